This is an optimization exercise on Yosys and OpenROAD, whose aim is small area, not a production implementation.
At most, simulation tests tie the RTL to the original design; equivalence was not proved.
Order is by start time. A run may have started before the one above it ended, and the first run may already hold edits.
The series may have gaps, and a smaller design here may also do less where the tests do not look.
Function not checked in run 2: the RTL went through the layout flow alone.
Power and IR drop assume default switching activity.

[design/flow/run.sh]
#!/bin/bash
# synth_recipe.tcl (not shown) runs the flow's synth.tcl, then flattens the netlist and writes it again
# the make line also repeats each setting of config.mk as NAME=value (left out here)
make -C /OpenROAD-flow-scripts/flow DESIGN_CONFIG=/design/flow/config.mk WORK_HOME=/design/flow/orfs CLKGATE_MAP_FILE= SYNTH_SCRIPT=/design/flow/synth_recipe.tcl finish
[design/flow/config.mk]
export PLATFORM = sky130hd
export DESIGN_NAME = control
export DESIGN_NICKNAME = control
export VERILOG_FILES = /design/flow/design.v
export SDC_FILE = /design/flow/constraint.sdc
export NUM_CORES = 4
export LEC_CHECK = 0
export CAP_MARGIN = 20
export CORE_MARGIN = 2
export CORE_UTILIZATION = 40
export SLEW_MARGIN = 20
[design/flow/constraint.sdc]
create_clock -name core_clock -period 16.0 [get_ports {clk}]
set_input_delay 3.2000 -clock core_clock [delete_from_list [all_inputs] [get_ports {clk}]]
set_output_delay 3.2000 -clock core_clock [all_outputs]
set_load 0.01 [all_outputs]
[design/flow/design.v]
`timescale 1ns / 1ps
module control (clk,sys_rst,rst_button,game_mode1_button,game_mode2_button,led,buttons,an,seg);
input clk, sys_rst, rst_button;
input [15:0] buttons;
input game_mode1_button,game_mode2_button;
output wire [6:0] seg;
output wire [ 3:0] an;
output wire [15:0] led; 
wire [6:0] score ;
wire [6:0] max_score;
wire [3:0] state;
wire [1:0] action_type;
wire [15:0] press;
wire rst;
wire game_mode1;
wire game_mode2;
  reset dut0(rst_button,rst, clk, sys_rst);   
game_mode dut2( game_mode1_button,game_mode2_button,game_mode1,game_mode2,clk,sys_rst );
spaceship_LED_state dut3( game_mode1,game_mode2,state, clk, rst, led, sys_rst);
check dut4( state, action_type, clk, buttons,press, sys_rst);
score_module dut5(action_type, score, max_score, clk, rst, sys_rst);
display dut6( score,max_score,seg,an,clk, sys_rst);
endmodule
module reset (button_rst_local,rst,clk,sys_rst);
      input button_rst_local,clk,sys_rst;
      output reg rst;
      always @( posedge clk) begin
      if( sys_rst==1'b1)
            rst<=1'b0;
      else if( button_rst_local==1'b1)
            rst<=1'b1;
      else
            rst<=1'b0;
      end
endmodule
`timescale 1ns / 1ps
module game_mode( game_mode1_button_local , game_mode2_button_local ,game_mode1,game_mode2,clk,sys_rst);
    output reg game_mode1;
    output reg game_mode2;
    input game_mode1_button_local , game_mode2_button_local , clk, sys_rst;
    always@ ( posedge clk) begin
        if( sys_rst==1)
            game_mode1<=0;
        else if( game_mode1_button_local==1)
            game_mode1<=1;
        else
            game_mode1<=0;
        if( sys_rst==1)
            game_mode2<=0;
        else if( game_mode2_button_local==1)
            game_mode2<=1;
        else
            game_mode2<=0;
    end
endmodule
module spaceship_LED_state(mode1, mode2, out_state, clk, rst,led_local, sys_rst);
      input clk, rst, mode1, mode2, sys_rst;
      output [3:0] out_state;
      output reg[ 15:0] led_local;
      reg [ 3:0 ] reg_state;     
      localparam [31:0] STEP = 32'd50;
      reg [31:0] counter;
      integer i;
      integer stay1,stay2;
      reg [31:0] ran;
      integer select;
      reg [3:0] n_state;
      reg [31:0] n_counter, n_ran;
      integer n_stay1, n_stay2, n_select;
      reg [15:0] n_led;
      always @ (posedge clk ) begin
            n_state = reg_state;
            n_counter = counter;
            n_ran = ran;
            n_stay1 = stay1;
            n_stay2 = stay2;
            n_select = select;
            if( mode1==1'b1) begin
                n_stay1=1;
                n_stay2=0;
            end
            if( mode2==1'b1) begin
                n_stay1=0;
                n_stay2=1;
            end
            if(n_stay1==1'b1)begin
                  n_stay1=1;
                  n_stay2=0;
                  if(rst==1'b1) begin
                      n_state=4'b0010;
                      n_counter=0;
                  end  
                   else if( n_counter==STEP ) begin
                        if( out_state==4'b1110)
                            n_state=4'b0010;
                        else
                            n_state=n_state+2;
                        n_counter=0;
                   end  
                   else
                        n_counter=n_counter+1; 
            end
            else begin
                  n_stay2=1;
                  n_stay1=0;
                  if( n_counter==STEP ) begin 
                        if( n_select==0) begin 
                              n_ran=n_ran+23;
                              n_select=1;
                        end
                        else if( n_select==1) begin
                              n_ran=n_ran+11;
                              n_select=2;
                        end
                        else if( n_select==2) begin
                              n_ran=n_ran+17;
                              n_select=3;
                        end
                        else begin
                              n_ran=n_ran+41;
                              n_select=0;
                        end
                        n_state= n_ran%14 +2;  
                        n_counter=0;
                  end
                  else
                        n_counter=n_counter+1;
            end
            if( sys_rst==1'b1) begin
                  n_state=4'b0010;
                  n_counter=0;
                  n_ran=0;
                  n_stay1=1;
                  n_stay2=0;
                  n_select=0;
            end
            for( i=0;i<16;i=i+1) begin
                  if( i==n_state-2 || i==n_state-1 || i==n_state) 
                        n_led[i]=1;
                  else
                        n_led[i]=0;
            end
            reg_state <= n_state;
            counter <= n_counter;
            ran <= n_ran;
            stay1 <= n_stay1;
            stay2 <= n_stay2;
            select <= n_select;
            led_local <= n_led;
      end      
      assign out_state=reg_state;
endmodule
module check(state, action_type, clk, buttons_local, press, sys_rst);
    input clk; 
    input sys_rst; 
    input [3:0] state; 
    input [15:0] buttons_local; 
    output reg [1:0] action_type; 
    output reg [15:0] press; 
integer i; 
integer flag; 
reg [1:0] n_action; 
reg [15:0] n_press; 
    always @(posedge clk) begin  
    n_press=press;
    flag=0; 
    n_action=2'b10; 
    for(i=0;i<16;i=i+1)begin
        if(flag!=0)i=i; 
        else if(i==state || i==state-1 || i==state-2)i=i; 
        else if(buttons_local[i]==1 && n_press[i]==0)begin     
            flag=1; 
            n_press[i]=1; 
            n_action=2'b00; 
        end
    end
    if(flag==0)begin     
        for(i=0;i<16;i=i+1)begin
            if((i==state || i==state-1 || i==state-2) && buttons_local[i]==1 && n_press[i]==0)begin  
                n_press[i]=1; 
                n_action=2'b01; 
            end
        end
     end
    for(i=0;i<16;i=i+1) begin
        if(buttons_local[i]==0 && n_press[i]==1) 
            n_press[i]=0;
    end
    if(sys_rst==1)begin
        n_press=16'b0000000000000000;
        n_action=2'b10;
    end
    press<=n_press;
    action_type<=n_action;
end
endmodule
module score_module (action_type,score_local,max_score_local,clk,rst,sys_rst);
      input [1:0] action_type;
      input clk,rst,sys_rst;
      output reg [6:0] max_score_local;
      output reg [6:0] score_local;
      always @(posedge clk) begin
            if( sys_rst==1'b1) begin
                  score_local<=7'b0000000;
                  max_score_local<=7'b0000000;
            end
            else if( rst==1'b1)  begin
                  score_local<=7'b0000000;
            end
            else if( action_type ==2'b01) begin
                  if(score_local==max_score_local)
                      max_score_local<=max_score_local+1;
                  score_local<=score_local+1;
            end
            else if( action_type==2'b00) begin
                if( score_local>0)
                    score_local<=score_local-1;
            end
            else begin
                  max_score_local<=max_score_local;
                  score_local<=score_local;
            end
      end
endmodule
module display( score, max_score, seg, an, clk, sys_rst);
      input clk; 
      input sys_rst; 
      input [6:0] score, max_score; 
      output reg [3:0] an; 
      output reg [6:0] seg; 
      reg [3:0]  score_digit_o, score_digit_t, max_score_digit_o, max_score_digit_t; 
      always @(score or max_score)begin  
            score_digit_o=score%10;
            score_digit_t=score/10;
            max_score_digit_o=max_score%10;
            max_score_digit_t=max_score/10; 
      end
      wire [6:0] s1, s2, s3, s4; 
      reg [1:0] state_dummy;  
      reg [3:0] seg_clk; 
      reg [1:0] state_local; 
      wire newclk; 
      decoder d1( score_digit_o,s1);
      decoder d2( score_digit_t,s2);
      decoder d3( max_score_digit_o,s3);
      decoder d4( max_score_digit_t,s4);
      assign newclk = (seg_clk == 4'b0111); 
      always@(posedge clk)  
          if(sys_rst)
              seg_clk<=0;
          else
              seg_clk<=seg_clk+1;  
      always@( posedge clk )begin 
          if(sys_rst)begin
          seg<=7'b1111111; 
          an<=4'b1111; 
          state_local<=2'b00;
          end
          else if(newclk)begin
          case(state_local) 
          2'b00: begin
          seg<=s1; 
          an<=4'b1011; 
          state_dummy=2'b01; 
          end
          2'b01: begin
          seg<=s2; 
          an<=4'b0111; 
          state_dummy=2'b10; 
          end
          2'b10: begin
          seg<=s3; 
          an<=4'b1110; 
          state_dummy=2'b11; 
          end
          2'b11: begin
          seg<=s4; 
          an<=4'b1101; 
          state_dummy=2'b00; 
          end
          default: begin 
          seg<=s1;
          an<=4'b1011; 
          state_dummy=2'b01;
          end
          endcase
          state_local <= state_dummy; 
          end
      end
endmodule
module decoder(digit_bcd, seg_l);
    input [3:0] digit_bcd;
    output reg [6:0] seg_l;
    always@( digit_bcd) begin
        case(digit_bcd)
            4'b0000: seg_l = 7'b1000000;   
            4'b0001: seg_l = 7'b1111001;   
            4'b0010: seg_l = 7'b0100100;   
            4'b0011: seg_l = 7'b0110000;   
            4'b0100: seg_l = 7'b0011001;   
            4'b0101: seg_l = 7'b0010010;   
            4'b0110: seg_l = 7'b0000010;   
            4'b0111: seg_l = 7'b1111000;   
            4'b1000: seg_l = 7'b0000000;   
            4'b1001: seg_l = 7'b0010000;   
            default: seg_l = 7'b1000000;   
        endcase 
 end
endmodule
==> flow_summary.json, run 1 <==
{
  "final.setup_skew_ns": 0.0117,
  "maximum_number_of_pins_on_one_net_before_global_route_repair": 85,
  "wirelength_mm": 32.5,
  "post-route-min-period_ns": 14.77,
  "detailed_place_hpwl_mm": 23.3,
  "run_status": "finished clean",
  "number_of_enable_flip_flop_cells_after_synthesis": 0,
  "max_freq_ghz": 0.0677,
  "hold_path_end": "dut6.seg_clk[0]",
  "design.die.area_sq_um": 34000,
  "postSynth.topFlopCell": "sky130_fd_sc_hd__dfxtp_1",
  "yosys_register_bits": 139,
  "post-place-ws_ns": 0.167,
  "final_cells": 2172,
  "hp-start": "dut6.seg_clk[0]",
  "placed_cells_incl_taps": 2139,
  "cp_common_cell": "sky130_fd_sc_hd__a21oi_1",
  "critPathKind": "reg2reg",
  "area_growth_pct": 11.5,
  "drtAntennaViolNets": 0,
  "routed_via_density": 5.77,
  "path_buf_inv": 2,
  "r2r-end": "dut3.led_local[2]",
  "mappedNetlistArea_sq_um": 13000,
  "proportion_of_layout_cells_with_a_drive_suffix_above_1_pct": 8.96,
  "wire_per_inst_microns": 14.9,
  "clock_tree.htree_level_count": 4,
  "max_slew_margin_pct": 31.5,
  "fraction_of_the_yosys_area_taken_by_sequential_cells_pct": 21.3,
  "final_weighted_congestion_in_routability_driven_placement": 0.864,
  "finalHoldViolCount": 0,
  "totalNegativeSetupSlack_ns": 0,
  "commonest_non_fill_non_tap_cell_in_the_layout": "sky130_fd_sc_hd__nor2_1",
  "die-height_microns": 185,
  "initial_core_util_pct": 40.4,
  "path_delay_family": "compound AO/OA/AOI/OAI gates",
  "total_global_route_track_usage_pct": 18.9,
  "coreArea_sq_um": 32300,
  "yosys_cell_types": 119,
  "ir_drop_v": 0.000113,
  "clk_pin_slew_ns": 0.06,
  "worst_r2r_startpoint": "dut3.select[0]",
  "drt_first_pass_iters": 5,
  "wire_length_of_the_first_global_routing_pass_mm": 55.2,
  "syn-mean-instance-area_sq_um": 7.53,
  "synth_cells": 1732,
  "holdPathStages": 1,
  "die_x_microns": 185,
  "synth-warning-count": 7,
  "max-cap-violations": 0,
  "postSynth.asyncResetShare_pct": 0,
  "drc_errors": 0,
  "min_period_over_period_pct": 92.3,
  "rows": 66,
  "clockRootBuffer": "sky130_fd_sc_hd__clkbuf_16",
  "critical_path_arrival_ns": 15.07,
  "timing.critical_path.from_type": "flop",
  "placement.io_buffers": 47,
  "clock-sinks": 139,
  "diodes": 0,
  "mappedNetlistNets": 1816,
  "total_clock_buffers_created_by_cts": 17,
  "dr_total_vias": 12500,
  "hold_slack_ns": 0.453,
  "crit_required_ns": 16.30,
  "power_leakage_nw": 5.21,
  "worstSetupEndpointType": "flop",
  "longest_clk_path_bufs": 2,
  "power-per-cell-area_nw_per_um2": 91.6,
  "global_route.overflow_total": 0,
  "rsz_0062_raised_after_global_routing": "no",
  "reg2reg_setup_slack_ns": 1.23,
  "least_setup_slack_across_all_paths_after_layout_ns": 1.23,
  "timing.final.max_slew_violations": 0,
  "final_net_count": 1801,
  "worst-path-max-fanout": 13,
  "tritoncts": "done",
  "cts_hold_buffers": 0,
  "timing.critical_path.slowest_cell_delay_ns": 0.57,
  "holdCritPathClass": "reg2reg",
  "grt_pass1_vias": 11600,
  "detailedRoute.firstIterationViolations": 962,
  "setup_violations": 0,
  "num_io_pins": 48,
  "tightestPinTransition_ns": 1.02,
  "crit_path_top_delay_cell": "sky130_fd_sc_hd__a2111o_1",
  "antenna_found_initial": 0,
  "timing.reg2reg.worst_path_depth": 56,
  "commonest_non_fill_non_tap_cells_in_the_layout": "sky130_fd_sc_hd__nor2_1 (206), sky130_fd_sc_hd__nand2_1 (159), sky130_fd_sc_hd__dfxtp_1 (139)",
  "clkLatencyLatePin_ns": 0.42
}
-- cells in the mapped netlist, types with 12 or more instances --
cell type / number / share of area [%]
sky130_fd_sc_hd__o21ai_0: 71 / 2.7
sky130_fd_sc_hd__a31oi_1: 27 / 1.3
sky130_fd_sc_hd__o21ai_1: 12 / 0.46
sky130_fd_sc_hd__nand2b_1: 25 / 1.2
sky130_fd_sc_hd__nor3_1: 45 / 1.7
sky130_fd_sc_hd__nand2_1: 159 / 4.6
sky130_fd_sc_hd__or2_2: 17 / 0.82
sky130_fd_sc_hd__a21o_1: 20 / 1.2
sky130_fd_sc_hd__ha_1: 61 / 5.9
sky130_fd_sc_hd__o211ai_1: 28 / 1.6
sky130_fd_sc_hd__nand3_1: 63 / 2.4
sky130_fd_sc_hd__mux2i_1: 24 / 1.8
sky130_fd_sc_hd__a211oi_1: 31 / 1.8
sky130_fd_sc_hd__or3_1: 22 / 1.1
sky130_fd_sc_hd__dfxtp_1: 139 / 21
sky130_fd_sc_hd__and3_1: 16 / 0.77
sky130_fd_sc_hd__inv_1: 54 / 1.6
sky130_fd_sc_hd__nor2_1: 206 / 5.9
sky130_fd_sc_hd__nor3b_1: 26 / 1.5
sky130_fd_sc_hd__nand4_1: 43 / 2.1
sky130_fd_sc_hd__xor2_1: 64 / 4.3
sky130_fd_sc_hd__buf_2: 20 / 0.77
sky130_fd_sc_hd__xnor2_1: 72 / 4.8
sky130_fd_sc_hd__a211o_1: 12 / 0.81
sky130_fd_sc_hd__nor4_1: 19 / 0.91
sky130_fd_sc_hd__a21oi_1: 116 / 4.5
sky130_fd_sc_hd__clkbuf_1: 60 / 1.7
-- power by group --
part	total, mW	internal (mW)	switching, mW
Clock	0.406	0.238	0.169
Combinational	0.536	0.225	0.312
Sequential	0.388	0.359	0.0292
-- kinds of logic after synthesis --
family	synth area share [%]
AO/OA/AOI/OAI	27.9
flip-flops	21.3
XOR/XNOR	9.98
adder cells (fa/ha/maj)	6.34
AND/OR/NAND/NOR	27.0
buffers and inverters	4.80
multiplexers	2.56
-- metal layers --
layer,vias up,routed length [microns],global-route usage [%]
met5,-,0,0
met4,0,368,3.94
met3,34,974,2.81
met2,239,15500,32.5
met1,5882,15600,25.1
li1,6371,-,-
-- repair_timing --
action | in CTS | in global routing
buffers inserted | 0 | 1
endpoints found under the setup margin | 0 | 16
resized for setup | 0 | 30
-- stage by stage --
stage               power [mW]  instance area [sq um]  utilization [%]
global route              1.43                  14500             45.0
floorplan                0.808                  13000                -
finish                    1.33                  14500             45.0
detailed placement       0.923                  13700             42.5
global placement         0.918                  13700             42.5
CTS                       1.34                  14300             44.4
-- state kept, by name (all words and copies together) (netlist names) --
signal                flops
dut0.rst                  1
dut2.game_mode1           1
dut2.game_mode2           1
dut3.counter             32
dut3.led_local           16
dut3.ran                 32
dut3.reg_state            4
dut3.select               2
dut3.stay1                1
dut4.action_type          2
dut4.press               16
dut5.max_score_local      7
dut5.score_local          7
dut6.an                   4
dut6.seg                  7
dut6.seg_clk              4
dut6.state_local          2
-- final cells by class --
cell class / instances / area [sq um]
flip-flops and latches: 139 / 2780
fillers: 3249 / 17800
clock buffers: 19 / 443
well taps: 442 / 553
repair buffers: 59 / 556
clock inverters: 13 / 153
inverters: 56 / 210
multi-input cells: 1444 / 9830
-- how the worst max path moves through the flow --
stage / start / to / slack [ns] / depth (start not counted)
global route: dut3.select[0] / dut3.led_local[2] / 0.07 / 56
global placement: dut3.select[0] / dut3.led_local[2] / 0.67 / 55
detailed placement: dut3.select[0] / dut3.led_local[2] / 0.17 / 55
floorplan: dut3.select[0] / dut3.led_local[2] / 2.60 / 61
CTS: dut3.select[0] / dut3.led_local[2] / 0.13 / 55
finish: dut3.select[0] / dut3.led_local[2] / 1.23 / 56
==> inputs of run 2 (changes only) <==
==> design/flow/design.v (replaced) <==
`timescale 1ns / 1ps
module control (clk,sys_rst,rst_button,game_mode1_button,game_mode2_button,led,buttons,an,seg);
input clk, sys_rst, rst_button;
input [15:0] buttons;
input game_mode1_button,game_mode2_button;
output wire [6:0] seg;
output wire [3:0] an;
output wire [15:0] led;
reg rst;
reg mode2;
reg [3:0] state;
reg [5:0] counter;
reg [29:0] ran_hi;
reg [1:0] select;
reg [2:0] ran7;            
reg [15:0] press;
reg act_hit, act_miss;     
reg [6:0] score, max_score;
reg [5:0] disp;
reg [3:0] digit;
wire step = (counter == 6'd50);
reg [3:0] delta;
reg [2:0] inc7;
always @* begin
    case (select)
    2'd0: begin delta = 4'd5;  inc7 = 3'd2; end
    2'd1: begin delta = 4'd3;  inc7 = 3'd4; end
    2'd2: begin delta = 4'd4;  inc7 = 3'd3; end
    default: begin delta = 4'd11; inc7 = 3'd6; end
    endcase
end
wire [30:0] ran_sum = {1'b0, ran_hi} + {27'd0, delta};
wire wrap = ran_sum[30];
wire [4:0] r7s = ran7 + inc7 + (wrap ? 3'd3 : 3'd0);
wire [2:0] r7n = (r7s >= 5'd14) ? r7s - 5'd14 : (r7s >= 5'd7) ? r7s - 5'd7 : r7s[2:0];
wire [1:0] sel_n = select + 2'd1;
wire [3:0] r14 = {1'b0, r7n} + ((r7n[0] ^ sel_n[0]) ? 4'd7 : 4'd0);
always @(posedge clk) begin
    if (sys_rst) begin
        rst <= 1'b0;
        mode2 <= 1'b0;
        state <= 4'd2;
        counter <= 6'd0;
        ran_hi <= 30'd0;
        select <= 2'd0;
        ran7 <= 3'd0;
    end else begin
        rst <= rst_button;
        if (game_mode2_button) mode2 <= 1'b1;
        else if (game_mode1_button) mode2 <= 1'b0;
        if (!mode2) begin
            if (rst) begin
                state <= 4'd2;
                counter <= 6'd0;
            end else if (step) begin
                state <= (state == 4'd14) ? 4'd2 : state + 4'd2;
                counter <= 6'd0;
            end else
                counter <= counter + 6'd1;
        end else begin
            if (step) begin
                ran_hi <= ran_sum[29:0];
                select <= sel_n;
                ran7 <= r7n;
                state <= r14 + 4'd2;
                counter <= 6'd0;
            end else
                counter <= counter + 6'd1;
        end
    end
end
wire [17:0] dec = 18'd1 << state;
wire [15:0] on = dec[15:0] | dec[16:1] | dec[17:2];
assign led = on;
wire [15:0] fresh = buttons & ~press;
wire [15:0] cand = fresh & ~on;
wire [15:0] hitv = fresh & on;
wire any_miss = |cand;
wire [15:0] first = cand & (~cand + 16'd1);
wire [15:0] setv = any_miss ? first : hitv;
always @(posedge clk) begin
    if (sys_rst) begin
        press <= 16'd0;
        act_hit <= 1'b0;
        act_miss <= 1'b0;
    end else begin
        press <= buttons & (press | setv);
        act_miss <= any_miss;
        act_hit <= ~any_miss & (|hitv);
    end
end
wire [6:0] score_inc = score + 7'd1;
always @(posedge clk) begin
    if (sys_rst) begin
        score <= 7'd0;
        max_score <= 7'd0;
    end else if (rst) begin
        score <= 7'd0;
    end else if (act_hit) begin
        if (score == max_score)
            max_score <= score_inc;
        score <= score_inc;
    end else if (act_miss) begin
        if (score != 7'd0)
            score <= score - 7'd1;
    end
end
wire newclk = (disp[3:0] == 4'hf);
wire [6:0] v = disp[5] ? max_score : score;
wire [3:0] units = v % 10;
wire [3:0] tens = v / 10;
always @(posedge clk) begin
    if (sys_rst) begin
        disp <= 6'b001000;
        digit <= 4'hf;
    end else begin
        disp <= disp + 6'd1;
        if (newclk)
            digit <= disp[4] ? tens : units;
    end
end
reg [6:0] seg_r;
always @* begin
    case (digit)
    4'd1: seg_r = 7'b1111001;
    4'd2: seg_r = 7'b0100100;
    4'd3: seg_r = 7'b0110000;
    4'd4: seg_r = 7'b0011001;
    4'd5: seg_r = 7'b0010010;
    4'd6: seg_r = 7'b0000010;
    4'd7: seg_r = 7'b1111000;
    4'd8: seg_r = 7'b0000000;
    4'd9: seg_r = 7'b0010000;
    4'd15: seg_r = 7'b1111111;
    default: seg_r = 7'b1000000;
    endcase
end
assign seg = seg_r;
reg [3:0] an_r;
always @* begin
    if (digit == 4'hf) an_r = 4'b1111;
    else case (disp[5:4])
    2'd1: an_r = 4'b1011;
    2'd2: an_r = 4'b0111;
    2'd3: an_r = 4'b1110;
    default: an_r = 4'b1101;
    endcase
end
assign an = an_r;
endmodule
==> flow_summary.json, run 2 <==
{
  "run_status": "finished clean",
  "synth.mux.area_fraction_pct": 2.83,
  "num_io_pins": 48,
  "routed_via_density": 5.56,
  "clockRootBuffer": "sky130_fd_sc_hd__clkbuf_16",
  "commonest_non_fill_non_tap_cell_in_the_layout": "sky130_fd_sc_hd__dfxtp_1",
  "holdPathStages": 2,
  "largest_register_ffs": 30,
  "post_cts_buffers": 0,
  "synth_fa_ha_area_share_pct": 8.15,
  "tightestPinTransition_ns": 0.938,
  "max_freq_ghz": 0.151,
  "mappedNetlistNets": 790,
  "total_power_uw": 655,
  "power_leakage_nw": 2.65,
  "number_of_enable_flip_flop_cells_after_synthesis": 0,
  "timing.final.max_slew_violations": 0,
  "holdCritPathClass": "reg2reg",
  "longest_clk_path_bufs": 2,
  "timing.critical_path.slowest_cell_delay_ns": 0.57,
  "clk_pin_slew_ns": 0.07,
  "worst_r2r_startpoint": "select[0]",
  "antenna_found_initial": 0,
  "hp-start": "ran_hi[3]",
  "worstSetupEndpointType": "flop",
  "min_period_over_period_pct": 41.3,
  "ir_drop_v": 0.0000775,
  "rows": 44,
  "tritoncts": "done",
  "worst-path-max-fanout": 7,
  "synth-warning-count": 1,
  "largest_registers": "ran_hi (30), press (16)",
  "die_x_microns": 126,
  "clock_tree.htree_level_count": 3,
  "synth_most_common_cell": "sky130_fd_sc_hd__dfxtp_1",
  "synth-simple-area-share_pct": 27.6,
  "dpl-instance-area_sq_um": 6510,
  "hold_slack_ns": 0.459,
  "finalInstanceArea_sq_um": 6820,
  "post_cts.resized_instances": 0,
  "area_growth_pct": 15.0,
  "global_route.overflow_total": 0,
  "placement.io_buffers": 47,
  "final.setup_skew_ns": 0.0117,
  "rsz_0062_raised_after_global_routing": "no",
  "cts_hold_buffers": 0,
  "mappedNetlistArea_sq_um": 5930,
  "post-route-min-period_ns": 6.60,
  "hold_path_end": "ran_hi[3]",
  "critical_path_arrival_ns": 6.82,
  "coreArea_sq_um": 14500,
  "final_weighted_congestion_in_routability_driven_placement": 0.891,
  "postSynth.topFlopCell": "sky130_fd_sc_hd__dfxtp_1",
  "netlist.area_leader.share_pct": 32.4,
  "total_global_route_track_usage_pct": 17.5,
  "share_of_the_synthesized_netlist_area_taken_by_xor_and_xnor_gates_pct": 7.53,
  "synth_compound_gate_area_share_pct": 16.3,
  "post_synth_most_frequent_cells": "sky130_fd_sc_hd__dfxtp_1 (96), sky130_fd_sc_hd__nor2_1 (93), sky130_fd_sc_hd__nand2_1 (53)",
  "design.die.area_sq_um": 15800,
  "max-cap-violations": 0,
  "finalHoldViolCount": 0,
  "synth_top_family_by_area": "simple AND/OR/NAND/NOR gates",
  "timing.critical_path.from_type": "flop",
  "final_net_count": 819,
  "crit_required_ns": 16.22,
  "max_slew_margin_pct": 35.7,
  "synth_top_cell_by_area": "sky130_fd_sc_hd__dfxtp_1",
  "totalNegativeSetupSlack_ns": 0,
  "reg2reg_setup_slack_ns": 9.40,
  "die-height_microns": 126,
  "initial_core_util_pct": 40.8,
  "drt_first_pass_iters": 5,
  "wire_per_inst_microns": 14.4,
  "yosys_register_bits": 96,
  "fraction_of_the_yosys_area_taken_by_sequential_cells_pct": 32.4,
  "largest_register": "ran_hi",
  "clkLatencyLatePin_ns": 0.36,
  "wire_length_of_the_first_global_routing_pass_mm": 23.3,
  "crit_path_top_delay_cell": "sky130_fd_sc_hd__fa_1",
  "setup_violations": 0,
  "total_clock_buffers_created_by_cts": 9,
  "commonest_non_fill_non_tap_cells_in_the_layout": "sky130_fd_sc_hd__dfxtp_1 (96), sky130_fd_sc_hd__nor2_1 (93), sky130_fd_sc_hd__nand2_1 (53)",
  "proportion_of_layout_cells_with_a_drive_suffix_above_1_pct": 5.46,
  "drc_errors": 0,
  "cp_common_cell": "sky130_fd_sc_hd__ha_1",
  "diodes": 0,
  "dr_total_vias": 5299,
  "maximum_number_of_pins_on_one_net_before_global_route_repair": 64,
  "timing.reg2reg.worst_path_depth": 30,
  "synth_cells": 735,
  "critPathKind": "reg2reg",
  "synth_area_leaders": "sky130_fd_sc_hd__dfxtp_1 (32%), sky130_fd_sc_hd__ha_1 (6.1%), sky130_fd_sc_hd__nor2_1 (5.9%)",
  "r2r-end": "state[3]",
  "detailedRoute.firstIterationViolations": 399,
  "syn-mean-instance-area_sq_um": 8.07,
  "wirelength_mm": 13.7,
  "power-per-cell-area_nw_per_um2": 96.0,
  "grt_pass1_vias": 4997,
  "yosys_cell_types": 66,
  "drtAntennaViolNets": 0,
  "postSynth.asyncResetShare_pct": 0,
  "detailed_place_hpwl_mm": 9.93,
  "final_util_pct": 46.9,
  "clock-sinks": 96
}
## run 2: worst max path at each step
stage	startpoint	to	slack, ns	cells past startpoint
after floorplan	select[0]	state[3]	10.00	30
after global placement	buttons[0]	press[7]	9.48	9
after detailed placement	buttons[0]	press[7]	9.38	9
after CTS	select[0]	state[3]	9.36	30
after global routing	select[0]	state[3]	9.00	30
final	select[0]	state[3]	9.40	30
## run 2: kinds of logic after synthesis
family / after synthesis
AO/OA/AOI/OAI: 141
XOR/XNOR: 51
adder cells (fa/ha/maj): 36
buffers and inverters: 77
flip-flops: 96
multiplexers: 16
AND/OR/NAND/NOR: 318
## run 2: critical path, delay by kind of cell, from the launching register on
family	cells	cell delay [ns]
buffers and inverters	6	0.43
and+or+nand+nor	5	0.80
DFF	1	0.49
AOI/OAI and AO/OA	7	1.17
adders and majority gates	11	3.43
xor gates and xnor gates	1	0.14
## run 2: through the flow
stage	cells	setup WS (ns)
after floorplan	735	10.00
after global placement	937	9.48
after detailed placement	937	9.38
after CTS	953	9.36
after global routing	953	9.00
final	953	9.40
## run 2: layout make-up
class	count	area, sq um
Fill cell	1453	7720
Clock buffer	9	225
Multi-Input combinational cell	562	3700
Clock inverter	7	86.3
Tap cell	184	230
Timing Repair Buffer	50	488
Inverter	45	169
Sequential cell	96	1920
## run 2: metal layers
metal | global-route usage, % | up-vias | share of wire (%)
met3 | 4.93 | 10 | 5.2
met1 | 22.5 | 2499 | 47
met2 | 29.5 | 140 | 48
met5 | 0 | - | 0
li1 | - | 2650 | -
met4 | 3.75 | 0 | 0.74
## run 2: report_power, final
part	internal [mW]	total [mW]	switching (mW)	leakage [nW]
clock network	0.125	0.228	0.103	0.156
registers	0.249	0.265	0.0160	0.778
logic	0.0694	0.161	0.0917	1.72
==> inputs of run 3 (changes only) <==
==> design/flow/design.v (replaced) <==
`timescale 1ns / 1ps
module control (clk,sys_rst,rst_button,game_mode1_button,game_mode2_button,led,buttons,an,seg);
input clk, sys_rst, rst_button;
input [15:0] buttons;
input game_mode1_button,game_mode2_button;
output wire [6:0] seg;
output wire [3:0] an;
output wire [15:0] led;
wire rst;
wire mode2;
wire [15:0] on;
wire act_hit, act_miss;
wire [3:0] score_t, score_u, max_t, max_u;
reset dut0(rst_button, game_mode1_button, game_mode2_button, rst, mode2, clk, sys_rst);
spaceship_LED_state dut3(mode2, rst, on, clk, sys_rst);
assign led = on;
check dut4(on, buttons, act_hit, act_miss, clk, sys_rst);
score_module dut5(act_hit, act_miss, rst, score_t, score_u, max_t, max_u, clk, sys_rst);
display dut6(score_t, score_u, max_t, max_u, seg, an, clk, sys_rst);
endmodule
module reset (rst_button, game_mode1_button, game_mode2_button, rst, mode2, clk, sys_rst);
input rst_button, game_mode1_button, game_mode2_button, clk, sys_rst;
output reg rst;
output reg mode2;
always @(posedge clk) begin
    if (sys_rst) begin
        rst <= 1'b0;
        mode2 <= 1'b0;
    end else begin
        rst <= rst_button;
        if (game_mode2_button) mode2 <= 1'b1;
        else if (game_mode1_button) mode2 <= 1'b0;
    end
end
endmodule
module spaceship_LED_state(mode2, rst, on, clk, sys_rst);
input mode2, rst, clk, sys_rst;
output [15:0] on;
reg [3:0] state;
reg [5:0] counter;
reg [29:0] ran_hi;
reg [1:0] select;
reg [2:0] ran7;            
wire step = (counter == 6'd50);
wire ran_en = mode2 & step;
reg [3:0] delta;           
reg [2:0] inc7;            
always @* begin
    case (select)
    2'd0: begin delta = 4'd5;  inc7 = 3'd2; end
    2'd1: begin delta = 4'd3;  inc7 = 3'd4; end
    2'd2: begin delta = 4'd4;  inc7 = 3'd3; end
    default: begin delta = 4'd11; inc7 = 3'd6; end
    endcase
end
wire [30:0] ran_sum = {1'b0, ran_hi} + {27'd0, ran_en ? delta : 4'd0};
wire wrap = ran_sum[30];   
wire [4:0] r7s = ran7 + inc7 + (wrap ? 3'd3 : 3'd0);
wire [2:0] r7n = (r7s >= 5'd14) ? r7s - 5'd14 : (r7s >= 5'd7) ? r7s - 5'd7 : r7s[2:0];
wire [1:0] sel_n = select + 2'd1;
wire [3:0] r14 = {1'b0, r7n} + ((r7n[0] ^ sel_n[0]) ? 4'd7 : 4'd0);
always @(posedge clk) begin
    if (sys_rst) begin
        state <= 4'd2;
        counter <= 6'd0;
        ran_hi <= 30'd0;
        select <= 2'd0;
        ran7 <= 3'd0;
    end else begin
        ran_hi <= ran_sum[29:0];
        if (!mode2) begin
            if (rst) begin
                state <= 4'd2;
                counter <= 6'd0;
            end else if (step) begin
                state <= (state == 4'd14) ? 4'd2 : state + 4'd2;
                counter <= 6'd0;
            end else
                counter <= counter + 6'd1;
        end else begin
            if (step) begin
                select <= sel_n;
                ran7 <= r7n;
                state <= r14 + 4'd2;
                counter <= 6'd0;
            end else
                counter <= counter + 6'd1;
        end
    end
end
wire [17:0] dec = 18'd1 << state;
assign on = dec[15:0] | dec[16:1] | dec[17:2];
endmodule
module check(on, buttons, act_hit, act_miss, clk, sys_rst);
input [15:0] on, buttons;
input clk, sys_rst;
output reg act_hit, act_miss;     
reg [15:0] press;
wire [15:0] fresh = buttons & ~press;
wire [15:0] cand = fresh & ~on;
wire [15:0] hitv = fresh & on;
wire any_miss = |cand;
wire [15:0] first = cand & (~cand + 16'd1);
wire [15:0] setv = any_miss ? first : hitv;
always @(posedge clk) begin
    if (sys_rst) begin
        press <= 16'd0;
        act_hit <= 1'b0;
        act_miss <= 1'b0;
    end else begin
        press <= buttons & (press | setv);
        act_miss <= any_miss;
        act_hit <= ~any_miss & (|hitv);
    end
end
endmodule
module score_module(act_hit, act_miss, rst, score_t, score_u, max_t, max_u, clk, sys_rst);
input act_hit, act_miss, rst, clk, sys_rst;
output reg [3:0] score_t, score_u, max_t, max_u;
wire u9 = (score_u == 4'd9);
wire u0 = (score_u == 4'd0);
wire t0 = (score_t == 4'd0);
wire top = (score_t == 4'd12) & (score_u == 4'd7);    
wire [3:0] inc_u = (u9 | top) ? 4'd0 : score_u + 4'd1;
wire [3:0] inc_t = top ? 4'd0 : u9 ? score_t + 4'd1 : score_t;
wire [3:0] dec_u = u0 ? 4'd9 : score_u - 4'd1;
wire [3:0] dec_t = u0 ? score_t - 4'd1 : score_t;
always @(posedge clk) begin
    if (sys_rst) begin
        score_t <= 4'd0; score_u <= 4'd0;
        max_t <= 4'd0; max_u <= 4'd0;
    end else if (rst) begin
        score_t <= 4'd0; score_u <= 4'd0;
    end else if (act_hit) begin
        if (score_t == max_t && score_u == max_u) begin
            max_t <= inc_t; max_u <= inc_u;
        end
        score_t <= inc_t; score_u <= inc_u;
    end else if (act_miss) begin
        if (!(t0 & u0)) begin
            score_t <= dec_t; score_u <= dec_u;
        end
    end
end
endmodule
module display(score_t, score_u, max_t, max_u, seg, an, clk, sys_rst);
input [3:0] score_t, score_u, max_t, max_u;
input clk, sys_rst;
output [6:0] seg;
output reg [3:0] an;
reg [5:0] disp;
reg [3:0] digit;
wire newclk = (disp[3:0] == 4'hf);
wire [3:0] nd = disp[5] ? (disp[4] ? max_t : max_u) : (disp[4] ? score_t : score_u);
always @(posedge clk) begin
    if (sys_rst) begin
        disp <= 6'b001000;
        digit <= 4'hf;
    end else begin
        disp <= disp + 6'd1;
        if (newclk)
            digit <= nd;
    end
end
wire [111:0] SEGTAB = {7'b1111111, {5{7'b1000000}},
    7'b0010000, 7'b0000000, 7'b1111000, 7'b0000010, 7'b0010010,
    7'b0011001, 7'b0110000, 7'b0100100, 7'b1111001, 7'b1000000};
assign seg = SEGTAB[digit*7 +: 7];
always @* begin
    if (digit == 4'hf) an = 4'b1111;
    else case (disp[5:4])
    2'd1: an = 4'b1011;
    2'd2: an = 4'b0111;
    2'd3: an = 4'b1110;
    default: an = 4'b1101;
    endcase
end
endmodule
==> design/flow/flow/run.sh (new file) <==
#!/bin/bash
# Own layout flow: the standard ORFS flow with
#  - the standard synthesis script, except that adders are not pre-mapped to
#    ha/fa cells and ABC maps the logic with an area-oriented script
#    (flow/abc_area.script); the registers are inferred exactly as in the
#    standard synthesis, which runs the same passes up to technology mapping;
#  - minimum-size port buffers (every input and output port still gets one);
#  - CTS without dummy loads.
# Each tool's output goes to the ORFS logs under orfs/logs/, and make's output
# to flow_make.log in the work folder.
set -euo pipefail
WORK=$(pwd)
SCR=$WORK/mysynth
mkdir -p "$SCR"

# synthesis script: synth_recipe.tcl with a copy of ORFS's synth.tcl
sed -e 's|^  log_cmd abc {\*}\$abc_args$|  set abc_args [lreplace $abc_args 1 1 $::env(OWN_ABC_SCRIPT)]\n  log_cmd abc {*}$abc_args|' \
    -e 's|\[dont_use_adder_kinds\] ne "none"$|[dont_use_adder_kinds] ne "none" \&\& 0|' \
    "$FLOW_HOME/scripts/synth.tcl" > "$SCR/synth.tcl"
grep -q 'OWN_ABC_SCRIPT' "$SCR/synth.tcl"
grep -q 'ne "none" && 0' "$SCR/synth.tcl"
sed -e "s|source \$::env(SCRIPTS_DIR)/synth.tcl|source $SCR/synth.tcl|" synth_recipe.tcl > "$SCR/synth_recipe.tcl"
grep -q "source $SCR/synth.tcl" "$SCR/synth_recipe.tcl"

export OWN_ABC_SCRIPT=$WORK/flow/abc_area.script
export BUFFER_PORTS_ARGS="-buffer_cell sky130_fd_sc_hd__buf_1"
export CTS_ARGS="-sink_clustering_enable -repair_clock_nets -dont_use_dummy_load"

make -C "$FLOW_HOME" DESIGN_CONFIG="$WORK/config.mk" WORK_HOME="$WORK/orfs" CLKGATE_MAP_FILE= \
    SYNTH_SCRIPT="$SCR/synth_recipe.tcl" finish > "$WORK/flow_make.log" 2>&1

RES=$WORK/orfs/results/$FLOW_PLATFORM/control/base
: # left out here: write the final layout as DEF
==> design/flow/flow/abc_area.script (new file) <==
strash
&get -n
&deepsyn -T 20
&put
strash
&get -n
&dch -f
&nf -R 1000
&put
==> design/flow/standard.sh (new file) <==
#!/bin/bash
# synth_recipe.tcl (not shown) runs the flow's synth.tcl, then flattens the netlist and writes it again
# the make line also repeats each setting of config.mk as NAME=value (left out here)
make -C /OpenROAD-flow-scripts/flow DESIGN_CONFIG=/design/flow/config.mk WORK_HOME=/design/flow/orfs CLKGATE_MAP_FILE= SYNTH_SCRIPT=/design/flow/synth_recipe.tcl "${@:-finish}"
--- a/design/flow/config.mk
+++ b/design/flow/config.mk
@@ -6,4 +6,6 @@
 export NUM_CORES = 4
 export LEC_CHECK = 0
+export ABC_AREA = 1
+export ABC_CLOCK_PERIOD_IN_PS = 16000
 export CAP_MARGIN = 20
 export CORE_MARGIN = 2
removed: design/flow/run.sh
==> flow_summary.json, run 3 <==
{
  "diodes": 0,
  "number_of_enable_flip_flop_cells_after_synthesis": 0,
  "final_weighted_congestion_in_routability_driven_placement": 0.881,
  "pwr-share-clk_pct": 26.4,
  "maximum_number_of_pins_on_one_net_before_global_route_repair": 70,
  "min_period_over_period_pct": 50.4,
  "synth_most_common_cell": "sky130_fd_sc_hd__dfxtp_1",
  "clock-sinks": 91,
  "worstSetupEndpointType": "flop",
  "timing.critical_path.from_type": "flop",
  "hp-start": "dut6.disp[0]",
  "multi_input_area_sq_um": 2400,
  "mappedNetlistNets": 563,
  "largest_registers": "dut3.ran_hi (30), dut4.press (16)",
  "clockRootBuffer": "sky130_fd_sc_hd__clkbuf_8",
  "run_status": "finished clean",
  "commonest_non_fill_non_tap_cell_in_the_layout": "sky130_fd_sc_hd__dfxtp_1",
  "netlist.area_leader.share_pct": 41.9,
  "commonest_non_fill_non_tap_cells_in_the_layout": "sky130_fd_sc_hd__dfxtp_1 (91), sky130_fd_sc_hd__nor2_1 (63), sky130_fd_sc_hd__a21oi_1 (48)",
  "crit_required_ns": 16.23,
  "cp_common_cell": "sky130_fd_sc_hd__and3_1",
  "clk_pin_slew_ns": 0.07,
  "dpl-instance-area_sq_um": 4710,
  "wire_per_inst_microns": 13.5,
  "die-height_microns": 108,
  "finalInstanceArea_sq_um": 4830,
  "area_growth_pct": 11.1,
  "longest_clk_path_bufs": 2,
  "crit_path_top_delay_cell": "sky130_fd_sc_hd__nor4_1",
  "max-cap-violations": 0,
  "rsz_0062_raised_after_global_routing": "no",
  "yosys_register_bits": 91,
  "pwr-share-seq_pct": 56.0,
  "fraction_of_the_yosys_area_taken_by_sequential_cells_pct": 41.9,
  "detailed_place_hpwl_mm": 7.23,
  "timing.reg2reg.worst_path_depth": 34,
  "nFillCells": 1108,
  "antenna_found_initial": 0,
  "largest_register_ffs": 30,
  "total_clock_buffers_created_by_cts": 9,
  "design.die.area_sq_um": 11700,
  "finalHoldViolCount": 0,
  "largest_register": "dut3.ran_hi",
  "holdPathStages": 1,
  "yosys_cell_types": 48,
  "timing.final.max_slew_violations": 0,
  "cts_hold_buffers": 0,
  "drc_errors": 0,
  "coreArea_sq_um": 10700,
  "reg2reg_setup_slack_ns": 7.93,
  "final-seq-area_sq_um": 1820,
  "ir_drop_v": 0.0000510,
  "final_net_count": 622,
  "hold_path_end": "dut6.disp[0]",
  "totalNegativeSetupSlack_ns": 0,
  "drt_first_pass_iters": 5,
  "power_leakage_nw": 1.79,
  "drtAntennaViolNets": 0,
  "dr_total_vias": 4095,
  "clock_tree.htree_level_count": 3,
  "routed_via_density": 5.54,
  "total_global_route_track_usage_pct": 17.3,
  "final.setup_skew_ns": 0.0273,
  "grt_pass1_vias": 3639,
  "critical_path_arrival_ns": 8.30,
  "wirelength_mm": 9.98,
  "synth_area_leaders": "sky130_fd_sc_hd__dfxtp_1 (42%), sky130_fd_sc_hd__a21oi_1 (5.5%), sky130_fd_sc_hd__nor2_1 (5.4%)",
  "postSynth.topFlopCell": "sky130_fd_sc_hd__dfxtp_1",
  "max_freq_ghz": 0.124,
  "post_cts.resized_instances": 0,
  "post-route-min-period_ns": 8.07,
  "path_delay_family": "simple AND/OR/NAND/NOR gates",
  "post_synth_most_frequent_cells": "sky130_fd_sc_hd__dfxtp_1 (91), sky130_fd_sc_hd__nor2_1 (63), sky130_fd_sc_hd__a21oi_1 (48)",
  "internal-power_uw": 319,
  "r2r-end": "dut3.state[2]",
  "initial_core_util_pct": 40.6,
  "tritoncts": "done",
  "num_io_pins": 48,
  "critPathKind": "reg2reg",
  "post_cts_buffers": 0,
  "clkLatencyLatePin_ns": 0.36,
  "mappedNetlistArea_sq_um": 4350,
  "wire_length_of_the_first_global_routing_pass_mm": 16.5,
  "synth_top_cell_by_area": "sky130_fd_sc_hd__dfxtp_1",
  "setup_violations": 0,
  "tightestPinTransition_ns": 0.741,
  "postSynth.asyncResetShare_pct": 0,
  "path_buf_inv": 0,
  "power.switching_uw": 137,
  "proportion_of_layout_cells_with_a_drive_suffix_above_1_pct": 1.84,
  "rows": 38,
  "power.share.combinational_pct": 17.6,
  "netSwitchingFraction_pct": 30.1,
  "detailedRoute.firstIterationViolations": 304,
  "syn-mean-instance-area_sq_um": 8.02,
  "startpoint": "dut3.counter[0]",
  "placement.io_buffers": 47,
  "holdCritPathClass": "reg2reg",
  "max_slew_margin_pct": 50.1,
  "worst-path-max-fanout": 7,
  "synth_cells": 542,
  "power-per-cell-area_nw_per_um2": 94.3,
  "hold_slack_ns": 0.466,
  "global_route.overflow_total": 0,
  "worst_r2r_startpoint": "dut3.counter[0]",
  "die_x_microns": 108,
  "synth-warning-count": 5,
  "timing.critical_path.slowest_cell_delay_ns": 0.63
}
run 3: changes by cell type after synthesis, moves of 18 or more:
cell / before / now
sky130_fd_sc_hd__xor2_1: 27 / 6
sky130_fd_sc_hd__nor2_1: 93 / 63
sky130_fd_sc_hd__clkinv_1: 0 / 33
sky130_fd_sc_hd__clkbuf_1: 24 / 0
sky130_fd_sc_hd__ha_1: 29 / 0
sky130_fd_sc_hd__xnor2_1: 24 / 6
sky130_fd_sc_hd__inv_1: 44 / 0
sky130_fd_sc_hd__a21oi_1: 28 / 48
sky130_fd_sc_hd__nand3_1: 37 / 15
sky130_fd_sc_hd__nor3_1: 17 / 41
run 3: power groups by stage:
stage          clock network (mW)  registers [mW]  logic [mW]
6_report                    0.120           0.255      0.0803
5_1_grt                     0.135           0.257      0.0915
4_1_cts                     0.127           0.254      0.0796
3_5_place_dp                    0           0.259      0.0792
3_3_place_gp                    0           0.259      0.0768
2_1_floorplan                   0           0.254      0.0601
run 3: routing by layer:
| layer | track usage [%] | wire, microns |
|---|---|---|
| met1 | 22.5 | 4900 |
| met4 | 5.86 | 155 |
| met3 | 4.04 | 357 |
| met2 | 28.2 | 4560 |
| met5 | 0 | 0 |
run 3: metrics by stage:
stage	util (%)	worst slack, ns	instances	total power, mW
2_1_floorplan	-	8.94	542	0.314
3_3_place_gp	44.0	8.39	730	0.336
3_5_place_dp	44.0	7.94	730	0.339
4_1_cts	45.2	7.89	739	0.461
5_1_grt	45.2	7.06	739	0.484
6_report	45.2	7.93	739	0.456
run 3: cells by family after synthesis:
family	synth area share, %
fa+ha+maj	0.230
compound gates	24.3
simple gates	28.3
buf+inv	2.85
xor+xnor	2.42
flops	41.9
run 3: how the worst max path moves through the flow:
| stage | endpoint | slack [ns] | cells after the start |
|---|---|---|---|
| floorplan | dut3.state[2] | 8.94 | 34 |
| global placement | dut3.state[2] | 8.39 | 34 |
| detailed placement | dut3.state[2] | 7.94 | 34 |
| CTS | dut3.state[2] | 7.89 | 34 |
| global route | dut3.state[2] | 7.06 | 32 |
| finish | dut3.state[2] | 7.93 | 34 |
run 3: layout make-up:
type,instances,share of cell area [%]
tap,140,3.63
timing repair buffer,48,3.83
inverter,33,2.56
clock buffer,9,2.56
sequential,91,37.7
multi-input combinational,418,49.7
==> inputs of run 4 (changes only) <==
--- a/design/flow/flow/run.sh
+++ b/design/flow/flow/run.sh
@@ -25,5 +25,5 @@
 export OWN_ABC_SCRIPT=$WORK/flow/abc_area.script
 export BUFFER_PORTS_ARGS="-buffer_cell sky130_fd_sc_hd__buf_1"
-export CTS_ARGS="-sink_clustering_enable -repair_clock_nets -dont_use_dummy_load"
+export CTS_ARGS="-sink_clustering_enable -repair_clock_nets -dont_use_dummy_load -buf_list sky130_fd_sc_hd__clkbuf_16 -sink_clustering_size 100 -sink_clustering_max_diameter 500"
 
 make -C "$FLOW_HOME" DESIGN_CONFIG="$WORK/config.mk" WORK_HOME="$WORK/orfs" CLKGATE_MAP_FILE= \
==> design/flow/flow/abc_area.script (replaced) <==
strash
&get -n
&deepsyn -I 4 -T 60
&put
strash
&get -n
&dch -f
&nf -R 1000
&put
==> flow_summary.json, run 4 <==
{
  "holdCritPathClass": "reg2reg",
  "dpl-instance-area_sq_um": 4680,
  "wire_per_inst_microns": 12.5,
  "min_period_over_period_pct": 50.7,
  "netSwitchingFraction_pct": 22.1,
  "coreArea_sq_um": 10400,
  "die_x_microns": 108,
  "mappedNetlistNets": 543,
  "clk_pin_slew_ns": 0.06,
  "critPathKind": "reg2reg",
  "postSynth.topFlopCell": "sky130_fd_sc_hd__dfxtp_1",
  "total_clock_buffers_created_by_cts": 9,
  "largest_register": "dut3.ran_hi",
  "internal-power_uw": 341,
  "worstSetupEndpointType": "flop",
  "tritoncts": "done",
  "post-route-min-period_ns": 8.12,
  "syn-mean-instance-area_sq_um": 8.28,
  "startpoint": "dut3.counter[0]",
  "commonest_non_fill_non_tap_cell_in_the_layout": "sky130_fd_sc_hd__dfxtp_1",
  "detailed_place_hpwl_mm": 6.52,
  "crit_path_top_delay_cell": "sky130_fd_sc_hd__nor4_2",
  "drc_errors": 0,
  "cts_hold_buffers": 0,
  "design.die.area_sq_um": 11700,
  "pwr-share-seq_pct": 53.6,
  "die-height_microns": 108,
  "num_io_pins": 48,
  "top_signal_layer_used": "met4",
  "longest_clk_path_bufs": 2,
  "synth_cells": 522,
  "pwr-share-clk_pct": 40.0,
  "power_leakage_nw": 1.73,
  "timing.critical_path.from_type": "flop",
  "largest_register_ffs": 30,
  "clkLatencyLatePin_ns": 0.33,
  "setup_violations": 0,
  "finalHoldViolCount": 0,
  "netlist.area_leader.share_pct": 42.2,
  "proportion_of_layout_cells_with_a_drive_suffix_above_1_pct": 2.76,
  "antenna_found_initial": 0,
  "power-per-cell-area_nw_per_um2": 89.3,
  "yosys_register_bits": 91,
  "routed-wl-met3_microns": 292,
  "final.setup_skew_ns": 0.0191,
  "post_cts_buffers": 0,
  "commonest_non_fill_non_tap_cells_in_the_layout": "sky130_fd_sc_hd__dfxtp_1 (91), sky130_fd_sc_hd__nor2_1 (65), sky130_fd_sc_hd__a21oi_1 (48)",
  "totalNegativeSetupSlack_ns": 0,
  "synth_most_common_cell": "sky130_fd_sc_hd__dfxtp_1",
  "rows": 37,
  "ir_drop_v": 0.0000491,
  "worst_r2r_startpoint": "dut3.counter[0]",
  "finalInstanceArea_sq_um": 4910,
  "wirelength_mm": 8.95,
  "met2RoutedLength_mm": 4.23,
  "max-cap-violations": 0,
  "power.switching_uw": 97.0,
  "max_freq_ghz": 0.123,
  "placement.io_buffers": 47,
  "total_global_route_track_usage_pct": 16.3,
  "nFillCells": 1030,
  "clock_tree.htree_level_count": 3,
  "synth_top_cell_by_area": "sky130_fd_sc_hd__dfxtp_1",
  "cp_common_cell": "sky130_fd_sc_hd__and3_1",
  "rsz_0062_raised_after_global_routing": "no",
  "power.share.combinational_pct": 6.4,
  "detailedRoute.firstIterationViolations": 126,
  "run_status": "finished clean",
  "number_of_enable_flip_flop_cells_after_synthesis": 0,
  "clock-sinks": 91,
  "wire_length_of_the_first_global_routing_pass_mm": 15.6,
  "hp-start": "dut6.disp[0]",
  "critical_path_arrival_ns": 8.33,
  "dr_total_vias": 3835,
  "timing.critical_path.slowest_cell_delay_ns": 0.51,
  "global_route.overflow_total": 0,
  "diodes": 0,
  "post_cts.resized_instances": 0,
  "initial_core_util_pct": 41.5,
  "final_net_count": 602,
  "max_slew_margin_pct": 48.6,
  "maximum_number_of_pins_on_one_net_before_global_route_repair": 77,
  "clockRootBuffer": "sky130_fd_sc_hd__clkbuf_16",
  "routed_via_density": 5.36,
  "timing.final.max_slew_violations": 0,
  "final_weighted_congestion_in_routability_driven_placement": 0.828,
  "wl_met1_mm": 4.37,
  "fraction_of_the_yosys_area_taken_by_sequential_cells_pct": 42.2,
  "reg2reg_setup_slack_ns": 7.88,
  "grt_pass1_vias": 3561,
  "largest_registers": "dut3.ran_hi (30), dut4.press (16)",
  "drtAntennaViolNets": 0,
  "crit_required_ns": 16.21,
  "drt_first_pass_iters": 4,
  "tightestPinTransition_ns": 0.771,
  "mappedNetlistArea_sq_um": 4320,
  "area_growth_pct": 13.6,
  "synth-warning-count": 5,
  "synth_area_leaders": "sky130_fd_sc_hd__dfxtp_1 (42%), sky130_fd_sc_hd__nor2_1 (5.6%), sky130_fd_sc_hd__a21oi_1 (5.6%)",
  "worst-path-max-fanout": 11,
  "post_synth_most_frequent_cells": "sky130_fd_sc_hd__dfxtp_1 (91), sky130_fd_sc_hd__nor2_1 (65), sky130_fd_sc_hd__a21oi_1 (48)",
  "postSynth.asyncResetShare_pct": 0,
  "yosys_cell_types": 48
}
[run 4: cell count changes after synthesis, moves of 4 or more]
cell and change:
sky130_fd_sc_hd__o21ai_0 -4, sky130_fd_sc_hd__and3_1 -5, sky130_fd_sc_hd__nand2_1 -8, sky130_fd_sc_hd__clkinv_1 -6, sky130_fd_sc_hd__o31ai_1 -6, sky130_fd_sc_hd__a21o_1 -4
sky130_fd_sc_hd__o22ai_1 -6, sky130_fd_sc_hd__mux4_2 +4, sky130_fd_sc_hd__nor3b_1 +9, sky130_fd_sc_hd__a31oi_1 -4
[run 4: cell families (layout without fill, tap and decap cells)]
| group | count (synthesis) | in the layout | share of synthesized area [%] |
|---|---|---|---|
| AND/OR/NAND/NOR | 248 | 248 | 29.6 |
| multiplexers | 6 | 6 | 2.55 |
| flip-flops | 91 | 91 | 42.2 |
| AO/OA/AOI/OAI | 137 | 137 | 20.7 |
| buffers and inverters | 27 | 84 | 2.35 |
| XOR/XNOR | 13 | 13 | 2.63 |
[run 4: critical path: cells and delay by family (launching register included)]
kind	cells	cell delay [ns]
flops	1	0.33
simple gates	26	6.05
compound gates	7	1.60
[run 4: routing by layer]
layer	track usage, %	vias to the layer above
met3	3.25	4
met1	20.7	1756
met5	0	-
met4	4.40	0
li1	-	2005
met2	28.2	70
[run 4: area by class of cell]
| type | count | area (sq um) | share of cell area [%] |
|---|---|---|---|
| Clock buffer | 9 | 225 | 4.59 |
| Timing Repair Buffer | 48 | 185 | 3.77 |
| Inverter | 27 | 101 | 2.06 |
| Tap cell | 136 | 170 | 3.47 |
| Sequential cell | 91 | 1820 | 37.1 |
| Multi-Input combinational cell | 404 | 2400 | 49.0 |
[run 4: power groups by stage]
stage	combinational (mW)	sequential (mW)	clock [mW]
3_3_place_gp	0.0277	0.240	0
5_1_grt	0.0323	0.235	0.188
4_1_cts	0.0284	0.235	0.181
2_1_floorplan	0.0188	0.239	0
6_report	0.0282	0.235	0.175
3_5_place_dp	0.0283	0.240	0
[run 4: worst paths after layout]
path	endpoint	cells after the start
worst max register to register	dut3.state[2]	33
worst min-delay path	dut6.disp[0]	1
worst max-delay path	dut3.state[2]	33
worst min register to register	dut6.disp[0]	1
[run 4: metrics by stage]
stage | hold slack [ns] | instances | power [mW] | setup WS (ns) | util (%)
2_1_floorplan | 0.403 | 522 | 0.257 | 8.69 | -
3_3_place_gp | 0.418 | 706 | 0.267 | 7.98 | 44.9
3_5_place_dp | 0.430 | 706 | 0.268 | 7.60 | 44.9
4_1_cts | 0.444 | 715 | 0.444 | 7.57 | 47.1
5_1_grt | 0.464 | 715 | 0.456 | 6.87 | 47.1
6_report | 0.444 | 715 | 0.438 | 7.88 | 47.1
==> inputs of run 5 (changes only) <==
--- a/design/flow/flow/run.sh
+++ b/design/flow/flow/run.sh
@@ -25,5 +25,5 @@
 export OWN_ABC_SCRIPT=$WORK/flow/abc_area.script
 export BUFFER_PORTS_ARGS="-buffer_cell sky130_fd_sc_hd__buf_1"
-export CTS_ARGS="-sink_clustering_enable -repair_clock_nets -dont_use_dummy_load -buf_list sky130_fd_sc_hd__clkbuf_16 -sink_clustering_size 100 -sink_clustering_max_diameter 500"
+export CTS_ARGS="-repair_clock_nets -dont_use_dummy_load -buf_list {sky130_fd_sc_hd__clkbuf_8 sky130_fd_sc_hd__clkbuf_16}"
 
 make -C "$FLOW_HOME" DESIGN_CONFIG="$WORK/config.mk" WORK_HOME="$WORK/orfs" CLKGATE_MAP_FILE= \
==> flow_summary.json, run 5 <==
{
  "routed_via_density": 5.34,
  "worst_r2r_startpoint": "dut3.counter[0]",
  "fraction_of_the_yosys_area_taken_by_sequential_cells_pct": 42.2,
  "holdCritPathClass": "reg2reg",
  "post_synth_most_frequent_cells": "sky130_fd_sc_hd__dfxtp_1 (91), sky130_fd_sc_hd__nor2_1 (65), sky130_fd_sc_hd__a21oi_1 (48)",
  "mappedNetlistNets": 543,
  "num_io_pins": 48,
  "final_net_count": 602,
  "total_power_uw": 385,
  "max_slew_margin_pct": 49.2,
  "synth_top_cell_by_area": "sky130_fd_sc_hd__dfxtp_1",
  "clockRootBuffer": "sky130_fd_sc_hd__clkbuf_8",
  "rsz_0062_raised_after_global_routing": "no",
  "synth_most_common_cell": "sky130_fd_sc_hd__dfxtp_1",
  "final_weighted_congestion_in_routability_driven_placement": 0.828,
  "path_buf_inv": 0,
  "netlist.area_leader.share_pct": 42.2,
  "setup_violations": 0,
  "cp_common_cell": "sky130_fd_sc_hd__and3_1",
  "dr_total_vias": 3819,
  "final_util_pct": 46.2,
  "hp-start": "dut6.disp[0]",
  "die-height_microns": 108,
  "clk_pin_slew_ns": 0.08,
  "clkLatencyLatePin_ns": 0.36,
  "longest_clk_path_bufs": 2,
  "wirelength_mm": 9.10,
  "path_delay_family": "simple AND/OR/NAND/NOR gates",
  "area_growth_pct": 11.2,
  "commonest_non_fill_non_tap_cells_in_the_layout": "sky130_fd_sc_hd__dfxtp_1 (91), sky130_fd_sc_hd__nor2_1 (65), sky130_fd_sc_hd__a21oi_1 (48)",
  "synth_area_leaders": "sky130_fd_sc_hd__dfxtp_1 (42%), sky130_fd_sc_hd__nor2_1 (5.6%), sky130_fd_sc_hd__a21oi_1 (5.6%)",
  "totalNegativeSetupSlack_ns": 0,
  "die_x_microns": 108,
  "wire_length_of_the_first_global_routing_pass_mm": 15.7,
  "number_of_enable_flip_flop_cells_after_synthesis": 0,
  "cts_hold_buffers": 0,
  "timing.critical_path.from_type": "flop",
  "initial_core_util_pct": 41.5,
  "tritoncts": "done",
  "critical_path_arrival_ns": 8.34,
  "post_cts_buffers": 0,
  "wire_per_inst_microns": 12.7,
  "pwr-share-seq_pct": 61.0,
  "power-per-cell-area_nw_per_um2": 80.1,
  "largest_registers": "dut3.ran_hi (30), dut4.press (16)",
  "coreArea_sq_um": 10400,
  "netSwitchingFraction_pct": 24.0,
  "max-cap-violations": 0,
  "crit_required_ns": 16.23,
  "ir_drop_v": 0.0000420,
  "detailedRoute.firstIterationViolations": 150,
  "synth_cells": 522,
  "postSynth.asyncResetShare_pct": 0,
  "synth-warning-count": 5,
  "grt_pass1_vias": 3590,
  "drtAntennaViolNets": 0,
  "proportion_of_layout_cells_with_a_drive_suffix_above_1_pct": 2.76,
  "global_route.overflow_total": 0,
  "diodes": 0,
  "final.setup_skew_ns": 0.0284,
  "antenna_found_initial": 0,
  "startpoint": "dut3.counter[0]",
  "detailed_place_hpwl_mm": 6.52,
  "tightestPinTransition_ns": 0.763,
  "max_freq_ghz": 0.123,
  "power_leakage_nw": 1.68,
  "clock-sinks": 91,
  "placement.io_buffers": 47,
  "maximum_number_of_pins_on_one_net_before_global_route_repair": 77,
  "run_status": "finished clean",
  "yosys_cell_types": 48,
  "postSynth.topFlopCell": "sky130_fd_sc_hd__dfxtp_1",
  "min_period_over_period_pct": 50.7,
  "finalHoldViolCount": 0,
  "design.die.area_sq_um": 11700,
  "crit_path_top_delay_cell": "sky130_fd_sc_hd__nor4_2",
  "post-route-min-period_ns": 8.11,
  "worst-path-max-fanout": 11,
  "timing.final.max_slew_violations": 0,
  "commonest_non_fill_non_tap_cell_in_the_layout": "sky130_fd_sc_hd__dfxtp_1",
  "critPathKind": "reg2reg",
  "worstSetupEndpointType": "flop",
  "pwr-share-clk_pct": 31.7,
  "post_cts.resized_instances": 0,
  "internal-power_uw": 293,
  "syn-mean-instance-area_sq_um": 8.28,
  "timing.critical_path.slowest_cell_delay_ns": 0.51,
  "clock_tree.htree_level_count": 3,
  "total_global_route_track_usage_pct": 16.3,
  "yosys_register_bits": 91,
  "power.share.combinational_pct": 7.3,
  "largest_register": "dut3.ran_hi",
  "power.switching_uw": 92.5,
  "rows": 37,
  "largest_register_ffs": 30,
  "drc_errors": 0,
  "drt_first_pass_iters": 4,
  "total_clock_buffers_created_by_cts": 9,
  "mappedNetlistArea_sq_um": 4320
}
-- run 5: cell count changes in the layout (fill, tap and decap cells not counted) --
cell                        previous run  this run
sky130_fd_sc_hd__clkbuf_16             9         0
sky130_fd_sc_hd__clkbuf_8              0         9
-- run 5: final timing paths --
kind         slack, ns             to  depth (start not counted)
max               7.89  dut3.state[2]                         33
min               0.45   dut6.disp[0]                          1
max reg2reg       7.89  dut3.state[2]                         33
min reg2reg       0.45   dut6.disp[0]                          1
-- run 5: area by class of cell --
cell class	instances	area, sq um
fill	1041	5610
multi-input combinational	404	2400
sequential	91	1820
timing repair buffer	48	185
tap	136	170
clock buffer	9	124
inverter	27	101
-- run 5: power groups by stage --
stage | clock network [mW] | logic [mW] | registers, mW
after floorplan | 0 | 0.0188 | 0.239
after global placement | 0 | 0.0277 | 0.240
after detailed placement | 0 | 0.0283 | 0.240
after CTS | 0.127 | 0.0284 | 0.235
after global routing | 0.133 | 0.0323 | 0.235
final | 0.122 | 0.0283 | 0.235
-- run 5: stage by stage --
stage          setup WS [ns]  hold slack [ns]  std cells  instance area, sq um
4_1_cts                 7.56            0.447        715                  4800
5_1_grt                 6.86            0.468        715                  4810
3_3_place_gp            7.98            0.418        706                  4680
6_report                7.89            0.450        715                  4810
3_5_place_dp            7.60            0.430        706                  4680
2_1_floorplan           8.69            0.403        522                  4320
-- run 5: layer usage --
layer,part of all wire [%],wire (microns),track usage [%]
met4,0.74,67,5.04
met1,49,4430,20.5
met5,0,0,0
met2,48,4340,28.3
met3,2.9,260,3.25
-- run 5: logic make-up after synthesis --
group / share of synthesized area (%)
multiplexers: 2.55
buffers and inverters: 2.35
AND/OR/NAND/NOR: 29.6
flip-flops: 42.2
XOR/XNOR: 2.63
AO/OA/AOI/OAI: 20.7
==> inputs of run 6 (changes only) <==
--- a/design/flow/design.v
+++ b/design/flow/design.v
@@ -42,5 +42,6 @@
 reg [1:0] select;
 reg [2:0] ran7;            
-wire step = (counter == 6'd50);
+wire step = (counter == 6'b010011);
+wire [5:0] cnt_inc = {counter[4:0], ~(counter[5] ^ counter[4])};
 wire ran_en = mode2 & step;
 reg [3:0] delta;           
@@ -77,5 +78,5 @@
                 counter <= 6'd0;
             end else
-                counter <= counter + 6'd1;
+                counter <= cnt_inc;
         end else begin
             if (step) begin
@@ -85,5 +86,5 @@
                 counter <= 6'd0;
             end else
-                counter <= counter + 6'd1;
+                counter <= cnt_inc;
         end
     end
==> flow_summary.json, run 6 <==
{
  "timing.final.max_slew_violations": 0,
  "postSynth.topFlopCell": "sky130_fd_sc_hd__dfxtp_1",
  "max-cap-violations": 0,
  "finalInstanceArea_sq_um": 4690,
  "initial_core_util_pct": 41.0,
  "antenna_found_initial": 0,
  "post-route-min-period_ns": 8.29,
  "max_freq_ghz": 0.121,
  "area_growth_pct": 11.4,
  "mappedNetlistNets": 531,
  "cts_hold_buffers": 0,
  "total_global_route_track_usage_pct": 16.6,
  "wirelength_mm": 9.09,
  "run_status": "finished clean",
  "critical_path_arrival_ns": 8.56,
  "clock_tree.htree_level_count": 3,
  "drt_first_pass_iters": 4,
  "drtAntennaViolNets": 0,
  "yosys_cell_types": 44,
  "syn-mean-instance-area_sq_um": 8.26,
  "holdPathStages": 1,
  "path_buf_inv": 0,
  "die-height_microns": 107,
  "setup_violations": 0,
  "grt_pass1_vias": 3441,
  "crit_path_top_delay_cell": "sky130_fd_sc_hd__nor3b_1",
  "path_delay_family": "simple AND/OR/NAND/NOR gates",
  "coreArea_sq_um": 10300,
  "synth_area_leaders": "sky130_fd_sc_hd__dfxtp_1 (43%), sky130_fd_sc_hd__nor2_1 (7.0%), sky130_fd_sc_hd__nor3_1 (5.5%)",
  "synth_top_cell_by_area": "sky130_fd_sc_hd__dfxtp_1",
  "maximum_number_of_pins_on_one_net_before_global_route_repair": 57,
  "crit_required_ns": 16.27,
  "detailed_place_hpwl_mm": 6.65,
  "worst_r2r_startpoint": "dut3.counter[3]",
  "proportion_of_layout_cells_with_a_drive_suffix_above_1_pct": 2.82,
  "largest_registers": "dut3.ran_hi (30), dut4.press (16)",
  "tightestPinTransition_ns": 0.918,
  "commonest_non_fill_non_tap_cell_in_the_layout": "sky130_fd_sc_hd__dfxtp_1",
  "use_met1_pct": 22.0,
  "top_usage_layer": "met2",
  "synth-warning-count": 5,
  "largest_register": "dut3.ran_hi",
  "detailedRoute.firstIterationViolations": 228,
  "totalNegativeSetupSlack_ns": 0,
  "grt.met3_usage_pct": 3.34,
  "placement.io_buffers": 47,
  "clock-sinks": 91,
  "global_route.overflow_total": 0,
  "ir_drop_v": 0.0000414,
  "post_synth_most_frequent_cells": "sky130_fd_sc_hd__dfxtp_1 (91), sky130_fd_sc_hd__nor2_1 (79), sky130_fd_sc_hd__nor3_1 (46)",
  "num_io_pins": 48,
  "dr_total_vias": 3807,
  "finalHoldViolCount": 0,
  "holdCritPathClass": "reg2reg",
  "post_cts.resized_instances": 0,
  "die_x_microns": 107,
  "drc_errors": 0,
  "largest_register_ffs": 30,
  "wire_length_of_the_first_global_routing_pass_mm": 15.5,
  "rsz_0062_raised_after_global_routing": "no",
  "total_power_uw": 431,
  "rows": 37,
  "commonest_non_fill_non_tap_cells_in_the_layout": "sky130_fd_sc_hd__dfxtp_1 (91), sky130_fd_sc_hd__nor2_1 (79), sky130_fd_sc_hd__nor3_1 (46), sky130_fd_sc_hd__buf_1 (46), sky130_fd_sc_hd__a21oi_1 (42)",
  "final_net_count": 590,
  "min_period_over_period_pct": 51.8,
  "cp_common_cell": "sky130_fd_sc_hd__and2_0",
  "fraction_of_the_yosys_area_taken_by_sequential_cells_pct": 43.3,
  "synth_most_common_cell": "sky130_fd_sc_hd__dfxtp_1",
  "final_weighted_congestion_in_routability_driven_placement": 0.876,
  "max_slew_margin_pct": 37.2,
  "cp_num_cells": 38,
  "timing.reg2reg.worst_path_depth": 38,
  "number_of_enable_flip_flop_cells_after_synthesis": 0,
  "dpl-instance-area_sq_um": 4570,
  "mappedNetlistArea_sq_um": 4210,
  "worst-path-max-fanout": 11,
  "total_clock_buffers_created_by_cts": 9,
  "final_util_pct": 45.7,
  "yosys_register_bits": 91,
  "critPathKind": "reg2reg",
  "power-per-cell-area_nw_per_um2": 91.8,
  "longest_clk_path_bufs": 2,
  "worstSetupEndpointType": "flop",
  "final.setup_skew_ns": 0.0285,
  "synth_cells": 510,
  "postSynth.asyncResetShare_pct": 0,
  "startpoint": "dut3.counter[3]",
  "hp-start": "dut6.disp[0]",
  "routed_via_density": 5.42,
  "post_cts_buffers": 0,
  "clockRootBuffer": "sky130_fd_sc_hd__clkbuf_8",
  "clkLatencyLatePin_ns": 0.37,
  "clk_pin_slew_ns": 0.09,
  "diodes": 0,
  "power_leakage_nw": 1.77,
  "netlist.area_leader.share_pct": 43.3,
  "wire_per_inst_microns": 12.9,
  "timing.critical_path.from_type": "flop",
  "timing.critical_path.slowest_cell_delay_ns": 0.47,
  "design.die.area_sq_um": 11400,
  "tritoncts": "done",
  "global_route.usage.met2_pct": 26.9
}
run 6: cell count changes after synthesis, moves of 4 or more:
cell | before | now
sky130_fd_sc_hd__a211oi_1 | 10 | 4
sky130_fd_sc_hd__a21oi_1 | 48 | 42
sky130_fd_sc_hd__clkinv_1 | 27 | 21
sky130_fd_sc_hd__nand2_1 | 28 | 34
sky130_fd_sc_hd__nand2b_1 | 12 | 16
sky130_fd_sc_hd__nor2_1 | 65 | 79
sky130_fd_sc_hd__nor2b_1 | 18 | 11
sky130_fd_sc_hd__nor3b_1 | 19 | 2
sky130_fd_sc_hd__o311a_1 | 1 | 9
sky130_fd_sc_hd__xnor2_1 | 8 | 13
run 6: report_power, final:
group          leakage, nW  switching (mW)  total, mW  internal, mW
logic                0.973          0.0331     0.0613        0.0283
registers            0.736          0.0153      0.251         0.235
clock network       0.0647          0.0686      0.119        0.0504
run 6: kinds of logic (layout without fill, tap and decap cells):
group           Yosys count  count (layout)  synth area share [%]
simple gates            250             250                  28.8
compound gates          122             122                  19.2
flops                    91              91                  43.3
buf+inv                  21              78                  1.87
xor+xnor                 19              19                  3.95
mux                       7               7                  2.85
run 6: layout make-up:
class | instances | area (sq um)
timing repair buffer | 48 | 185
clock buffer | 9 | 124
multi-input combinational | 398 | 2310
sequential | 91 | 1820
fill | 1047 | 5580
tap | 136 | 170
inverter | 21 | 78.8
run 6: metrics by stage:
stage | setup WS (ns) | instances | hold WS, ns
2_1_floorplan | 8.81 | 510 | 0.403
3_3_place_gp | 8.20 | 694 | 0.416
3_5_place_dp | 7.87 | 694 | 0.430
4_1_cts | 7.78 | 703 | 0.441
5_1_grt | 6.81 | 703 | 0.470
6_report | 7.71 | 703 | 0.438
run 6: layer usage:
metal | share of wire [%] | vias to the layer above
met1 | 48 | 1760
met2 | 46 | 78
li1 | - | 1953
met5 | 0 | -
met4 | 1.6 | 0
met3 | 4.2 | 16
run 6: final timing paths:
path                         to  slack, ns
setup / recovery  dut3.state[2]       7.71
hold / removal     dut6.disp[0]       0.44
setup reg to reg  dut3.state[2]       7.71
hold reg to reg    dut6.disp[0]       0.44

## re-timing with driven ports
The flow's constraints put no driver on any port. The routed layouts listed below were extracted and timed again, unchanged, in two steps. Step 1: set_driving_cell puts a clkbuf_16 on clk and a buf_2 on each other input, an assumption about the parent block. Step 2 moves the port delays by t, midway between the first and last clock arrival at a register: inputs arrive t later, outputs are due t later. That takes back most of the time a late clock gives input paths. Slacks: ideal ports / drivers / drivers and shift; pairs: ideal ports / drivers.
run | t (ns) | setup WS [ns] | worst hold slack (ns) | latest minus earliest clock arrival (ns)
run 1 | 0.461 | 1.232 / 1.232 / 1.232 | 0.453 / 0.453 / 0.453 | 0.012 / 0.012
run 2 | 0.389 | 9.399 / 9.399 / 9.269 | 0.459 / 0.459 / 0.459 | 0.013 / 0.013
run 3 | 0.378 | 7.932 / 7.932 / 7.932 | 0.466 / 0.466 / 0.466 | 0.027 / 0.027
run 4 | 0.359 | 7.884 / 7.884 / 7.884 | 0.444 / 0.444 / 0.444 | 0.022 / 0.022
run 5 | 0.376 | 7.890 / 7.890 / 7.890 | 0.450 / 0.450 / 0.450 | 0.029 / 0.029
run 6 | 0.383 | 7.710 / 7.710 / 7.710 | 0.438 / 0.438 / 0.438 | 0.038 / 0.037
After both steps setup and hold are still met in every run listed. For run 2, which loses most, drivers alone change the setup slack by 0.000 ns; drivers and shift together by -0.130 ns.
